This is an optimization exercise on Yosys and OpenROAD, whose aim is small area, a short achievable clock period and few clock cycles, not a production implementation.
At most, simulation tests tie the RTL to the original design; equivalence was not proved.
Order is by start time. A run may have started before the one above it ended, and the first run may already hold edits.
Some runs may be left out. An edit can pass the tests and still lose a function that they never use.
Only the layout flow was run in runs 1 to 6; the RTL was not checked for function there.
Power figures rest on the tool's default switching activity, not on a simulated workload.

`config.mk`:
```
export PLATFORM = sky130hd
export DESIGN_NAME = mdu_top
export DESIGN_NICKNAME = mdu_top
export VERILOG_FILES = /design/flow/design.v
export SDC_FILE = /design/flow/constraint.sdc
export NUM_CORES = 4
export LEC_CHECK = 0
export CAP_MARGIN = 20
export CORE_MARGIN = 2
export CORE_UTILIZATION = 40
export PLACE_DENSITY = 0.6
export SLEW_MARGIN = 20
```
`constraint.sdc`:
```
create_clock -name core_clock -period 7.0 [get_ports {clk}]
set_input_delay 1.4000 -clock core_clock [delete_from_list [all_inputs] [get_ports {clk}]]
set_output_delay 1.4000 -clock core_clock [all_outputs]
set_load 0.01 [all_outputs]
```
`design.v`:
```
module mul(   
    input           clk,
    input           rst_n,
    input           mul_valid,
    input           flush,
    input           mulw,
    input [1:0]     mul_signed,
    input [63:0]    multiplicand,
    input [63:0]    multiplier,
    output          mul_ready,
    output          out_valid,
    output [63:0]   result_hi,
    output [63:0]   result_lo
);
    reg [15:0]  		fsm;
    reg [15:0]  		fsm_next;    
    wire [127:0]    	result_signed;
    wire 					multiplicand_sign;
    wire 					multiplier_sign;
    reg [63:0]  		multiplicand_reg;
    reg [63:0]  		multiplier_reg;
    reg [127:0] 		result_reg;
    wire [63:0] 		multiplicand_unsign;
    wire [63:0] 		multiplier_unsign;
	 wire [64:0]			unsign_add;
    reg 					re_sign;
    always@(*)begin
        if(fsm == 'd0)begin
            fsm_next = mul_valid ?16'd1:16'd0;
        end
        else begin
            if(fsm<=16'd64)
                fsm_next = fsm+16'd1;
            else 
                fsm_next = 'd0;
        end
    end
    always@(posedge clk)begin
        if(!rst_n)begin
            fsm <= 'd0;
        end
        else begin
            fsm <= flush?'d0:fsm_next;
        end
    end
    assign mul_ready = fsm=='d0;
    assign out_valid = fsm=='d65;
    assign {result_hi,result_lo} = result_signed;
    assign result_signed = re_sign?(~result_reg+1'b1):result_reg;
   assign {multiplicand_sign,multiplier_sign} = mul_signed;
    assign multiplicand_unsign =(multiplicand_sign&&multiplicand[63])?(64'b1+~multiplicand):multiplicand;
    assign multiplier_unsign = (multiplier_sign&&multiplier[63])?(64'b1+~multiplier):multiplier;
    always@(posedge clk)begin
        if(!rst_n)begin
            multiplicand_reg <= 'b0;
            multiplier_reg   <= 'b0;
        end
        else begin
            if(mul_valid&&(fsm=='d0))begin
                multiplicand_reg <= multiplicand_unsign;
                multiplier_reg   <= multiplier_unsign;
            end
            else if(fsm!='d0)begin
                multiplier_reg   <= {1'b0,multiplier_reg[63:1]};
            end
        end
    end
    always@(posedge clk)begin
        if(!rst_n)begin
            result_reg <= 'b0;
        end
        else begin
            if(fsm=='d0)
                result_reg <= 'b0;
            else
                result_reg <= {unsign_add,result_reg[63:1]};
        end
    end
	assign unsign_add = multiplier_reg[0]?result_reg[127:64]+multiplicand_reg:result_reg[127:64];
    always@(*)begin
        if(multiplicand_sign&&multiplier_sign)begin
            re_sign = multiplicand[63]^multiplier[63];
        end
        else begin
            if(multiplicand_sign||multiplier_sign)begin
                re_sign = multiplicand_sign?multiplicand[63]:multiplier[63];
            end
            else begin
                re_sign = 1'b0;
            end
        end
    end
endmodule
module ysyx_050518_div(
    input       clk,
    input       rst_n,
    input [63:0]    dividend,
    input [63:0]    divisor,
    input           div_valid,
    input           div_signed,
    input           flush,
    output          out_ready,
    output          out_valid,
    output wire [63:0]   quotient,
    output wire [63:0]   remainder
    );
    reg [6:0]   fsm;
    wire [6:0]   fsm_next;
    always@(posedge clk)begin
        if(!rst_n||flush)begin
            fsm <= 7'b0;
        end
        else begin  
            fsm <= fsm_next;
        end
    end
    assign fsm_next = (fsm==7'b0)?((div_valid)?7'd1:7'd0):((fsm==7'd65)?7'd0:(fsm+7'd1));
    assign out_ready = (fsm==7'b0);
    assign out_valid = (fsm==7'd65);
    reg [63:0]      dividend_r;
    reg [63:0]      divisor_r;
    wire            div_w_r = 1'b0;
    reg             div_signed_r;
    always@(posedge clk)begin
        if(div_valid&&out_ready)begin
           dividend_r   <= dividend; 
           divisor_r    <= divisor;
           div_signed_r <= div_signed;
        end
    end
    wire            quotient_sign;
    assign          quotient_sign  =  (!div_signed)|(div_w_r?(dividend[31] & divisor[31])|((!dividend[31]) & (!divisor[31])):(dividend[63] & divisor[63])|((!dividend[63]) & (!divisor[63])));
    wire            remainder_sign;
    assign          remainder_sign =  (!div_signed)|(div_w_r?((!dividend[31] & !divisor[31])|((dividend[31]) & (!divisor[31]))):((!dividend[63] & !divisor[63])|((!dividend[63]) & (divisor[63]))));
    wire [63:0]     sign_to_unsign_0 = div_w_r?(div_signed?(dividend[31] ?(~dividend)+1'b1:dividend):dividend):(div_signed?(dividend[63] ?(~dividend)+1'b1:dividend):dividend);
    wire [63:0]     sign_to_unsign_1 = div_w_r?(div_signed?(divisor[31] ?(~divisor)+1'b1:divisor):divisor):(div_signed?(divisor[63] ?(~divisor)+1'b1:divisor):divisor);
    reg [1:0]   sign_r;
    always@(posedge clk)begin
        if(fsm ==7'd1)begin
            sign_r <= {remainder_sign,quotient_sign};
        end
    end
    wire [127:0]     add_out;
    reg [127:0]      add_in1_r;
    reg [127:0]      add_in2_r;
    reg [127:0]     add_in2;
    wire [127:0] _add_in2_r;
    assign _add_in2_r = ~add_in2_r;
    wire c_out_add_0;
    assign add_out = add_in1_r + _add_in2_r +1'b1; 
    always@(posedge clk)begin
        if(!rst_n)begin
            add_in1_r   <= 128'b0;
        end
        else begin
            if(div_valid&&out_ready)begin
                add_in1_r <= {64'b0,sign_to_unsign_0};
            end
            else begin
                if((!add_out[127]))begin
                    add_in1_r <= add_out;
                end
            end
        end
    end    
    always@(posedge clk)begin
        if(!rst_n)begin
            add_in2_r   <= 128'b0;
        end
        else begin
            if(div_valid&&out_ready)begin
                add_in2_r <= {1'b0,sign_to_unsign_1,63'b0};
            end
            else begin
                add_in2_r <= {1'b0,add_in2_r[127:1]};
            end
        end
    end    
    reg [63:0]      ans;
    always@(posedge clk)begin
        if(!rst_n)begin
            ans <= 'b0;
        end
        else begin
            if(fsm!='d0)begin
                ans <= {ans[62:0],!add_out[127]};
            end
            else begin
                ans <= 'b0;
            end
        end
    end
    wire [63:0]q_signed;
    assign quotient = div_w_r?(sign_r[0]?ans:(({{32{1'b1}},~(ans[31:0])})+64'b1)):(sign_r[0]?ans:((~ans)+64'b1));
    wire [63:0]r_signed;
    assign remainder = div_w_r?(sign_r[1]?add_in1_r[63:0]:(({{32{1'b1}},~(add_in1_r[31:0])})+64'b1)):(sign_r[1]?add_in1_r[63:0]:((~add_in1_r[63:0])+64'b1));
endmodule
module mdu_top(
    input           clk,
    input           rst_n,
    input           in_valid,
    input           in_div,
    input  [1:0]    in_signed,
    input  [63:0]   a,
    input  [63:0]   b,
    output          in_ready,
    output          out_valid,
    output [63:0]   out_hi,
    output [63:0]   out_lo
);
    wire        mul_ready;
    wire        mul_out_valid;
    wire [63:0] mul_hi;
    wire [63:0] mul_lo;
    mul mul(
        .clk(clk)
        ,.rst_n(rst_n)
        ,.mul_valid(in_valid&&!in_div)
        ,.flush(1'b0)
        ,.mulw(1'b0)
        ,.mul_signed(in_signed)
        ,.multiplicand(a)
        ,.multiplier(b)
        ,.mul_ready(mul_ready)
        ,.out_valid(mul_out_valid)
        ,.result_hi(mul_hi)
        ,.result_lo(mul_lo)
    );
    wire        div_ready;
    wire        div_out_valid;
    wire [63:0] quotient;
    wire [63:0] remainder;
    ysyx_050518_div div(
        .clk(clk)
        ,.rst_n(rst_n)
        ,.dividend(a)
        ,.divisor(b)
        ,.div_valid(in_valid&&in_div)
        ,.div_signed(in_signed[1])
        ,.flush(1'b0)
        ,.out_ready(div_ready)
        ,.out_valid(div_out_valid)
        ,.quotient(quotient)
        ,.remainder(remainder)
    );
    assign in_ready  = mul_ready && div_ready;
    assign out_valid = mul_out_valid || div_out_valid;
    assign out_hi    = div_out_valid ? remainder : mul_hi;
    assign out_lo    = div_out_valid ? quotient  : mul_lo;
endmodule
```
`run.sh`:
```
#!/bin/bash
# synth_recipe.tcl (not shown) runs the flow's synth.tcl, then flattens the netlist and writes it again
# the make line also repeats each setting of config.mk as NAME=value (left out here)
make -C /OpenROAD-flow-scripts/flow DESIGN_CONFIG=/design/flow/config.mk WORK_HOME=/design/flow/orfs CLKGATE_MAP_FILE= SYNTH_SCRIPT=/design/flow/synth_recipe.tcl finish
```
==> results of run 1 <==
-- layout make-up --
cell class,instances,area [um^2]
clock buffers,102,2140
inverters,246,931
fillers,11000,57700
flip-flops and latches,599,12000
clock inverters,35,434
well taps,1403,1760
multi-input cells,4795,29100
repair buffers,318,3080
diodes,5,12.5
-- power breakdown --
group / internal (mW) / total, mW / switching [mW]
clock network: 2.45 / 4.11 / 1.65
registers: 3.82 / 4.39 / 0.568
logic: 4.11 / 11.6 / 7.45
-- cell usage after synthesis, types with 9 or more instances --
master    count  area share, %
xor2_1      306            6.2
xnor2_1     256            5.2
o41ai_1      24           0.48
a211oi_1    136            2.4
o21bai_1     57           0.99
mux2i_1      55            1.3
nor3b_1      10           0.17
a31oi_1      47           0.68
buf_1        26           0.23
nand3_1      70           0.81
ha_1        204            5.9
nor2b_1      19           0.27
a21oi_1     639            7.4
o21ai_0     325            3.8
o31ai_1      48           0.83
or4_1        34           0.59
and3_1      141            2.0
clkbuf_1    331            2.9
o211ai_1     21           0.36
nand3b_1     14           0.24
and2_1       23           0.33
nor4_1       64           0.92
nand2b_1     15           0.22
inv_1       246            2.1
nor2_1      946            8.2
a21boi_0     23           0.40
or2_2        17           0.25
a221oi_1     14           0.28
a311oi_1     84            1.7
a21o_1       99            1.7
dfxtp_1     597             28
nand2_1     538            4.7
and4_1       10           0.20
nand4_1      88            1.3
o21a_1       34           0.59
a41oi_1       9           0.18
nor3_1      186            2.1
or3_1       112            1.6
-- layout by cell type, fill, tap and decap left out, types with 14 or more instances in the layout --
master and count:
a31oi_1 47, inv_1 245, or2_2 17, nand2_1 534, nor3_1 184, clkbuf_16 77
clkdlybuf4s50_1 262, a21oi_1 638, a311oi_1 84, and2_1 21, xnor2_1 254, nand4_1 88
mux2i_1 55, o31ai_1 48, nor4_1 63, o41ai_1 24, buf_4 53, o211ai_1 21
xor2_1 306, a221oi_1 14, clkinv_2 17, o21bai_1 57, o21a_1 34, o21ai_0 325
or3_1 112, a21boi_0 23, dfxtp_1 596, nand3_1 68, a21o_1 99, nor2_1 944
nand2b_1 15, ha_1 204, nand3b_1 14, and3_1 140, a211oi_1 136, or4_1 34
nor2b_1 18
-- through the flow --
stage | cells | utilization, % | power [mW] | instance area (um^2)
global route | 7499 | 46.1 | 21.4 | 49400
floorplan | 6006 | - | 12.4 | 43400
detailed placement | 7359 | 43.7 | 15.7 | 46800
finish | 7503 | 46.1 | 20.1 | 49500
CTS | 7496 | 46.1 | 19.9 | 49400
global placement | 7359 | 43.7 | 15.6 | 46800
-- worst max-delay path, delay by kind of cell, from the launching register on --
family,cells,cell delay [ns]
AO/OA/AOI/OAI,2,0.78
XOR/XNOR,1,0.18
buffers and inverters,1,0.63
flip-flops,1,0.33
AND/OR/NAND/NOR,8,2.85
-- cells by family (layout without fill, tap and decap cells) --
logic type	Yosys count	after routing	share of synthesized area (%)
and+or+nand+nor	2342	2342	25.2
xor gates and xnor gates	562	562	11.4
DFF	599	599	27.7
AOI/OAI and AO/OA	1617	1617	22.9
other	1	14	0.00865
buffers and inverters	612	701	5.49
muxes	59	59	1.37
adders and majority gates	206	206	5.98
-- metal layers --
layer  vias to the layer above  share of wire (%)  global-route usage [%]
met1                     20600                 45                    38.5
met5                         -             0.0080                       0
li1                      21200                  -                       -
met3                       304                7.0                    4.45
met4                         2                4.3                    10.8
met2                      1611                 44                    44.0
-- how the worst max path moves through the flow --
stage / startpoint / to / slack [ns]
after floorplan: in_signed[1] / out_hi[7] / 2.06
final: mul.result_reg[32] / out_hi[20] / 0.20
after CTS: mul.result_reg[40] / out_hi[63] / 0.04
after global routing: div.add_in1_r[2] / out_hi[63] / 0.006
after detailed placement: mul.result_reg[40] / out_hi[63] / 0.75
after global placement: a[4] / div.add_in1_r[63] / 0.75
-- what timing repair did --
item                                    CTS  global route
setup buffers                             0             0
gates resized for setup                   0             3
hold endpoints to repair                  0             0
endpoints found under the setup margin    0             4
==> impl_metrics.py, run 1 <==
metrics = {
    "status": {
        "status": "no timing/DRC/antenna violations",
    },
    "timing": {
        "rsz0062_at_grt": "false",
        "finalHoldViolCount": 0,
        "hold_ws_ns": 0.429,
        "setup_tns_ns": 0,
        "min_period_ns": 6.80,
        "period_share_pct": 97.2,
        "worstMarginPinSlew_ns": 1.24,
        "slew_violations": 0,
        "fmax_mhz": 147,
        "skew_ns": 0.0202,
        "worst_slack_ns": 0.196,
        "finalSetupViolCount": 0,
        "slew_headroom_pct": 16.6,
    },
    "critical_path": {
        "r2r_end": "div.add_in1_r[122]",
        "r2r-start": "div.add_in1_r[0]",
        "startpoint_type": "flip-flop",
        "crit_fanout": 6,
        "cp.arrival_ns": 5.40,
        "critPathKind": "reg2out",
        "r2r_cells": 15,
        "crit_chain": "or4_4 -> nor4b_2 -> nand2_1 -> or3_4 -> or4_4 -> or2_4 -> nor2_4 -> nand2_1 -> o41ai_1 -> xor2_1 -> a21oi_1 -> clkdlybuf4s50_1",
        "worstPathRequired_ns": 5.60,
        "cp-end-kind": "output pin",
        "slowest_delay_ns": 0.63,
        "cpMaxStageDelayCell": "clkdlybuf4s50_1",
        "r2r_setup_slack_ns": 1.98,
    },
    "clocking": {
        "clk_latency_ns": 0.65,
        "clock_path_buffers": 3,
        "path_clk_slew_ns": 0.06,
        "cts-buffers-inserted": 76,
        "htreeDepth": 3,
        "tritoncts": "built",
        "clock-sinks": 599,
        "cts-root-buf": "clkbuf_16",
        "holdBufCountCts": 0,
    },
    "yosys": {
        "ys_ff_latch": 599,
        "ys_types": 90,
        "async_reset_ff_share_pct": 0,
        "synthCells": 5998,
        "yosysWarnings": 2,
        "synth_edf_count": 2,
        "ys.flop_type": "dfxtp_1",
        "yosysSeqAreaShare_pct": 27.7,
        "avgSynthCellArea_um2": 7.23,
        "syn_area_um2": 43300,
    },
    "die": {
        "core_um2": 107000,
        "num_io_pins": 264,
        "initial_core_util_pct": 40.4,
        "die_y_um": 333,
        "dieArea_um2": 111000,
        "die_w_um": 333,
        "rows": 120,
    },
    "placed_design": {
        "place_congestion": 1.06,
        "io_buffers": 263,
        "hpwlAfterDp_mm": 124,
        "post-place-ws_ns": 0.753,
    },
    "cells_and_area": {
        "area_growth_pct": 14.1,
        "layout-drive-gt1-share_pct": 4.40,
        "final_nets": 6376,
        "largest_reg_flops": 128,
    },
    "route": {
        "drt_iter0_drc": 4144,
        "via_per_inst": 5.84,
        "routed_wl_mm": 162,
        "via_count": 43800,
        "dr.pass1.iters": 6,
        "postRouteAntennaNets": 0,
        "drc_errors": 0,
        "wl_per_cell_um": 21.6,
    },
    "global_routing": {
        "grt_start_max_net_pins": 114,
        "grt_overflow_total": 0,
        "antenna_found_initial": 4,
        "grt_usage_pct": 28.1,
        "grt_pass1_wl_mm": 245,
        "grt_pass1_vias": 40600,
    },
    "power_and_ir_drop": {
        "ir_worst_vdd_uv": 492,
        "p_per_area_nw_per_um2": 406,
        "cellLeakagePower_nw": 20.1,
    },
    "worst_hold_path": {
        "hold_path_end": "div.add_in2_r[45]",
        "hp-class": "reg2reg",
        "worstHoldPathCells": 2,
        "min_from": "div.add_in2_r[46]",
    },
    "run": {
        "cap_violations": 0,
    },
}
==> run 2, diff against run 1 <==
==> design.v (replaced) <==
module mdu_top(
    input           clk,
    input           rst_n,
    input           in_valid,
    input           in_div,
    input  [1:0]    in_signed,
    input  [63:0]   a,
    input  [63:0]   b,
    output          in_ready,
    output          out_valid,
    output [63:0]   out_hi,
    output [63:0]   out_lo
);
    reg         busy;
    reg         ov;
    reg         isdiv;
    reg         swap;       
    reg         rneg;       
    reg         dsub;       
    reg         qneg;       
    reg [4:0]   cnt;
    reg [4:0]   SH;
    reg [63:0]  H;
    reg [63:0]  L;
    reg [65:0]  X;
    reg [8:0]   DG;
    assign in_ready  = !busy;
    assign out_valid = ov;
    wire start = in_valid && !busy;
    wire        sa = in_signed[1] & a[63];
    wire        sb = (in_div ? in_signed[1] : in_signed[0]) & b[63];
    wire [6:0]  bla, blb;      
    lzc64 u_lza(.x(a ^ {64{sa}}), .bl(bla));
    lzc64 u_lzb(.x(b ^ {64{sb}}), .bl(blb));
    wire        swap_n = bla < blb;
    wire        msel   = start ? swap_n : swap;
    wire        ms     = msel ? sa : sb;
    wire [63:0] mv     = msel ? a : b;
    wire [72:0] mx     = {{8{ms}}, mv, 1'b0};
    wire [3:0]  g0     = swap_n ? bla[6:3] : blb[6:3];
    wire [3:0]  gnext  = start ? g0 : (cnt[3:0] - 4'd1);
    wire [8:0]  dg_next = mx[{gnext, 3'b000} +: 9];
    wire [65:0] xe = X;
    reg  [73:0] rows [0:3];
    reg  [3:0]  negs;
    integer m;
    always @(*) begin
        for (m = 0; m < 4; m = m + 1) begin : booth
            reg y1, y0, ym;
            reg one, two, ng;
            reg [65:0] pp;
            y1 = DG[2*m+2]; y0 = DG[2*m+1]; ym = DG[2*m];
            one = y0 ^ ym;
            two = (y1 & ~y0 & ~ym) | (~y1 & y0 & ym);
            ng  = y1 & ~(y0 & ym);
            pp  = ({66{one}} & xe) | ({66{two}} & {xe[64:0], 1'b0});
            pp  = pp ^ {66{ng}};
            negs[m] = ng;
            rows[m] = {8'b0, ~pp[65], pp[64:0]} << (2*m);
        end
    end
    localparam [73:0] CB = (74'd1 << 65) + (74'd1 << 67) + (74'd1 << 69) + (74'd1 << 71);
    localparam [73:0] CK = ~CB + 74'd1;
    wire [73:0] accw = {2'b0, L, 8'b0} | {67'b0, negs[3], 1'b0, negs[2], 1'b0, negs[1], 1'b0, negs[0]};
    function [147:0] csa(input [73:0] x, input [73:0] y, input [73:0] z);
        csa = {x ^ y ^ z, ((x & y) | (x & z) | (y & z)) << 1};
    endfunction
    wire [73:0] s1, c1, s2, c2, s3, c3, s4, c4;
    assign {s1, c1} = csa(accw, rows[0], rows[1]);
    assign {s2, c2} = csa(rows[2], rows[3], CK);
    assign {s3, c3} = csa(s1, c1, s2);
    assign {s4, c4} = csa(s3, c3, c2);
    wire [73:0] V = s4 + c4;
    wire [55:0] up_inc = H[55:0] + 56'd1;
    wire [55:0] up_dec = H[55:0] - 56'd1;
    wire [55:0] up = V[73] ? up_dec : (V[72] ? up_inc : H[55:0]);
    wire pa = sa & onehot64(a ^ {a[62:0], 1'b0});
    wire pb = sb & onehot64(b ^ {b[62:0], 1'b0});
    wire [7:0] sdiff = {1'b0, bla} + {7'b0, pa} - {1'b0, blb} - {7'b0, pb};
    wire       qz = sdiff[7];
    wire       bz = (b == 64'd0);
    wire [4:0] dcnt = sdiff[5:1];
    wire [65:0] Xs = X << {SH, 1'b0};
    function onehot64(input [63:0] v);
        integer j;
        reg seen, bad;
        begin
            seen = 1'b0; bad = 1'b0;
            for (j = 0; j < 64; j = j + 1) begin
                bad = bad | (seen & v[j]);
                seen = seen | v[j];
            end
            onehot64 = seen & ~bad;
        end
    endfunction
    function [65:0] dstep(input [66:0] r, input [66:0] d, input sub, input neg);
        reg [66:0] q, t;
        reg        z, ok;
        begin
            q = d ^ {67{sub}};
            t = r + q + {66'b0, sub};
            z = sub ? (q == ~r) : ((r ^ q) == {r[65:0] | q[65:0], 1'b0});
            ok = neg ? (t[66] | z) : ~t[66];
            dstep = {ok, ok ? t[64:0] : r[64:0]};
        end
    endfunction
    wire [66:0] r0 = {{3{rneg & H[63]}}, H};
    wire [65:0] st1 = dstep(r0, {Xs[65], Xs}, dsub, rneg);
    wire [66:0] r1 = {{2{st1[64]}}, st1[64:0]};
    wire [66:0] r1x = {{3{rneg & st1[63]}}, st1[63:0]};
    wire [65:0] st2 = dstep(r1x, {{2{Xs[65]}}, Xs[65:1]}, dsub, rneg);
    always @(posedge clk) begin
        if (!rst_n) begin
            busy <= 1'b0;
            ov   <= 1'b0;
        end else if (start) begin
            busy <= 1'b1;
            ov   <= in_div & (bz | qz);
        end else if (ov) begin
            busy <= 1'b0;
            ov   <= 1'b0;
        end else if (busy) begin
            ov   <= (cnt == 5'd0);
        end
    end
    always @(posedge clk) begin
        if (start) begin
            isdiv <= in_div;
            swap  <= swap_n;
            rneg  <= sa;
            dsub  <= ~(sa ^ sb);
            qneg  <= in_div & (sa ^ sb) & ~bz & ~qz;
            DG    <= dg_next;
            if (in_div) begin
                H   <= a;
                L   <= bz ? (sa ? 64'd1 : {64{1'b1}}) : 64'd0;
                X   <= {sb, b, 1'b0};
                SH  <= dcnt;
                cnt <= dcnt;
            end else begin
                H   <= 64'd0;
                L   <= 64'd0;
                X   <= swap_n ? {{2{sb}}, b} : {{2{sa}}, a};
                cnt <= {1'b0, g0};
            end
        end else if (busy && !ov) begin
            cnt <= cnt - 5'd1;
            DG  <= dg_next;
            if (isdiv) begin
                H <= st2[63:0];
                L <= {L[61:0], st1[65], st2[65]};
                X  <= {{2{Xs[65]}}, Xs[65:2]};
                SH <= 5'd0;
            end else begin
                H <= {up, V[71:64]};
                L <= V[63:0];
            end
        end
    end
    assign out_hi = H;
    assign out_lo = qneg ? (~L + 64'd1) : L;
endmodule
module lzc64(input [63:0] x, output [6:0] bl);
    wire [31:0] v1; wire [31:0] c1;
    wire [15:0] v2; wire [31:0] c2;
    wire [7:0]  v3; wire [23:0] c3;
    wire [3:0]  v4; wire [15:0] c4;
    wire [1:0]  v5; wire [9:0]  c5;
    wire        v6; wire [5:0]  c6;
    genvar i;
    generate
        for (i = 0; i < 32; i = i + 1) begin : l1
            assign v1[i] = x[2*i+1] | x[2*i];
            assign c1[i] = x[2*i+1];
        end
        for (i = 0; i < 16; i = i + 1) begin : l2
            assign v2[i] = v1[2*i+1] | v1[2*i];
            assign c2[2*i +: 2] = v1[2*i+1] ? {1'b1, c1[2*i+1]} : {1'b0, c1[2*i]};
        end
        for (i = 0; i < 8; i = i + 1) begin : l3
            assign v3[i] = v2[2*i+1] | v2[2*i];
            assign c3[3*i +: 3] = v2[2*i+1] ? {1'b1, c2[2*(2*i+1) +: 2]} : {1'b0, c2[2*(2*i) +: 2]};
        end
        for (i = 0; i < 4; i = i + 1) begin : l4
            assign v4[i] = v3[2*i+1] | v3[2*i];
            assign c4[4*i +: 4] = v3[2*i+1] ? {1'b1, c3[3*(2*i+1) +: 3]} : {1'b0, c3[3*(2*i) +: 3]};
        end
        for (i = 0; i < 2; i = i + 1) begin : l5
            assign v5[i] = v4[2*i+1] | v4[2*i];
            assign c5[5*i +: 5] = v4[2*i+1] ? {1'b1, c4[4*(2*i+1) +: 4]} : {1'b0, c4[4*(2*i) +: 4]};
        end
    endgenerate
    assign v6 = v5[1] | v5[0];
    assign c6 = v5[1] ? {1'b1, c5[9:5]} : {1'b0, c5[4:0]};
    assign bl = v6 ? ({1'b0, c6} + 7'd1) : 7'd0;
endmodule
==> impl_metrics.py, run 2 <==
metrics = {
    "route": {
        "postRouteAntennaNets": 0,
        "via_per_inst": 5.98,
        "drc_errors": 0,
        "drt_iter0_drc": 8678,
        "dr.pass1.iters": 8,
        "wl_per_cell_um": 27.8,
        "via_count": 65000,
        "routed_wl_mm": 303,
    },
    "yosys": {
        "yosysSeqAreaShare_pct": 12.6,
        "avgSynthCellArea_um2": 7.60,
        "ys.flop_type": "edfxtp_1",
        "synth_fa_ha_area_share_pct": 18.9,
        "yosysMostFrequentCell": "inv_1",
        "synth_edf_count": 217,
        "synth_top_area_share_pct": 12.5,
        "synth_top_family_by_area": "compound AO/OA/AOI/OAI gates",
        "async_reset_ff_share_pct": 0,
        "synthCells": 6866,
        "synth_area_leader_cell": "edfxtp_1",
        "ys_top_cells_by_area": "edfxtp_1, ha_1, xnor2_1",
        "synth.top_cells.by_count": "inv_1, clkbuf_1, xnor2_1",
        "synth-simple-area-share_pct": 15.6,
        "synthMuxAreaShare_pct": 5.60,
        "yosysWarnings": 2,
        "synth_compound_area_share_pct": 25.1,
        "ys_types": 93,
        "syn_area_um2": 52200,
        "ys_ff_latch": 220,
        "synthXorXnorAreaFrac_pct": 12.8,
    },
    "timing": {
        "period_share_pct": 141,
        "min_period_ns": 9.85,
        "worst_slack_ns": -2.85,
        "worstMarginPinSlew_ns": 1.05,
        "fmax_mhz": 102,
        "finalSetupViolCount": 84,
        "rsz0062_at_grt": "true",
        "skew_ns": 0.0290,
        "setup_tns_ns": -161.99,
        "slew_headroom_pct": 30.1,
        "slew_violations": 0,
        "finalHoldViolCount": 0,
    },
    "critical_path": {
        "crit_fanout": 9,
        "r2r_end": "H[57]",
        "r2r_cells": 42,
        "r2r-start": "SH[1]",
        "startpoint_type": "primary input",
        "cp-end-kind": "flip-flop",
        "worstPathRequired_ns": 7.51,
        "r2r_setup_slack_ns": -2.19,
        "cp.arrival_ns": 10.36,
        "crit_top_cell": "or4_4",
        "slowest_delay_ns": 0.58,
        "cpMaxStageDelayCell": "fa_1",
        "critPathKind": "in2reg",
    },
    "placed_design": {
        "place_congestion": 1.07,
        "io_buffers": 263,
        "hpwlAfterDp_mm": 249,
    },
    "die": {
        "core_um2": 129000,
        "die_w_um": 365,
        "dieArea_um2": 133000,
        "rows": 132,
        "num_io_pins": 264,
        "die_y_um": 365,
        "initial_core_util_pct": 40.3,
    },
    "global_routing": {
        "antenna_found_initial": 23,
        "grt_start_max_net_pins": 90,
        "grt_usage_pct": 43.7,
        "grt_pass1_wl_mm": 425,
        "grt_overflow_total": 0,
        "grt_pass1_vias": 61400,
    },
    "cells_and_area": {
        "mostFrequentLayoutCells": "buf_4, inv_1, nand2_1",
        "fill_cells": 11600,
        "area_growth_pct": 54.6,
        "final_nets": 9899,
        "largest_reg_flops": 66,
        "layout_commonest_cell": "buf_4",
        "layout-drive-gt1-share_pct": 36.5,
    },
    "clocking": {
        "tritoncts": "built",
        "htreeDepth": 2,
        "cts-buffers-inserted": 36,
        "path_clk_slew_ns": 0.07,
        "clock-sinks": 220,
        "clock_path_buffers": 3,
        "clk_latency_ns": 0.64,
        "holdBufCountCts": 0,
        "cts-root-buf": "clkbuf_16",
    },
    "status": {
        "status": "failed layout checks",
        "so_faults": "negative setup slack",
    },
    "worst_hold_path": {
        "hp-class": "reg2reg",
        "min_from": "busy",
        "hold_path_end": "ov",
        "worstHoldPathCells": 2,
    },
    "run": {
        "cap_violations": 0,
    },
}
[run 2: cell count changes after synthesis, sizes merged, moves of 163 or more]
cell    change
dfxtp     -594
nor2      -515
inv       +468
a22oi     +291
ha        +267
xnor2     +248
edfxtp    +215
fa        +193
clkbuf    +183
a21oi     -163
[run 2: cell families (layout without fill, tap and decap cells)]
group	Yosys count	in the layout
compound gates	1997	1997
xor+xnor	760	760
mux	228	228
buf+inv	1302	3560
other cells	0	7
simple gates	1687	1688
fa+ha+maj	672	672
flops	220	220
[run 2: timing repair]
action,in CTS,in global routing
endpoints found under the setup margin,140,156
pin swaps,101,148
gates cloned,10,4
setup buffers,88,74
gates resized for setup,622,341
[run 2: critical path, delay by kind of cell]
| family | cells | cell delay, ns |
|---|---|---|
| AO/OA/AOI/OAI | 10 | 1.56 |
| XOR/XNOR | 1 | 0.17 |
| adder cells (fa/ha/maj) | 3 | 1.07 |
| buffers and inverters | 3 | 0.47 |
| multiplexers | 1 | 0.22 |
| AND/OR/NAND/NOR | 20 | 5.46 |
[run 2: worst max-delay path by stage]
stage | from | end | slack [ns] | cells after the start
final | b[2] | ov | -2.85 | 38
after global routing | b[2] | qneg | -3.06 | 38
after CTS | b[2] | ov | -2.85 | 39
after detailed placement | b[2] | ov | -4.41 | 40
after global placement | b[2] | ov | -4.36 | 40
after floorplan | b[2] | qneg | -2.74 | 37
[run 2: per-layer routing]
| layer | global-route usage (%) | vias to the layer above | part of all wire (%) |
|---|---|---|---|
| met4 | 21.6 | 14 | 6.1 |
| met5 | 0 | - | 0.027 |
| met3 | 10.7 | 785 | 12 |
| met2 | 63.4 | 3866 | 41 |
| met1 | 60.1 | 31500 | 41 |
| li1 | - | 28800 | - |
[run 2: stage by stage]
step | cells | utilization, % | hold WS [ns] | setup WS (ns) | cell area (um^2)
global route | 10900 | 62.3 | 0.639 | -3.06 | 80600
detailed placement | 10700 | 56.9 | 0.618 | -4.41 | 73700
floorplan | 6866 | - | 0.503 | -2.74 | 52900
global placement | 10700 | 56.9 | 0.645 | -4.36 | 73700
finish | 10900 | 62.3 | 0.639 | -2.85 | 80600
CTS | 10800 | 60.7 | 0.615 | -2.85 | 78500
[run 2: cell type report]
type,instances,area (um^2),area share (%)
flip-flops and latches,220,6580,8.15
clock buffers,43,970,1.20
well taps,1742,2180,2.70
inverters,719,2720,3.38
repair buffers,2777,22800,28.3
clock inverters,21,304,0.377
multi-input cells,5345,45000,55.8
diodes,7,17.5,0.0217
Power of run 2 is left out: the tool's default activity adds up to more than one toggle a clock period on the data nets, which glitch-free logic cannot reach.
==> run 3, diff against run 2 <==
--- a/design.v
+++ b/design.v
@@ -20,5 +20,7 @@
     reg         qneg;       
     reg [4:0]   cnt;
-    reg [4:0]   SH;
+    reg         align;      
+    reg [6:0]   LA;
+    reg [6:0]   LB;
     reg [63:0]  H;
     reg [63:0]  L;
@@ -75,23 +77,14 @@
     wire [55:0] up_dec = H[55:0] - 56'd1;
     wire [55:0] up = V[73] ? up_dec : (V[72] ? up_inc : H[55:0]);
-    wire pa = sa & onehot64(a ^ {a[62:0], 1'b0});
-    wire pb = sb & onehot64(b ^ {b[62:0], 1'b0});
-    wire [7:0] sdiff = {1'b0, bla} + {7'b0, pa} - {1'b0, blb} - {7'b0, pb};
-    wire       qz = sdiff[7];
+    wire pa, pb;
+    onehot64 u_pa(.v(a ^ {a[62:0], 1'b0}), .oh(pa));
+    onehot64 u_pb(.v(b ^ {b[62:0], 1'b0}), .oh(pb));
+    wire [6:0] la = bla + {6'b0, sa & pa};
+    wire [6:0] lb = blb + {6'b0, sb & pb};
+    wire       qz = la < lb;
     wire       bz = (b == 64'd0);
+    wire [6:0] sdiff = LA - LB;
     wire [4:0] dcnt = sdiff[5:1];
-    wire [65:0] Xs = X << {SH, 1'b0};
-    function onehot64(input [63:0] v);
-        integer j;
-        reg seen, bad;
-        begin
-            seen = 1'b0; bad = 1'b0;
-            for (j = 0; j < 64; j = j + 1) begin
-                bad = bad | (seen & v[j]);
-                seen = seen | v[j];
-            end
-            onehot64 = seen & ~bad;
-        end
-    endfunction
+    wire [65:0] Xs = X << {dcnt, 1'b0};
     function [65:0] dstep(input [66:0] r, input [66:0] d, input sub, input neg);
         reg [66:0] q, t;
@@ -106,8 +99,8 @@
     endfunction
     wire [66:0] r0 = {{3{rneg & H[63]}}, H};
-    wire [65:0] st1 = dstep(r0, {Xs[65], Xs}, dsub, rneg);
+    wire [65:0] st1 = dstep(r0, {X[65], X}, dsub, rneg);
     wire [66:0] r1 = {{2{st1[64]}}, st1[64:0]};
     wire [66:0] r1x = {{3{rneg & st1[63]}}, st1[63:0]};
-    wire [65:0] st2 = dstep(r1x, {{2{Xs[65]}}, Xs[65:1]}, dsub, rneg);
+    wire [65:0] st2 = dstep(r1x, {{2{X[65]}}, X[65:1]}, dsub, rneg);
     always @(posedge clk) begin
         if (!rst_n) begin
@@ -121,5 +114,5 @@
             ov   <= 1'b0;
         end else if (busy) begin
-            ov   <= (cnt == 5'd0);
+            ov   <= (cnt == 5'd0) & ~align;
         end
     end
@@ -131,25 +124,33 @@
             dsub  <= ~(sa ^ sb);
             qneg  <= in_div & (sa ^ sb) & ~bz & ~qz;
-            DG    <= dg_next;
+        end
+    end
+    always @(posedge clk) begin
+        DG <= dg_next;
+        if (start) begin
             if (in_div) begin
                 H   <= a;
                 L   <= bz ? (sa ? 64'd1 : {64{1'b1}}) : 64'd0;
                 X   <= {sb, b, 1'b0};
-                SH  <= dcnt;
-                cnt <= dcnt;
+                LA  <= la;
+                LB  <= lb;
+                align <= ~(bz | qz);
             end else begin
                 H   <= 64'd0;
                 L   <= 64'd0;
                 X   <= swap_n ? {{2{sb}}, b} : {{2{sa}}, a};
+                align <= 1'b0;
                 cnt <= {1'b0, g0};
             end
-        end else if (busy && !ov) begin
+        end else if (align) begin
+            align <= 1'b0;
+            cnt   <= dcnt;
+            X     <= Xs;
+        end else begin
             cnt <= cnt - 5'd1;
-            DG  <= dg_next;
             if (isdiv) begin
                 H <= st2[63:0];
                 L <= {L[61:0], st1[65], st2[65]};
-                X  <= {{2{Xs[65]}}, Xs[65:2]};
-                SH <= 5'd0;
+                X <= {{2{X[65]}}, X[65:2]};
             end else begin
                 H <= {up, V[71:64]};
@@ -195,2 +196,30 @@
     assign bl = v6 ? ({1'b0, c6} + 7'd1) : 7'd0;
 endmodule
+module onehot64(input [63:0] v, output oh);
+    wire [31:0] a1, m1; wire [15:0] a2, m2; wire [7:0] a3, m3;
+    wire [3:0] a4, m4; wire [1:0] a5, m5;
+    genvar i;
+    generate
+        for (i = 0; i < 32; i = i + 1) begin : l1
+            assign a1[i] = v[2*i] | v[2*i+1];
+            assign m1[i] = v[2*i] & v[2*i+1];
+        end
+        for (i = 0; i < 16; i = i + 1) begin : l2
+            assign a2[i] = a1[2*i] | a1[2*i+1];
+            assign m2[i] = m1[2*i] | m1[2*i+1] | (a1[2*i] & a1[2*i+1]);
+        end
+        for (i = 0; i < 8; i = i + 1) begin : l3
+            assign a3[i] = a2[2*i] | a2[2*i+1];
+            assign m3[i] = m2[2*i] | m2[2*i+1] | (a2[2*i] & a2[2*i+1]);
+        end
+        for (i = 0; i < 4; i = i + 1) begin : l4
+            assign a4[i] = a3[2*i] | a3[2*i+1];
+            assign m4[i] = m3[2*i] | m3[2*i+1] | (a3[2*i] & a3[2*i+1]);
+        end
+        for (i = 0; i < 2; i = i + 1) begin : l5
+            assign a5[i] = a4[2*i] | a4[2*i+1];
+            assign m5[i] = m4[2*i] | m4[2*i+1] | (a4[2*i] & a4[2*i+1]);
+        end
+    endgenerate
+    assign oh = (a5[0] | a5[1]) & ~(m5[0] | m5[1] | (a5[0] & a5[1]));
+endmodule
==> impl_metrics.py, run 3 <==
metrics = {
    "status": {
        "status": "failed layout checks",
        "so_faults": "negative setup slack",
    },
    "yosys": {
        "yosysSeqAreaShare_pct": 12.6,
        "yosysWarnings": 2,
        "syn_area_um2": 53300,
        "synth_top_area_share_pct": 12.1,
        "synth_area_leader_cell": "edfxtp_1",
        "ys_types": 91,
        "async_reset_ff_share_pct": 0,
        "yosysMostFrequentCell": "inv_1",
        "synth_edf_count": 215,
        "ys_ff_latch": 228,
        "synthCells": 7083,
        "synth.top_cells.by_count": "inv_1, a21oi_1, clkbuf_1",
        "ys.flop_type": "edfxtp_1",
        "ys_top_cells_by_area": "edfxtp_1, ha_1, fa_1",
        "avgSynthCellArea_um2": 7.53,
    },
    "timing": {
        "rsz0062_at_grt": "true",
        "skew_ns": 0.0436,
        "slew_violations": 0,
        "finalSetupViolCount": 74,
        "min_period_ns": 7.71,
        "worst_slack_ns": -0.711,
        "slew_headroom_pct": 20.2,
        "finalHoldViolCount": 0,
        "period_share_pct": 110,
        "fmax_mhz": 130,
        "worstMarginPinSlew_ns": 1.20,
        "setup_tns_ns": -36.55,
    },
    "critical_path": {
        "crit_start": "dsub",
        "cp_num_buf_inv": 11,
        "startpoint_type": "flip-flop",
        "cpMaxStageDelayCell": "or3_1",
        "critPathKind": "reg2reg",
        "cp-end-kind": "flip-flop",
        "cp.arrival_ns": 8.06,
        "crit_fanout": 17,
        "worstPathRequired_ns": 7.35,
        "slowest_delay_ns": 0.40,
        "crit_top_cell": "buf_4",
        "crit_family": "compound AO/OA/AOI/OAI gates",
        "r2r-start": "dsub",
    },
    "clocking": {
        "clk_latency_ns": 0.64,
        "tritoncts": "built",
        "clock-sinks": 228,
        "path_clk_slew_ns": 0.07,
        "htreeDepth": 2,
        "clock_path_buffers": 3,
        "cts-buffers-inserted": 34,
        "cts-root-buf": "clkbuf_16",
    },
    "route": {
        "routed_wl_mm": 322,
        "via_per_inst": 6.21,
        "dr.pass1.iters": 9,
        "postRouteAntennaNets": 0,
        "wl_per_cell_um": 30.5,
        "drt_iter0_drc": 9951,
        "via_count": 65600,
        "drc_errors": 0,
    },
    "die": {
        "initial_core_util_pct": 40.4,
        "dieArea_um2": 136000,
        "rows": 133,
        "die_w_um": 369,
        "die_y_um": 369,
        "num_io_pins": 264,
        "core_um2": 132000,
    },
    "cells_and_area": {
        "layout-drive-gt1-share_pct": 27.4,
        "fill_cells": 12500,
        "layout_commonest_cell": "buf_4",
        "final_nets": 9576,
        "final_cell_count_no_fill": 10600,
        "mostFrequentLayoutCells": "buf_4, inv_1, a21oi_1",
        "area_growth_pct": 41.1,
        "final_util_pct": 57.1,
        "multi_input_area_um2": 43700,
        "regArea_um2": 6720,
        "largest_reg_flops": 66,
    },
    "run": {
        "cap_violations": 0,
    },
    "global_routing": {
        "grt_pass1_vias": 62000,
        "grt_pass1_wl_mm": 450,
        "antenna_found_initial": 16,
        "grt_usage_pct": 45.6,
        "grt_start_max_net_pins": 132,
        "grt_overflow_total": 0,
    },
    "placed_design": {
        "hpwlAfterDp_mm": 267,
        "place_congestion": 1.10,
        "io_buffers": 263,
        "post-place-ws_ns": -1.59,
        "dp_cells": 10500,
    },
    "worst_hold_path": {
        "hp-class": "reg2reg",
        "min_from": "busy",
    },
}
run 3: cell count changes after synthesis, moves of 30 or more:
cell	before	now
a222oi_1	5	35
nand3_1	112	149
mux2i_1	149	245
xor2_1	256	363
o211ai_1	32	70
mux4_2	48	8
a21oi_1	476	560
xnor2_1	504	416
a211oi_1	101	50
o21ai_0	425	358
run 3: routing by layer:
layer / vias to the layer above / track usage (%) / part of all wire (%)
li1: 28700 / - / -
met5: - / 0.178 / 0.021
met1: 31600 / 62.0 / 40
met4: 8 / 28.5 / 7.9
met3: 813 / 12.6 / 13
met2: 4503 / 63.3 / 39
run 3: through the flow:
stage          hold slack (ns)  cell area (um^2)
2_1_floorplan            0.496             53500
4_1_cts                  0.614             74700
3_5_place_dp             0.599             71800
3_3_place_gp             0.589             71800
5_1_grt                  0.645             75200
6_report                 0.616             75200
run 3: repair_timing:
item,CTS,global route
buffers inserted,34,1
resized for setup,298,104
cloned,6,0
hold buffers,0,0
endpoints found under the setup margin,88,100
pin swaps,51,22
run 3: worst register-to-register path, delay by kind of cell, from the launching register on:
family                   cells  cell delay [ns]
multiplexers                 1             0.19
flip-flops                   1             0.38
adder cells (fa/ha/maj)      2             0.52
buffers and inverters       11             1.85
XOR/XNOR                     1             0.19
AND/OR/NAND/NOR              9             1.53
AO/OA/AOI/OAI               12             2.75
run 3: kinds of logic (layout without fill, tap and decap cells):
logic type	count (synthesis)	in the layout	synth area share [%]
AOI/OAI and AO/OA	2072	2072	25.7
and+or+nand+nor	1766	1766	16.1
buffers and inverters	1303	3021	9.20
xor gates and xnor gates	779	779	12.8
adders and majority gates	665	665	18.3
muxes	270	270	5.30
DFF	228	228	12.6
other	0	10	0
run 3: path summary, 6_finish.rpt:
kind	depth (start not counted)	endpoint	slack [ns]
max reg2reg	36	H[41]	-0.71
min	2	busy	0.62
max	36	H[41]	-0.71
min reg2reg	2	busy	0.62
run 3: cell type report:
type	count	area share (%)
repair buffers	2256	25.0
clock inverters	19	0.299
well taps	1755	2.92
inverters	707	3.54
multi-input cells	5552	58.1
flip-flops and latches	228	8.93
clock buffers	39	1.18
diodes	10	0.0333
Power of run 3 is left out for the same reason.
==> run 4, diff against run 3 <==
--- a/design.v
+++ b/design.v
@@ -24,4 +24,7 @@
     reg [6:0]   LB;
     reg [63:0]  H;
+    reg [63:0]  HB;         
+    reg         F;          
+    reg [6:0]   TZ;         
     reg [63:0]  L;
     reg [65:0]  X;
@@ -86,21 +89,18 @@
     wire [6:0] sdiff = LA - LB;
     wire [4:0] dcnt = sdiff[5:1];
-    wire [65:0] Xs = X << {dcnt, 1'b0};
-    function [65:0] dstep(input [66:0] r, input [66:0] d, input sub, input neg);
-        reg [66:0] q, t;
-        reg        z, ok;
-        begin
-            q = d ^ {67{sub}};
-            t = r + q + {66'b0, sub};
-            z = sub ? (q == ~r) : ((r ^ q) == {r[65:0] | q[65:0], 1'b0});
-            ok = neg ? (t[66] | z) : ~t[66];
-            dstep = {ok, ok ? t[64:0] : r[64:0]};
-        end
-    endfunction
-    wire [66:0] r0 = {{3{rneg & H[63]}}, H};
-    wire [65:0] st1 = dstep(r0, {X[65], X}, dsub, rneg);
-    wire [66:0] r1 = {{2{st1[64]}}, st1[64:0]};
-    wire [66:0] r1x = {{3{rneg & st1[63]}}, st1[63:0]};
-    wire [65:0] st2 = dstep(r1x, {{2{X[65]}}, X[65:1]}, dsub, rneg);
+    wire [65:0] Xs = (X << {dcnt, 1'b0}) | ({66{dsub}} & ~({66{1'b1}} << {dcnt, 1'b0}));
+    wire [63:0] R   = F ? H : HB;
+    wire [66:0] r0  = {{3{rneg & R[63]}}, R};
+    wire [66:0] xa  = {X[65], X};
+    wire [66:0] xb  = {{2{X[65]}}, X[65:1]};
+    wire [66:0] t1  = r0 + xa + {66'b0, dsub};
+    wire [66:0] t2b = r0 + xb + {66'b0, dsub};
+    wire [66:0] cs_s = r0 ^ xa ^ xb;
+    wire [66:0] cs_c = {(r0[65:0] & xa[65:0]) | (r0[65:0] & xb[65:0]) | (xa[65:0] & xb[65:0]), dsub};
+    wire [66:0] t2a = cs_s + cs_c + {66'b0, dsub};
+    wire ok1  = rneg ? (t1[66]  | (t1  == 67'd0)) : ~t1[66];
+    wire ok2a = rneg ? (t2a[66] | (t2a == 67'd0)) : ~t2a[66];
+    wire ok2b = rneg ? (t2b[66] | (t2b == 67'd0)) : ~t2b[66];
+    wire ok2  = ok1 ? ok2a : ok2b;
     always @(posedge clk) begin
         if (!rst_n) begin
@@ -131,6 +131,8 @@
             if (in_div) begin
                 H   <= a;
+                F   <= 1'b1;
+                TZ  <= 7'd64;
                 L   <= bz ? (sa ? 64'd1 : {64{1'b1}}) : 64'd0;
-                X   <= {sb, b, 1'b0};
+                X   <= {sb, b, 1'b0} ^ {66{~(sa ^ sb)}};
                 LA  <= la;
                 LB  <= lb;
@@ -138,4 +140,5 @@
             end else begin
                 H   <= 64'd0;
+                F   <= 1'b1;
                 L   <= 64'd0;
                 X   <= swap_n ? {{2{sb}}, b} : {{2{sa}}, a};
@@ -150,6 +153,9 @@
             cnt <= cnt - 5'd1;
             if (isdiv) begin
-                H <= st2[63:0];
-                L <= {L[61:0], st1[65], st2[65]};
+                H  <= ok1 ? t2a[63:0] : t2b[63:0];
+                HB <= ok1 ? t1[63:0] : R;
+                F  <= ok2;
+                L  <= {L[61:0], ok1, ok2};
+                TZ <= ok2 ? 7'd0 : ok1 ? 7'd1 : (TZ[6] ? TZ : TZ + 7'd2);
                 X <= {{2{X[65]}}, X[65:2]};
             end else begin
@@ -159,6 +165,7 @@
         end
     end
-    assign out_hi = H;
-    assign out_lo = qneg ? (~L + 64'd1) : L;
+    wire [63:0] above = ({64{1'b1}} << TZ[5:0]) << 1;
+    assign out_hi = F ? H : HB;
+    assign out_lo = L ^ ({64{qneg & ~TZ[6]}} & above);
 endmodule
 module lzc64(input [63:0] x, output [6:0] bl);
==> impl_metrics.py, run 4 <==
metrics = {
    "yosys": {
        "synth_top_family_by_area": "compound AO/OA/AOI/OAI gates",
        "synth.top_cells.by_count": "nand2_1, a21oi_1, inv_1",
        "ys.flop_type": "edfxtp_1",
        "yosysWarnings": 2,
        "synthXorXnorAreaFrac_pct": 10.6,
        "ys_types": 111,
        "avgSynthCellArea_um2": 7.72,
        "synth_area_leader_cell": "edfxtp_1",
        "synthCells": 7809,
        "synth_compound_area_share_pct": 26.2,
        "synth_top_area_share_pct": 14.3,
        "synthMuxAreaShare_pct": 6.85,
        "ys_top_cells_by_area": "edfxtp_1, fa_1, ha_1",
        "yosysMostFrequentCell": "nand2_1",
        "syn_area_um2": 60200,
        "yosysSeqAreaShare_pct": 14.7,
        "async_reset_ff_share_pct": 0,
        "synth-simple-area-share_pct": 16.8,
        "synth_fa_ha_area_share_pct": 17.2,
        "synth_edf_count": 286,
        "ys_ff_latch": 300,
    },
    "die": {
        "core_um2": 150000,
        "dieArea_um2": 154000,
        "num_io_pins": 264,
        "die_w_um": 392,
        "rows": 142,
        "initial_core_util_pct": 40.2,
        "die_y_um": 392,
    },
    "route": {
        "routed_wl_mm": 322,
        "postRouteAntennaNets": 0,
        "drc_errors": 0,
        "dr.pass1.iters": 9,
        "drt_iter0_drc": 8996,
        "via_per_inst": 6.40,
        "via_count": 68600,
        "wl_per_cell_um": 30.1,
    },
    "global_routing": {
        "grt_pass1_wl_mm": 454,
        "grt_start_max_net_pins": 100,
        "grt_overflow_total": 0,
        "grt_usage_pct": 40.3,
        "grt_pass1_vias": 64500,
        "antenna_found_initial": 21,
    },
    "clocking": {
        "tritoncts": "built",
        "cts-root-buf": "clkbuf_16",
        "holdBufCountCts": 0,
        "cts-buffers-inserted": 43,
        "clock-sinks": 300,
        "path_clk_slew_ns": 0.06,
        "htreeDepth": 2,
        "clk_latency_ns": 0.66,
        "clock_path_buffers": 3,
    },
    "critical_path": {
        "cp-end-kind": "flip-flop",
        "cpMaxStageDelayCell": "fa_1",
        "r2r-start": "DG[7]",
        "startpoint_type": "flip-flop",
        "cp_num_buf_inv": 7,
        "slowest_delay_ns": 0.51,
        "r2r_end": "H[43]",
        "critPathKind": "reg2reg",
        "r2r_cells": 28,
        "crit_fanout": 17,
        "crit_family": "compound AO/OA/AOI/OAI gates",
        "cp.arrival_ns": 7.61,
        "r2r_setup_slack_ns": -0.22,
        "worstPathRequired_ns": 7.39,
    },
    "worst_hold_path": {
        "hp-class": "reg2reg",
        "min_from": "busy",
        "worstHoldPathCells": 2,
        "hold_path_end": "busy",
    },
    "timing": {
        "slew_headroom_pct": 21.0,
        "worst_slack_ns": -0.219,
        "hold_ws_ns": 0.588,
        "min_period_ns": 7.22,
        "skew_ns": 0.0350,
        "finalSetupViolCount": 5,
        "slew_violations": 0,
        "rsz0062_at_grt": "true",
        "period_share_pct": 103,
        "finalHoldViolCount": 0,
        "fmax_mhz": 139,
        "worstMarginPinSlew_ns": 1.18,
    },
    "cells_and_area": {
        "mostFrequentLayoutCells": "buf_4, nand2_1, a21oi_1",
        "layout-drive-gt1-share_pct": 19.2,
        "final_nets": 9469,
        "largest_reg_flops": 66,
        "area_growth_pct": 25.5,
        "layout_commonest_cell": "buf_4",
    },
    "placed_design": {
        "io_buffers": 263,
        "place_congestion": 1.09,
        "post-place-ws_ns": -1.20,
        "hpwlAfterDp_mm": 262,
    },
    "run": {
        "cap_violations": 0,
    },
    "status": {
        "so_faults": "negative setup slack",
        "status": "failed layout checks",
    },
}
## run 4: how the worst max path moves through the flow
stage           from    end  slack [ns]  depth (start not counted)
2_1_floorplan  DG[2]  H[53]       0.004                         27
3_3_place_gp   DG[4]  H[43]       -1.20                         28
3_5_place_dp   DG[1]  H[43]       -1.20                         28
4_1_cts        DG[2]  H[43]       -0.05                         30
5_1_grt        DG[0]  H[43]       -0.22                         28
6_report       DG[7]  H[43]       -0.22                         28
## run 4: cell type report
class | instances | area [um^2]
well taps | 2016 | 2520
fillers | 14600 | 74100
inverters | 590 | 2220
multi-input cells | 6305 | 48500
flip-flops and latches | 300 | 8900
diodes | 5 | 12.5
clock buffers | 51 | 1140
repair buffers | 1426 | 12100
clock inverters | 26 | 240
## run 4: metrics by stage
| step | std cells | TNS (ns) | area (um^2) | utilization (%) |
|---|---|---|---|---|
| 2_1_floorplan | 7809 | 0 | 60300 | - |
| 3_5_place_dp | 10600 | -55.42 | 72200 | 48.2 |
| 3_3_place_gp | 10600 | -56.05 | 72200 | 48.2 |
| 5_1_grt | 10700 | -2.08 | 75600 | 50.5 |
| 4_1_cts | 10700 | -0.0527 | 74300 | 49.6 |
| 6_report | 10700 | -0.496 | 75600 | 50.5 |
## run 4: cells by family after synthesis
family	count (synthesis)
AOI/OAI and AO/OA	2390
DFF	300
adders and majority gates	670
xor gates and xnor gates	731
buffers and inverters	1204
and+or+nand+nor	2117
muxes	397
## run 4: metal layers
layer  vias to the layer above  wire, um  global-route usage (%)
met5                         -       137                       0
met2                      4430    132000                    58.9
met4                        20     22000                    21.8
met1                     33100    131000                    54.3
met3                       929     37200                    10.0
li1                      30100         -                       -
## run 4: worst reg2reg max path: cells and delay by family, from the launching register on
kind	cells	cell delay [ns]
simple gates	2	0.50
buf+inv	7	1.02
fa+ha+maj	5	1.78
compound gates	12	2.86
xor+xnor	2	0.41
flops	1	0.42
## run 4: what timing repair did
| item | in CTS | in global routing |
|---|---|---|
| gates cloned | 0 | 3 |
| endpoints found under the setup margin | 70 | 125 |
| pin swaps | 59 | 120 |
| setup buffers | 15 | 22 |
| gates resized for setup | 133 | 219 |
Power of run 4 is left out for the same reason.
==> run 5, diff against run 4 <==
--- a/design.v
+++ b/design.v
@@ -29,5 +29,6 @@
     reg [63:0]  L;
     reg [65:0]  X;
-    reg [8:0]   DG;
+    reg [11:0]  DG;         
+    reg [1:0]   KR;         
     assign in_ready  = !busy;
     assign out_valid = ov;
@@ -38,12 +39,48 @@
     lzc64 u_lza(.x(a ^ {64{sa}}), .bl(bla));
     lzc64 u_lzb(.x(b ^ {64{sb}}), .bl(blb));
-    wire        swap_n = bla < blb;
-    wire        msel   = start ? swap_n : swap;
-    wire        ms     = msel ? sa : sb;
-    wire [63:0] mv     = msel ? a : b;
-    wire [72:0] mx     = {{8{ms}}, mv, 1'b0};
-    wire [3:0]  g0     = swap_n ? bla[6:3] : blb[6:3];
-    wire [3:0]  gnext  = start ? g0 : (cnt[3:0] - 4'd1);
-    wire [8:0]  dg_next = mx[{gnext, 3'b000} +: 9];
+    wire [63:0] am = a ^ {64{sa}};
+    wire [63:0] bm = b ^ {64{sb}};
+    wire [8:0]  ta, tb;
+    assign ta[0] = 1'b1;
+    assign tb[0] = 1'b1;
+    genvar gg;
+    generate
+        for (gg = 1; gg <= 8; gg = gg + 1) begin : therm
+            assign ta[gg] = |am[63:8*gg-1];
+            assign tb[gg] = |bm[63:8*gg-1];
+        end
+    endgenerate
+    wire [8:0]  oha = ta & ~{1'b0, ta[8:1]};
+    wire [8:0]  ohb = tb & ~{1'b0, tb[8:1]};
+    wire        swap_n = |(tb & ~ta);
+    wire [72:0] ax     = {{8{sa}}, a, 1'b0};
+    wire [72:0] bx     = {{8{sb}}, b, 1'b0};
+    reg  [8:0]  ga0, gb0;
+    reg  [3:0]  gna, gnb;
+    integer k;
+    always @(*) begin
+        ga0 = 9'd0; gb0 = 9'd0; gna = 4'd0; gnb = 4'd0;
+        for (k = 0; k <= 8; k = k + 1) begin
+            ga0 = ga0 | ({9{oha[k]}} & ax[8*k +: 9]);
+            gb0 = gb0 | ({9{ohb[k]}} & bx[8*k +: 9]);
+            gna = gna | ({4{oha[k]}} & k[3:0]);
+            gnb = gnb | ({4{ohb[k]}} & k[3:0]);
+        end
+    end
+    wire [72:0] mx     = swap ? ax : bx;
+    wire [8:0]  gi     = mx[{cnt[3:0] - 4'd1, 3'b000} +: 9];
+    wire [3:0]  g0     = swap_n ? gna : gnb;
+    wire [8:0]  grp    = start ? (swap_n ? ga0 : gb0) : gi;
+    reg  [11:0] dg_next;
+    integer n;
+    always @(*) begin
+        for (n = 0; n < 4; n = n + 1) begin : enc
+            reg y1, y0, ym;
+            y1 = grp[2*n+2]; y0 = grp[2*n+1]; ym = grp[2*n];
+            dg_next[n]     = y0 ^ ym;
+            dg_next[4+n]   = (y1 & ~y0 & ~ym) | (~y1 & y0 & ym);
+            dg_next[8+n]   = y1 & ~(y0 & ym);
+        end
+    end
     wire [65:0] xe = X;
     reg  [73:0] rows [0:3];
@@ -52,11 +89,7 @@
     always @(*) begin
         for (m = 0; m < 4; m = m + 1) begin : booth
-            reg y1, y0, ym;
             reg one, two, ng;
             reg [65:0] pp;
-            y1 = DG[2*m+2]; y0 = DG[2*m+1]; ym = DG[2*m];
-            one = y0 ^ ym;
-            two = (y1 & ~y0 & ~ym) | (~y1 & y0 & ym);
-            ng  = y1 & ~(y0 & ym);
+            one = DG[m]; two = DG[4+m]; ng = DG[8+m];
             pp  = ({66{one}} & xe) | ({66{two}} & {xe[64:0], 1'b0});
             pp  = pp ^ {66{ng}};
@@ -77,7 +110,6 @@
     assign {s4, c4} = csa(s3, c3, c2);
     wire [73:0] V = s4 + c4;
-    wire [55:0] up_inc = H[55:0] + 56'd1;
-    wire [55:0] up_dec = H[55:0] - 56'd1;
-    wire [55:0] up = V[73] ? up_dec : (V[72] ? up_inc : H[55:0]);
+    wire [55:0] hk = {H[63:8] + {{54{KR[1]}}, KR}};
+    wire [55:0] up = {hk[47:0], H[7:0]};
     wire pa, pb;
     onehot64 u_pa(.v(a ^ {a[62:0], 1'b0}), .oh(pa));
@@ -131,4 +163,5 @@
             if (in_div) begin
                 H   <= a;
+                KR  <= 2'b00;
                 F   <= 1'b1;
                 TZ  <= 7'd64;
@@ -140,4 +173,5 @@
             end else begin
                 H   <= 64'd0;
+                KR  <= 2'b00;
                 F   <= 1'b1;
                 L   <= 64'd0;
@@ -154,4 +188,5 @@
             if (isdiv) begin
                 H  <= ok1 ? t2a[63:0] : t2b[63:0];
+                KR <= 2'b00;
                 HB <= ok1 ? t1[63:0] : R;
                 F  <= ok2;
@@ -160,5 +195,6 @@
                 X <= {{2{X[65]}}, X[65:2]};
             end else begin
-                H <= {up, V[71:64]};
+                H  <= {up, V[71:64]};
+                KR <= V[73:72];
                 L <= V[63:0];
             end
@@ -166,5 +202,5 @@
     end
     wire [63:0] above = ({64{1'b1}} << TZ[5:0]) << 1;
-    assign out_hi = F ? H : HB;
+    assign out_hi = F ? {hk, H[7:0]} : HB;
     assign out_lo = L ^ ({64{qneg & ~TZ[6]}} & above);
 endmodule
==> impl_metrics.py, run 5 <==
metrics = {
    "yosys": {
        "ys_types": 110,
        "yosysSeqAreaShare_pct": 13.5,
        "syn_area_um2": 66700,
        "synth.top_cells.by_count": "nand2_1, a21oi_1, nor2_1",
        "avgSynthCellArea_um2": 7.53,
        "yosysMostFrequentCell": "nand2_1",
        "synth_area_leader_cell": "edfxtp_1",
        "ys.flop_type": "edfxtp_1",
        "synthCells": 8855,
        "yosysWarnings": 2,
        "ys_ff_latch": 305,
        "synth_edf_count": 287,
        "ys_top_cells_by_area": "edfxtp_1, ha_1, fa_1",
        "async_reset_ff_share_pct": 0,
        "synth_top_area_share_pct": 12.9,
    },
    "critical_path": {
        "crit_fanout": 18,
        "startpoint_type": "flip-flop",
        "r2r-start": "F",
        "cp-end-kind": "flip-flop",
        "worstPathRequired_ns": 7.33,
        "r2r_end": "TZ[3]",
        "r2r_cells": 19,
        "critPathKind": "reg2reg",
        "r2r_setup_slack_ns": -0.02,
        "cp.arrival_ns": 7.36,
    },
    "die": {
        "die_w_um": 412,
        "dieArea_um2": 170000,
        "core_um2": 165000,
        "rows": 149,
        "die_y_um": 412,
        "num_io_pins": 264,
        "initial_core_util_pct": 40.3,
    },
    "cells_and_area": {
        "mostFrequentLayoutCells": "buf_4, nand2_1, a21oi_1",
        "multi_input_area_um2": 53100,
        "largest_reg_flops": 66,
        "final_util_pct": 47.8,
        "regArea_um2": 9030,
        "layout_commonest_cell": "buf_4",
        "final_nets": 10300,
        "fill_cells": 16600,
        "area_growth_pct": 18.6,
        "layout-drive-gt1-share_pct": 13.7,
    },
    "timing": {
        "min_period_ns": 7.02,
        "finalHoldViolCount": 0,
        "worstMarginPinSlew_ns": 1.22,
        "slew_headroom_pct": 18.2,
        "setup_tns_ns": -0.127,
        "fmax_mhz": 142,
        "skew_ns": 0.0682,
        "period_share_pct": 100,
        "finalSetupViolCount": 6,
        "worst_slack_ns": -0.0223,
        "slew_violations": 0,
    },
    "route": {
        "via_count": 78000,
        "dr.pass1.iters": 9,
        "routed_wl_mm": 387,
        "via_per_inst": 6.68,
        "postRouteAntennaNets": 0,
        "drc_errors": 0,
        "wl_per_cell_um": 33.1,
        "drt_iter0_drc": 12100,
    },
    "worst_hold_path": {
        "worstHoldPathCells": 2,
        "hold_path_end": "KR[0]",
        "hp-class": "reg2reg",
        "min_from": "KR[0]",
    },
    "placed_design": {
        "post-place-ws_ns": -0.227,
        "io_buffers": 263,
        "hpwlAfterDp_mm": 317,
        "place_congestion": 1.07,
    },
    "clocking": {
        "path_clk_slew_ns": 0.07,
        "cts-buffers-inserted": 45,
        "htreeDepth": 2,
        "cts-root-buf": "clkbuf_16",
        "tritoncts": "built",
        "clock_path_buffers": 3,
        "clock-sinks": 305,
        "clk_latency_ns": 0.69,
    },
    "run": {
        "cap_violations": 0,
    },
    "global_routing": {
        "grt_pass1_wl_mm": 538,
        "grtUsageMet1_pct": 61.4,
        "use_met3_pct": 12.3,
        "met2_usage_pct": 60.7,
        "antenna_found_initial": 22,
        "grt_usage_pct": 43.7,
        "grt_overflow_total": 0,
        "grt_pass1_vias": 71900,
        "top_usage_layer": "met1",
        "grt_start_max_net_pins": 77,
    },
    "status": {
        "status": "failed layout checks",
        "so_faults": "negative setup slack",
    },
}
run 5: layout make-up:
class,instances,area share (%)
Clock buffer,49,1.47
Tap cell,2189,3.46
Multi-Input combinational cell,7251,67.2
Sequential cell,305,11.4
Timing Repair Buffer,1235,13.1
Inverter,612,2.91
Antenna cell,6,0.0190
Clock inverter,34,0.411
run 5: stage by stage:
stage	cells	instance area (um^2)	hold slack, ns
global route	11700	79100	0.592
CTS	11700	78800	0.585
finish	11700	79100	0.589
global placement	11600	77200	0.628
floorplan	8855	66700	0.429
detailed placement	11600	77200	0.614
run 5: timing repair:
| item | 4_1_cts | 5_1_grt |
|---|---|---|
| resized for setup | 22 | 40 |
| buffers inserted | 9 | 5 |
| setup endpoints to repair | 12 | 103 |
| hold buffers | 0 | 0 |
| pin swaps | 4 | 6 |
run 5: cells by family (layout without fill, tap and decap cells):
| family | count (synthesis) | after routing | share of synthesized area, % |
|---|---|---|---|
| buffers and inverters | 1299 | 1930 | 7.50 |
| adders and majority gates | 720 | 720 | 16.4 |
| AOI/OAI and AO/OA | 2865 | 2865 | 28.1 |
| other | 0 | 6 | 0 |
| xor gates and xnor gates | 700 | 700 | 9.19 |
| DFF | 305 | 305 | 13.5 |
| muxes | 389 | 389 | 6.82 |
| and+or+nand+nor | 2577 | 2577 | 18.5 |
run 5: critical path, cell delays in order (launching register included):
cell	delay (ns)
dfxtp_4	0.41
buf_12	0.21
buf_4	0.17
mux2_2	0.46
ha_1	0.43
inv_1	0.09
o22ai_1	0.45
o21ai_1	0.26
o31ai_1	0.45
buf_4	0.19
a21oi_1	0.09
xor2_1	0.54
and4b_1	0.29
nand4_1	0.29
or4b_1	0.72
or4_1	0.61
nor4b_1	0.30
o21bai_2	0.19
buf_12	0.16
o21a_1	0.34
run 5: worst max path at each step:
stage               slack (ns)    endpoint  start
global placement         -0.17       H[58]   H[0]
global route            -0.008  out_hi[44]  KR[1]
floorplan                 0.61       TZ[0]      F
finish                   -0.02       TZ[3]      F
detailed placement       -0.23        H[6]  DG[5]
CTS                       0.03  out_hi[63]  KR[1]
run 5: routing by layer:
layer / vias up / wire length (um)
met5: - / 115
met4: 14 / 23400
met3: 1050 / 48900
met2: 5424 / 152000
met1: 37900 / 163000
li1: 33600 / -
Power of run 5 is left out for the same reason.
==> run 6, diff against run 5 <==
--- a/design.v
+++ b/design.v
@@ -118,4 +118,5 @@
     wire [6:0] lb = blb + {6'b0, sb & pb};
     wire       qz = la < lb;
+    wire       q2 = (la <= lb + 7'd1);
     wire       bz = (b == 64'd0);
     wire [6:0] sdiff = LA - LB;
@@ -131,7 +132,13 @@
     wire [66:0] cs_c = {(r0[65:0] & xa[65:0]) | (r0[65:0] & xb[65:0]) | (xa[65:0] & xb[65:0]), dsub};
     wire [66:0] t2a = cs_s + cs_c + {66'b0, dsub};
-    wire ok1  = rneg ? (t1[66]  | (t1  == 67'd0)) : ~t1[66];
-    wire ok2a = rneg ? (t2a[66] | (t2a == 67'd0)) : ~t2a[66];
-    wire ok2b = rneg ? (t2b[66] | (t2b == 67'd0)) : ~t2b[66];
+    function zsum(input [66:0] p, input [66:0] q, input c);
+        zsum = c ? &(p ^ q) : ((p ^ q) == {p[65:0] | q[65:0], 1'b0});
+    endfunction
+    wire z1   = zsum(r0, xa, dsub);
+    wire z2a  = zsum(cs_s, cs_c, dsub);
+    wire z2b  = zsum(r0, xb, dsub);
+    wire ok1  = rneg ? (t1[66]  | z1)  : ~t1[66];
+    wire ok2a = rneg ? (t2a[66] | z2a) : ~t2a[66];
+    wire ok2b = rneg ? (t2b[66] | z2b) : ~t2b[66];
     wire ok2  = ok1 ? ok2a : ok2b;
     always @(posedge clk) begin
@@ -170,5 +177,6 @@
                 LA  <= la;
                 LB  <= lb;
-                align <= ~(bz | qz);
+                align <= ~(bz | q2);
+                cnt   <= 5'd0;
             end else begin
                 H   <= 64'd0;
==> impl_metrics.py, run 6 <==
metrics = {
    "critical_path": {
        "worstPathRequired_ns": 5.60,
        "startpoint_type": "flip-flop",
        "crit_family": "compound AO/OA/AOI/OAI gates",
        "crit_cells": 14,
        "slowest_delay_ns": 0.54,
        "crit_start": "KR[1]",
        "r2r_end": "H[30]",
        "cp_num_buf_inv": 2,
        "setup.worst_path.end": "out_hi[47]",
        "crit_chain": "buf_12 -> ha_1 -> a22o_1 -> o31a_1 -> a41o_1 -> a311o_2 -> a211oi_4 -> a21oi_1 -> a21o_1 -> a2111o_1 -> a21oi_1 -> xnor2_2 -> a21o_1 -> clkdlybuf4s50_1",
        "critPathKind": "reg2out",
        "cpMaxStageDelayCell": "clkdlybuf4s50_1",
        "r2r_cells": 22,
        "cp-end-kind": "output pin",
        "r2r_setup_slack_ns": 0.25,
        "cp.arrival_ns": 5.45,
        "crit_fanout": 26,
        "r2r-start": "X[0]",
    },
    "yosys": {
        "ys_top_cells_by_area": "edfxtp_1, ha_1, xnor2_1",
        "ys_types": 105,
        "syn_area_um2": 66900,
        "synthCells": 8735,
        "synth_top_area_share_pct": 12.7,
        "synth_area_leader_cell": "edfxtp_1",
        "yosysMostFrequentCell": "inv_1",
        "synth_edf_count": 282,
        "async_reset_ff_share_pct": 0,
        "avgSynthCellArea_um2": 7.66,
        "ys.flop_type": "edfxtp_1",
        "synth.top_cells.by_count": "inv_1, a21oi_1, ha_1",
        "ys_ff_latch": 305,
        "yosysSeqAreaShare_pct": 13.3,
        "yosysWarnings": 2,
    },
    "die": {
        "die_y_um": 413,
        "core_um2": 167000,
        "num_io_pins": 264,
        "dieArea_um2": 171000,
        "initial_core_util_pct": 40.2,
        "rows": 150,
        "die_w_um": 413,
    },
    "clocking": {
        "tritoncts": "built",
        "htreeDepth": 2,
        "path_clk_slew_ns": 0.06,
        "clock_path_buffers": 3,
        "clock-sinks": 305,
        "cts-root-buf": "clkbuf_16",
        "cts-buffers-inserted": 42,
        "clk_latency_ns": 0.71,
    },
    "cells_and_area": {
        "mostFrequentLayoutCells": "inv_1, a21oi_1, buf_4",
        "area_growth_pct": 15.1,
        "layout-drive-gt1-share_pct": 10.7,
        "final_nets": 10100,
        "layout_commonest_cell": "inv_1",
        "largest_reg_flops": 66,
        "fill_cells": 16900,
    },
    "timing": {
        "finalHoldViolCount": 0,
        "rsz0062_at_grt": "false",
        "slew_violations": 0,
        "min_period_ns": 6.85,
        "finalSetupViolCount": 0,
        "worst_slack_ns": 0.152,
        "skew_ns": 0.0361,
        "slew_headroom_pct": 15.0,
        "fmax_mhz": 146,
        "worstMarginPinSlew_ns": 1.28,
        "period_share_pct": 97.8,
    },
    "route": {
        "drt_iter0_drc": 10200,
        "drc_errors": 0,
        "routed_wl_mm": 400,
        "dr.pass1.iters": 9,
        "postRouteAntennaNets": 0,
        "via_count": 73900,
        "via_per_inst": 6.54,
        "wl_per_cell_um": 35.4,
    },
    "placed_design": {
        "post-place-ws_ns": -0.00969,
        "place_congestion": 1.13,
        "io_buffers": 263,
        "hpwlAfterDp_mm": 332,
    },
    "global_routing": {
        "grt_pass1_wl_mm": 546,
        "grt_usage_pct": 45.3,
        "antenna_found_initial": 39,
        "grt_overflow_total": 0,
        "grt_start_max_net_pins": 103,
        "grt_pass1_vias": 69800,
    },
    "run": {
        "cap_violations": 0,
    },
    "worst_hold_path": {
        "hp-class": "reg2reg",
    },
    "status": {
        "status": "no timing/DRC/antenna violations",
    },
}
run 6: changes by cell type in the layout (fill, tap and decap cells not counted), moves of 50 or more:
| cell | before | now |
|---|---|---|
| inv_1 | 598 | 830 |
| ha_1 | 450 | 661 |
| nor3_1 | 167 | 103 |
| xnor2_1 | 505 | 623 |
| xor2_1 | 185 | 261 |
| buf_4 | 933 | 692 |
| a21o_1 | 212 | 262 |
| nand2_1 | 819 | 576 |
| o21ai_0 | 603 | 488 |
| mux2i_1 | 276 | 200 |
run 6: final cells by class:
| class | instances | area (um^2) | share of cell area [%] |
|---|---|---|---|
| Multi-Input combinational cell | 6871 | 52300 | 67.9 |
| Sequential cell | 305 | 8960 | 11.6 |
| Timing Repair Buffer | 987 | 8480 | 11.0 |
| Inverter | 840 | 3160 | 4.10 |
| Tap cell | 2204 | 2760 | 3.58 |
| Clock buffer | 53 | 1120 | 1.46 |
| Clock inverter | 25 | 250 | 0.325 |
| Antenna cell | 18 | 45.0 | 0.0585 |
run 6: how the worst min path moves through the flow:
stage,start,depth (start not counted),slack (ns),end
2_1_floorplan,KR[0],2,0.46,KR[0]
3_3_place_gp,cnt[4],2,0.58,cnt[4]
3_5_place_dp,cnt[4],2,0.58,cnt[4]
4_1_cts,cnt[4],2,0.60,cnt[4]
5_1_grt,cnt[4],2,0.63,cnt[4]
6_report,cnt[4],2,0.61,cnt[4]
run 6: logic make-up (layout without fill, tap and decap cells):
| kind of cell | after synthesis | after routing | synth area share, % |
|---|---|---|---|
| xor gates and xnor gates | 897 | 897 | 11.7 |
| and+or+nand+nor | 2128 | 2128 | 15.3 |
| muxes | 251 | 251 | 4.50 |
| DFF | 305 | 305 | 13.3 |
| other | 0 | 18 | 0 |
| buffers and inverters | 1559 | 1905 | 8.89 |
| adders and majority gates | 923 | 923 | 20.2 |
| AOI/OAI and AO/OA | 2672 | 2672 | 26.1 |
run 6: what timing repair did:
action	4_1_cts	5_1_grt
setup endpoints to repair	6	16
buffers inserted	0	11
hold buffers	0	0
gates resized for setup	5	11
pin swaps	0	1
run 6: metrics by stage:
| step | instances | util (%) | hold WS [ns] | setup TNS [ns] | cell area (um^2) |
|---|---|---|---|---|---|
| after floorplan | 8735 | - | 0.457 | 0 | 66900 |
| after global placement | 11200 | 45.3 | 0.577 | -0.00865 | 75400 |
| after detailed placement | 11200 | 45.3 | 0.580 | -0.00969 | 75400 |
| after CTS | 11300 | 46.1 | 0.598 | 0 | 76800 |
| after global routing | 11300 | 46.2 | 0.633 | 0 | 77000 |
| final | 11300 | 46.2 | 0.606 | 0 | 77100 |
run 6: worst register-to-register path: cells and delay by family, from the launching register on:
| family | cells | cell delay [ns] |
|---|---|---|
| buf+inv | 8 | 1.79 |
| fa+ha+maj | 2 | 0.67 |
| mux | 2 | 0.46 |
| simple gates | 1 | 0.51 |
| compound gates | 9 | 2.38 |
| flops | 1 | 0.65 |
run 6: per-layer routing:
metal	vias up	global-route usage [%]	part of all wire (%)
met5	-	0	0.049
met4	30	30.6	8.1
met3	1073	11.5	10
met2	4757	68.6	43
met1	36300	56.5	39
li1	31700	-	-
Power of run 6 is left out for the same reason.
==> run 7, diff against run 6 <==
--- a/design.v
+++ b/design.v
@@ -21,9 +21,5 @@
     reg [4:0]   cnt;
     reg         align;      
-    reg [6:0]   LA;
-    reg [6:0]   LB;
     reg [63:0]  H;
-    reg [63:0]  HB;         
-    reg         F;          
     reg [6:0]   TZ;         
     reg [63:0]  L;
@@ -120,8 +116,8 @@
     wire       q2 = (la <= lb + 7'd1);
     wire       bz = (b == 64'd0);
-    wire [6:0] sdiff = LA - LB;
-    wire [4:0] dcnt = sdiff[5:1];
+    wire [6:0] sdiff = la - lb;
+    wire [4:0] dcnt = cnt;
     wire [65:0] Xs = (X << {dcnt, 1'b0}) | ({66{dsub}} & ~({66{1'b1}} << {dcnt, 1'b0}));
-    wire [63:0] R   = F ? H : HB;
+    wire [63:0] R   = H;
     wire [66:0] r0  = {{3{rneg & R[63]}}, R};
     wire [66:0] xa  = {X[65], X};
@@ -171,16 +167,12 @@
                 H   <= a;
                 KR  <= 2'b00;
-                F   <= 1'b1;
                 TZ  <= 7'd64;
                 L   <= bz ? (sa ? 64'd1 : {64{1'b1}}) : 64'd0;
                 X   <= {sb, b, 1'b0} ^ {66{~(sa ^ sb)}};
-                LA  <= la;
-                LB  <= lb;
                 align <= ~(bz | q2);
-                cnt   <= 5'd0;
+                cnt   <= sdiff[5:1];
             end else begin
                 H   <= 64'd0;
                 KR  <= 2'b00;
-                F   <= 1'b1;
                 L   <= 64'd0;
                 X   <= swap_n ? {{2{sb}}, b} : {{2{sa}}, a};
@@ -190,13 +182,10 @@
         end else if (align) begin
             align <= 1'b0;
-            cnt   <= dcnt;
             X     <= Xs;
         end else begin
             cnt <= cnt - 5'd1;
             if (isdiv) begin
-                H  <= ok1 ? t2a[63:0] : t2b[63:0];
+                H  <= ok2 ? (ok1 ? t2a[63:0] : t2b[63:0]) : (ok1 ? t1[63:0] : R);
                 KR <= 2'b00;
-                HB <= ok1 ? t1[63:0] : R;
-                F  <= ok2;
                 L  <= {L[61:0], ok1, ok2};
                 TZ <= ok2 ? 7'd0 : ok1 ? 7'd1 : (TZ[6] ? TZ : TZ + 7'd2);
@@ -210,5 +199,5 @@
     end
     wire [63:0] above = ({64{1'b1}} << TZ[5:0]) << 1;
-    assign out_hi = F ? {hk, H[7:0]} : HB;
+    assign out_hi = {hk, H[7:0]};
     assign out_lo = L ^ ({64{qneg & ~TZ[6]}} & above);
 endmodule
==> impl_metrics.py, run 7 <==
metrics = {
    "yosys": {
        "avgSynthCellArea_um2": 7.49,
        "syn_area_um2": 63300,
        "ys.flop_type": "edfxtp_1",
        "synthCells": 8455,
        "ys_ff_latch": 228,
        "async_reset_ff_share_pct": 0,
        "yosysSeqAreaShare_pct": 10.5,
        "synth_edf_count": 211,
        "synth.top_cells.by_count": "inv_1, nand2_1, ha_1",
        "synth_top_area_share_pct": 13.0,
        "synth_area_leader_cell": "ha_1",
        "yosysMostFrequentCell": "inv_1",
        "ys_types": 106,
        "yosysWarnings": 2,
        "ys_top_cells_by_area": "ha_1, edfxtp_1, xnor2_1",
    },
    "clocking": {
        "path_clk_slew_ns": 0.06,
        "cts-root-buf": "clkbuf_16",
        "clock_path_buffers": 3,
        "htreeDepth": 1,
        "clock-sinks": 228,
        "clk_latency_ns": 0.65,
        "cts-buffers-inserted": 29,
        "tritoncts": "built",
    },
    "timing": {
        "slew_headroom_pct": 18.6,
        "worstMarginPinSlew_ns": 1.21,
        "period_share_pct": 97.8,
        "slew_violations": 0,
        "min_period_ns": 6.85,
        "fmax_mhz": 146,
        "finalHoldViolCount": 0,
        "setup_tns_ns": 0,
        "finalSetupViolCount": 0,
        "skew_ns": 0.0641,
    },
    "cells_and_area": {
        "layout-drive-gt1-share_pct": 10.2,
        "final_nets": 9764,
        "mostFrequentLayoutCells": "inv_1, nand2_1, ha_1",
        "largest_reg_flops": 66,
        "area_growth_pct": 14.1,
        "layout_commonest_cell": "inv_1",
    },
    "die": {
        "die_y_um": 402,
        "initial_core_util_pct": 40.1,
        "num_io_pins": 264,
        "rows": 146,
        "core_um2": 158000,
        "dieArea_um2": 162000,
        "die_w_um": 402,
    },
    "route": {
        "wl_per_cell_um": 34.5,
        "postRouteAntennaNets": 0,
        "via_count": 71200,
        "drt_iter0_drc": 10900,
        "via_per_inst": 6.59,
        "routed_wl_mm": 373,
        "dr.pass1.iters": 10,
        "drc_errors": 0,
    },
    "status": {
        "status": "no timing/DRC/antenna violations",
    },
    "placed_design": {
        "hpwlAfterDp_mm": 308,
        "io_buffers": 263,
        "place_congestion": 1.09,
    },
    "run": {
        "cap_violations": 0,
    },
    "global_routing": {
        "grt_usage_pct": 44.3,
        "antenna_found_initial": 21,
        "grt_start_max_net_pins": 120,
        "grt_pass1_wl_mm": 512,
        "grt_overflow_total": 0,
        "grt_pass1_vias": 66800,
    },
    "critical_path": {
        "startpoint_type": "flip-flop",
        "worstPathRequired_ns": 5.60,
        "r2r_setup_slack_ns": 0.24,
        "critPathKind": "reg2out",
        "cp-end-kind": "output pin",
        "crit_fanout": 19,
        "cp.arrival_ns": 5.45,
    },
    "worst_hold_path": {
        "hp-class": "reg2reg",
    },
}
-- run 7: changes by cell type in the layout (fill, tap and decap cells not counted), moves of 63 or more --
cell      previous run  this run
o211ai_1            87       157
a21oi_1            737       615
edfxtp_1           282       211
nand3_1            219       144
o21ai_1             14        77
nor2_1             573       494
mux2i_1            200        97
nand2_1            576       704
-- run 7: worst max-delay path, cell delays in order (launching register included) --
cell and delay (ns):
dfxtp_4 0.51, buf_4 0.28, ha_1 0.32, a21oi_1 0.15, a21boi_0 0.14, a211oi_2 0.28, buf_4 0.22, o311ai_0 0.15
o21ai_0 0.34, o41ai_2 0.14, a2111oi_2 0.63, o21ai_2 0.20, a221o_1 0.33, a21oi_1 0.24, o21ai_1 0.13, xnor2_1 0.19
clkdlybuf4s50_1 0.57
-- run 7: metrics by stage --
stage | setup WS, ns | utilization, % | hold WS (ns) | std cells | cell area, um^2
after CTS | 0.0116 | 45.7 | 0.528 | 10800 | 72200
after detailed placement | -0.0148 | 45.1 | 0.515 | 10700 | 71200
after global placement | -0.0845 | 45.1 | 0.499 | 10700 | 71200
final | 0.152 | 45.8 | 0.535 | 10800 | 72300
after floorplan | 0.998 | - | 0.473 | 8455 | 63300
after global routing | -0.0717 | 45.8 | 0.550 | 10800 | 72300
-- run 7: timing repair --
item	CTS	global route
endpoints found under the setup margin	6	12
gates resized for setup	3	15
hold buffers	0	0
buffers inserted	0	1
pin swaps	0	2
-- run 7: cell families after synthesis --
kind of cell               Yosys count  synth area share [%]
xor gates and xnor gates           890                  12.3
AOI/OAI and AO/OA                 2630                  27.2
muxes                              170                  4.00
buffers and inverters             1568                  9.48
DFF                                228                  10.5
adders and majority gates          923                  21.3
and+or+nand+nor                   2046                  15.1
-- run 7: final timing paths --
path         start          to  cells past startpoint
max reg2reg  X[23]       H[37]                     15
min reg2reg  KR[0]       KR[0]                      1
max          KR[1]  out_hi[63]                     16
min          KR[0]       KR[0]                      1
-- run 7: routing by layer --
layer | vias to the layer above | part of all wire (%) | GRT usage [%]
met5 | - | 0.058 | 0
met2 | 5036 | 40 | 62.7
met3 | 997 | 13 | 14.5
met4 | 18 | 7.1 | 25.1
li1 | 30500 | - | -
met1 | 34700 | 40 | 58.7
-- run 7: layout make-up --
type                            count  area (um^2)
Clock buffer                       36          762
Tap cell                         2072         2590
Clock inverter                     18          226
Multi-Input combinational cell   6659        50800
Antenna cell                       11         27.5
Sequential cell                   228         6720
Inverter                          858         3220
Timing Repair Buffer              933         7910
Fill cell                       16100        85600
Testbench counts for the RTL of run 7, summed over its fixed seeds: cycles 35,761.
Power of run 7 is left out for the same reason.
==> run 8, diff against run 7 <==
--- a/design.v
+++ b/design.v
@@ -106,6 +106,6 @@
     assign {s4, c4} = csa(s3, c3, c2);
     wire [73:0] V = s4 + c4;
-    wire [55:0] hk = {H[63:8] + {{54{KR[1]}}, KR}};
-    wire [55:0] up = {hk[47:0], H[7:0]};
+    wire [63:0] hk = H + {{54{KR[1]}}, KR, 8'b0} + {63'b0, isdiv & rneg};
+    wire [55:0] up = {hk[55:8], H[7:0]};
     wire pa, pb;
     onehot64 u_pa(.v(a ^ {a[62:0], 1'b0}), .oh(pa));
@@ -120,5 +120,5 @@
     wire [65:0] Xs = (X << {dcnt, 1'b0}) | ({66{dsub}} & ~({66{1'b1}} << {dcnt, 1'b0}));
     wire [63:0] R   = H;
-    wire [66:0] r0  = {{3{rneg & R[63]}}, R};
+    wire [66:0] r0  = {{3{rneg}}, R};
     wire [66:0] xa  = {X[65], X};
     wire [66:0] xb  = {{2{X[65]}}, X[65:1]};
@@ -128,13 +128,7 @@
     wire [66:0] cs_c = {(r0[65:0] & xa[65:0]) | (r0[65:0] & xb[65:0]) | (xa[65:0] & xb[65:0]), dsub};
     wire [66:0] t2a = cs_s + cs_c + {66'b0, dsub};
-    function zsum(input [66:0] p, input [66:0] q, input c);
-        zsum = c ? &(p ^ q) : ((p ^ q) == {p[65:0] | q[65:0], 1'b0});
-    endfunction
-    wire z1   = zsum(r0, xa, dsub);
-    wire z2a  = zsum(cs_s, cs_c, dsub);
-    wire z2b  = zsum(r0, xb, dsub);
-    wire ok1  = rneg ? (t1[66]  | z1)  : ~t1[66];
-    wire ok2a = rneg ? (t2a[66] | z2a) : ~t2a[66];
-    wire ok2b = rneg ? (t2b[66] | z2b) : ~t2b[66];
+    wire ok1  = t1[66]  ^ ~rneg;
+    wire ok2a = t2a[66] ^ ~rneg;
+    wire ok2b = t2b[66] ^ ~rneg;
     wire ok2  = ok1 ? ok2a : ok2b;
     always @(posedge clk) begin
@@ -165,5 +159,5 @@
         if (start) begin
             if (in_div) begin
-                H   <= a;
+                H   <= a - {63'b0, sa};
                 KR  <= 2'b00;
                 TZ  <= 7'd64;
@@ -199,5 +193,5 @@
     end
     wire [63:0] above = ({64{1'b1}} << TZ[5:0]) << 1;
-    assign out_hi = {hk, H[7:0]};
+    assign out_hi = hk;
     assign out_lo = L ^ ({64{qneg & ~TZ[6]}} & above);
 endmodule
==> impl_metrics.py, run 8 <==
metrics = {
    "yosys": {
        "synth.top_cells.by_count": "a21oi_1, inv_1, xnor2_1",
        "yosysMostFrequentCell": "a21oi_1",
        "ys_ff_latch": 228,
        "ys_top_cells_by_area": "ha_1, edfxtp_1, xnor2_1",
        "synth_area_leader_cell": "ha_1",
        "ys.flop_type": "edfxtp_1",
        "yosysSeqAreaShare_pct": 11.3,
        "synthCells": 7676,
        "synth_edf_count": 211,
        "avgSynthCellArea_um2": 7.70,
        "syn_area_um2": 59100,
        "synth_top_area_share_pct": 11.2,
        "async_reset_ff_share_pct": 0,
        "yosysWarnings": 2,
        "ys_types": 93,
    },
    "clocking": {
        "htreeDepth": 1,
        "cts-buffers-inserted": 31,
        "clk_latency_ns": 0.66,
        "clock_path_buffers": 3,
        "cts-root-buf": "clkbuf_16",
        "path_clk_slew_ns": 0.07,
        "clock-sinks": 228,
        "tritoncts": "built",
    },
    "global_routing": {
        "grt_pass1_wl_mm": 412,
        "grt_usage_pct": 36.4,
        "antenna_found_initial": 17,
        "grt_overflow_total": 0,
        "grt_pass1_vias": 60800,
        "grt_start_max_net_pins": 104,
    },
    "timing": {
        "finalHoldViolCount": 0,
        "rsz0062_at_grt": "false",
        "min_period_ns": 6.80,
        "fmax_mhz": 147,
        "finalSetupViolCount": 0,
        "worstMarginPinSlew_ns": 1.18,
        "skew_ns": 0.0286,
        "slew_headroom_pct": 21.1,
        "period_share_pct": 97.1,
        "slew_violations": 0,
    },
    "die": {
        "num_io_pins": 264,
        "die_y_um": 388,
        "die_w_um": 388,
        "dieArea_um2": 151000,
        "rows": 141,
        "initial_core_util_pct": 40.2,
        "core_um2": 147000,
    },
    "route": {
        "drt_iter0_drc": 7988,
        "dr.pass1.iters": 10,
        "drc_errors": 0,
        "postRouteAntennaNets": 0,
        "wl_per_cell_um": 28.5,
        "via_count": 63700,
        "via_per_inst": 6.38,
        "routed_wl_mm": 285,
    },
    "critical_path": {
        "critPathKind": "reg2out",
        "cp.arrival_ns": 5.40,
        "crit_start": "rneg",
        "crit_fanout": 4,
        "cp-end-kind": "output pin",
        "startpoint_type": "flip-flop",
        "r2r-start": "DG[1]",
        "worstPathRequired_ns": 5.60,
    },
    "cells_and_area": {
        "multi_input_area_um2": 47900,
        "regArea_um2": 6710,
        "final_util_pct": 46.4,
        "final_cell_count_no_fill": 9996,
        "area_growth_pct": 15.4,
        "mostFrequentLayoutCells": "a21oi_1, inv_1, buf_4",
        "final_nets": 8963,
        "fill_cells": 14900,
        "layout-drive-gt1-share_pct": 10.9,
        "largest_reg_flops": 66,
        "layout_commonest_cell": "a21oi_1",
    },
    "placed_design": {
        "dp_cells": 9932,
        "hpwlAfterDp_mm": 234,
        "io_buffers": 263,
        "place_congestion": 1.11,
    },
    "worst_hold_path": {
        "min_from": "busy",
        "hp-class": "reg2reg",
    },
    "run": {
        "cap_violations": 0,
    },
    "status": {
        "status": "no timing/DRC/antenna violations",
    },
}
==> run 8: critical path, stage by stage, from the launching register on <==
cell and delay, ns:
edfxtp_1 0.35, and2_2 0.27, ha_1 0.23, ha_1 0.21, nand2_1 0.08, or4_1 0.47, nand3_1 0.14, nor4b_1 0.27
buf_4 0.19, o2111a_1 0.28, o22ai_2 0.21, a311o_1 0.44, a21boi_1 0.26, o211ai_1 0.18, a21boi_2 0.22, nor4b_1 0.07
a311oi_1 0.27, clkdlybuf4s50_1 0.59
==> run 8: metrics by stage <==
| stage | setup slack, ns | hold WS [ns] | setup TNS, ns | area, um^2 |
|---|---|---|---|---|
| 2_1_floorplan | 0.341 | 0.457 | 0 | 59100 |
| 3_3_place_gp | -0.171 | 0.551 | -0.388 | 67100 |
| 5_1_grt | 0.00347 | 0.602 | 0 | 68200 |
| 6_report | 0.201 | 0.586 | 0 | 68200 |
| 4_1_cts | 0.0915 | 0.574 | 0 | 68100 |
| 3_5_place_dp | -0.0500 | 0.556 | -0.131 | 67100 |
==> run 8: metal layers <==
layer  track usage, %  part of all wire [%]
met1             48.1                    41
met3             8.68                    11
met4             19.9                   6.7
met5            0.128                 0.039
met2             54.6                    42
==> run 8: cells by family (layout without fill, tap and decap cells) <==
kind of cell | count (synthesis) | count (layout) | synth area share, %
AO/OA/AOI/OAI | 2535 | 2535 | 28.1
XOR/XNOR | 801 | 801 | 11.9
adder cells (fa/ha/maj) | 792 | 792 | 20.1
buffers and inverters | 1210 | 1597 | 7.88
flip-flops | 228 | 228 | 11.3
multiplexers | 279 | 279 | 6.10
other | 0 | 3 | 0
AND/OR/NAND/NOR | 1831 | 1831 | 14.6
==> run 8: what timing repair did <==
action                     in CTS  in global routing
pin swaps                       0                  1
buffers inserted                0                  3
hold buffers                    0                  0
gates resized for setup         7                  4
setup endpoints to repair       8                  6
==> run 8: cell type report <==
type	count	share of cell area [%]
timing repair buffer	909	11.4
clock inverter	17	0.242
inverter	630	3.47
tap	1930	3.54
clock buffer	41	1.28
multi-input combinational	6238	70.2
sequential	228	9.84
antenna	3	0.0110
==> run 8: worst paths after layout <==
check                                   to  slack (ns)  depth (start not counted)
worst max-delay path            out_hi[62]        0.20                         17
worst min-delay path                  busy        0.59                          2
worst max register to register        H[6]        0.26                         24
worst min register to register        busy        0.59                          2
Testbench counts for the RTL of run 8, summed over its fixed seeds: cycles 35,761.
Power of run 8 is left out for the same reason.
==> run 9, diff against run 8 <==
--- a/config.mk
+++ b/config.mk
@@ -10,3 +10,4 @@
 export CORE_UTILIZATION = 40
 export PLACE_DENSITY = 0.6
+export SETUP_SLACK_MARGIN = 0.4
 export SLEW_MARGIN = 20
==> impl_metrics.py, run 9 <==
metrics = {
    "yosys": {
        "yosysSeqAreaShare_pct": 11.3,
        "ys_types": 93,
        "ys_ff_latch": 228,
        "ys.flop_type": "edfxtp_1",
        "async_reset_ff_share_pct": 0,
        "synthCells": 7676,
        "synth_top_area_share_pct": 11.2,
        "ys_top_cells_by_area": "ha_1, edfxtp_1, xnor2_1",
        "syn_area_um2": 59100,
        "yosysWarnings": 2,
        "yosysMostFrequentCell": "a21oi_1",
        "avgSynthCellArea_um2": 7.70,
        "synth.top_cells.by_count": "a21oi_1, inv_1, xnor2_1",
        "synth_edf_count": 211,
        "synth_area_leader_cell": "ha_1",
    },
    "critical_path": {
        "worstPathRequired_ns": 5.60,
        "cp.arrival_ns": 5.13,
        "cpMaxStageDelayCell": "clkdlybuf4s50_1",
        "cp-end-kind": "output pin",
        "crit_chain": "buf_12 -> ha_1 -> a21o_1 -> a2111oi_1 -> o221ai_1 -> o2111a_2 -> o22ai_4 -> a311o_1 -> and4b_1 -> o31ai_1 -> buf_4 -> a221oi_1 -> xnor2_1 -> clkdlybuf4s50_1",
        "critPathKind": "reg2out",
        "crit_fanout": 11,
        "slowest_delay_ns": 0.57,
        "startpoint_type": "flip-flop",
    },
    "cells_and_area": {
        "layout_commonest_cell": "buf_4",
        "mostFrequentLayoutCells": "buf_4, a21oi_1, inv_1",
        "layout-drive-gt1-share_pct": 11.6,
        "area_growth_pct": 16.3,
        "post-route-cell-area_um2": 68700,
        "final_nets": 8983,
        "largest_reg_flops": 66,
        "final_cell_count_no_fill": 10000,
    },
    "global_routing": {
        "grt_start_max_net_pins": 97,
        "grt_pass1_wl_mm": 419,
        "antenna_found_initial": 16,
        "grt_overflow_total": 0,
        "grt_usage_pct": 37.2,
        "grt_pass1_vias": 60300,
    },
    "die": {
        "core_um2": 147000,
        "initial_core_util_pct": 40.2,
        "num_io_pins": 264,
        "die_w_um": 388,
        "rows": 141,
        "die_y_um": 388,
        "dieArea_um2": 151000,
    },
    "timing": {
        "worstMarginPinSlew_ns": 1.25,
        "min_period_ns": 6.53,
        "slew_headroom_pct": 15.9,
        "finalSetupViolCount": 0,
        "skew_ns": 0.0356,
        "finalHoldViolCount": 0,
        "period_share_pct": 93.3,
        "fmax_mhz": 153,
        "slew_violations": 0,
        "rsz0062_at_grt": "false",
    },
    "clocking": {
        "htreeDepth": 2,
        "clock_path_buffers": 3,
        "cts-buffers-inserted": 34,
        "cts-root-buf": "clkbuf_16",
        "clock-sinks": 228,
        "clk_latency_ns": 0.63,
        "path_clk_slew_ns": 0.06,
        "tritoncts": "built",
    },
    "route": {
        "postRouteAntennaNets": 0,
        "dr.pass1.iters": 8,
        "via_count": 64400,
        "routed_wl_mm": 291,
        "drt_iter0_drc": 7904,
        "via_per_inst": 6.43,
        "wl_per_cell_um": 29.1,
        "drc_errors": 0,
    },
    "placed_design": {
        "io_buffers": 263,
        "dp_cells": 9926,
        "place_congestion": 1.07,
        "hpwlAfterDp_mm": 239,
        "dpl-instance-area_um2": 67000,
    },
    "status": {
        "status": "no timing/DRC/antenna violations",
    },
    "run": {
        "cap_violations": 0,
    },
    "worst_hold_path": {
        "hp-class": "reg2reg",
    },
}
run 9: what timing repair did:
item / CTS / global route
setup endpoints to repair: 22 / 54
pin swaps: 2 / 5
gates resized for setup: 16 / 60
setup buffers: 5 / 20
hold buffers: 0 / 0
cloned: 0 / 0
run 9: final timing paths:
check / startpoint / to / slack [ns] / cells past startpoint
min: busy / busy / 0.57 / 2
max: KR[1] / out_hi[60] / 0.47 / 14
max reg2reg: X[17] / L[57] / 0.56 / 24
min reg2reg: busy / busy / 0.57 / 2
run 9: layout make-up:
cell class,count,area [um^2]
fill,14800,78400
multi-input combinational,6238,48100
timing repair buffer,926,7970
sequential,228,6720
tap,1930,2410
inverter,630,2360
clock buffer,37,872
clock inverter,25,280
antenna,2,5.00
run 9: cells by family after synthesis:
logic type      share of synthesized area (%)
compound gates                           28.1
simple gates                             14.6
buf+inv                                  7.88
xor+xnor                                 11.9
fa+ha+maj                                20.1
mux                                      6.10
flops                                    11.3
run 9: through the flow:
stage	worst slack [ns]	setup TNS [ns]	utilization (%)	hold slack, ns
5_1_grt	0.396	0	46.7	0.596
2_1_floorplan	0.655	0	-	0.457
3_3_place_gp	-0.190	-0.656	45.5	0.525
6_report	0.472	0	46.7	0.567
3_5_place_dp	-0.111	-0.352	45.5	0.545
4_1_cts	0.395	0	46.4	0.559
run 9: worst max-delay path: cells and delay by family (launching register included):
family                   cells  cell delay [ns]
flip-flops                   1             0.48
adder cells (fa/ha/maj)      1             0.32
XOR/XNOR                     1             0.17
buffers and inverters        3             0.95
AND/OR/NAND/NOR              1             0.24
AO/OA/AOI/OAI                8             2.32
run 9: per-layer routing:
layer | global-route usage [%] | vias to the layer above | share of wire (%)
li1 | - | 28700 | -
met2 | 55.9 | 3641 | 42
met3 | 6.52 | 590 | 9.8
met5 | 0 | - | 0.042
met1 | 51.2 | 31400 | 42
met4 | 18.4 | 20 | 6.1
Power of run 9 is left out for the same reason.
==> run 10, diff against run 9 <==
--- a/config.mk
+++ b/config.mk
@@ -10,4 +10,4 @@
 export CORE_UTILIZATION = 40
 export PLACE_DENSITY = 0.6
-export SETUP_SLACK_MARGIN = 0.4
+export SETUP_SLACK_MARGIN = 0.7
 export SLEW_MARGIN = 20
==> impl_metrics.py, run 10 <==
metrics = {
    "global_routing": {
        "grt_usage_pct": 37.0,
        "grt_start_max_net_pins": 104,
        "grt_pass1_vias": 60800,
        "grt_pass1_wl_mm": 417,
        "grt_overflow_total": 0,
        "antenna_found_initial": 15,
    },
    "die": {
        "die_w_um": 388,
        "initial_core_util_pct": 40.2,
        "rows": 141,
        "num_io_pins": 264,
        "core_um2": 147000,
        "die_y_um": 388,
        "dieArea_um2": 151000,
    },
    "yosys": {
        "yosysMostFrequentCell": "a21oi_1",
        "synth.top_cells.by_count": "a21oi_1, inv_1, xnor2_1",
        "synth_fa_ha_area_share_pct": 20.1,
        "syn_area_um2": 59100,
        "synthXorXnorAreaFrac_pct": 11.9,
        "synth_top_family_by_area": "compound AO/OA/AOI/OAI gates",
        "synth-simple-area-share_pct": 14.6,
        "ys_top_cells_by_area": "ha_1, edfxtp_1, xnor2_1",
        "synthMuxAreaShare_pct": 6.10,
        "avgSynthCellArea_um2": 7.70,
        "synthCells": 7676,
        "synth_edf_count": 211,
        "ys_ff_latch": 228,
        "ys_types": 93,
        "async_reset_ff_share_pct": 0,
        "yosysWarnings": 2,
        "synth_compound_area_share_pct": 28.1,
        "synth_area_leader_cell": "ha_1",
        "synth_top_area_share_pct": 11.2,
        "ys.flop_type": "edfxtp_1",
        "yosysSeqAreaShare_pct": 11.3,
    },
    "critical_path": {
        "cp-end-kind": "flip-flop",
        "cp.arrival_ns": 6.52,
        "r2r_cells": 26,
        "crit_fanout": 7,
        "critPathKind": "reg2reg",
        "worstPathRequired_ns": 7.32,
        "startpoint_type": "flip-flop",
    },
    "timing": {
        "period_share_pct": 88.7,
        "worstMarginPinSlew_ns": 1.14,
        "slew_violations": 0,
        "finalHoldViolCount": 0,
        "fmax_mhz": 161,
        "min_period_ns": 6.21,
        "rsz0062_at_grt": "true",
        "setup_tns_ns": 0,
        "finalSetupViolCount": 0,
        "slew_headroom_pct": 24.0,
        "skew_ns": 0.0335,
    },
    "clocking": {
        "clock-sinks": 228,
        "htreeDepth": 2,
        "tritoncts": "built",
        "clk_latency_ns": 0.62,
        "path_clk_slew_ns": 0.06,
        "cts-root-buf": "clkbuf_16",
        "clock_path_buffers": 3,
        "holdBufCountCts": 0,
        "cts-buffers-inserted": 35,
    },
    "cells_and_area": {
        "layout-drive-gt1-share_pct": 12.9,
        "layout_commonest_cell": "buf_4",
        "area_growth_pct": 17.9,
        "largest_reg_flops": 66,
        "final_cell_count_no_fill": 10000,
        "mostFrequentLayoutCells": "buf_4, inv_1, a21oi_1",
        "final_nets": 9005,
        "fill_cells": 14700,
    },
    "route": {
        "via_count": 64300,
        "routed_wl_mm": 291,
        "wl_per_cell_um": 29.0,
        "drt_iter0_drc": 7556,
        "postRouteAntennaNets": 0,
        "drc_errors": 0,
        "dr.pass1.iters": 9,
        "via_per_inst": 6.40,
    },
    "worst_hold_path": {
        "hp-class": "reg2reg",
        "worstHoldPathCells": 2,
    },
    "placed_design": {
        "dp_cells": 9915,
        "hpwlAfterDp_mm": 238,
        "place_congestion": 1.07,
        "io_buffers": 263,
    },
    "run": {
        "cap_violations": 0,
    },
    "status": {
        "status": "no timing/DRC/antenna violations",
    },
}
[run 10: path summary, 6_finish.rpt]
check | to | slack, ns | start
min reg2reg | busy | 0.60 | busy
max | H[7] | 0.79 | X[18]
max reg2reg | H[7] | 0.79 | X[18]
min | busy | 0.60 | busy
[run 10: stage by stage]
stage	worst slack, ns	hold WS [ns]	cell area (um^2)	utilization [%]
floorplan	0.712	0.457	59100	-
global placement	-0.210	0.573	66900	45.5
detailed placement	-0.220	0.572	66900	45.5
CTS	0.628	0.589	68800	46.7
global route	0.623	0.626	69600	47.3
finish	0.793	0.601	69700	47.3
[run 10: what timing repair did]
action	4_1_cts	5_1_grt
pin swaps	15	45
gates cloned	0	0
gates resized for setup	76	147
setup endpoints to repair	61	133
hold endpoints to repair	0	0
buffers inserted	31	27
[run 10: layout make-up]
| class | count | area, um^2 | share of cell area (%) |
|---|---|---|---|
| repair buffers | 947 | 8250 | 11.8 |
| well taps | 1930 | 2410 | 3.47 |
| diodes | 5 | 12.5 | 0.0180 |
| flip-flops and latches | 228 | 6730 | 9.66 |
| multi-input cells | 6238 | 48700 | 69.8 |
| clock buffers | 42 | 943 | 1.35 |
| inverters | 630 | 2360 | 3.39 |
| clock inverters | 21 | 293 | 0.420 |
[run 10: critical path: stages (launching register included)]
cell and delay (ns):
edfxtp_1 0.53, a22oi_2 0.28, xnor2_2 0.09, fa_1 0.51
inv_1 0.05, fa_1 0.46, fa_1 0.51, inv_1 0.06
ha_1 0.30, buf_4 0.19, nand4_1 0.11, o211ai_1 0.33
a2111oi_2 0.08, buf_4 0.17, a21oi_1 0.13, buf_4 0.16
o2111ai_2 0.13, buf_4 0.18, a31oi_4 0.24, a211o_1 0.19
o211ai_1 0.22, buf_4 0.22, nor3_2 0.22, o21a_1 0.15
o32a_1 0.14, buf_4 0.17, o21ai_0 0.08
[run 10: layer usage]
metal,GRT usage [%],routed length [um],up-vias
li1,-,-,28800
met2,54.8,121000,3526
met5,0,78,-
met4,21.0,19600,12
met1,49.0,120000,31300
met3,9.29,30200,659
[run 10: cell families (layout without fill, tap and decap cells)]
family                   count (synthesis)  count (layout)
AO/OA/AOI/OAI                         2535            2535
AND/OR/NAND/NOR                       1831            1831
buffers and inverters                 1210            1640
XOR/XNOR                               801             801
adder cells (fa/ha/maj)                792             792
multiplexers                           279             279
flip-flops                             228             228
other                                    0               5
Power of run 10 is left out for the same reason.
==> run 11, diff against run 10 <==
--- a/config.mk
+++ b/config.mk
@@ -10,4 +10,4 @@
 export CORE_UTILIZATION = 40
 export PLACE_DENSITY = 0.6
-export SETUP_SLACK_MARGIN = 0.7
+export SETUP_SLACK_MARGIN = 1.0
 export SLEW_MARGIN = 20
==> impl_metrics.py, run 11 <==
metrics = {
    "global_routing": {
        "antenna_found_initial": 15,
        "grt_start_max_net_pins": 103,
        "grt_pass1_wl_mm": 426,
        "grt_pass1_vias": 61100,
        "grt_overflow_total": 0,
        "grt_usage_pct": 37.9,
    },
    "yosys": {
        "avgSynthCellArea_um2": 7.70,
        "async_reset_ff_share_pct": 0,
        "ys.flop_type": "edfxtp_1",
        "synth_edf_count": 211,
        "ys_types": 93,
        "synth_top_area_share_pct": 11.2,
        "synth.top_cells.by_count": "a21oi_1, inv_1, xnor2_1",
        "synth_area_leader_cell": "ha_1",
        "ys_ff_latch": 228,
        "yosysMostFrequentCell": "a21oi_1",
        "ys_top_cells_by_area": "ha_1, edfxtp_1, xnor2_1",
        "syn_area_um2": 59100,
        "yosysWarnings": 2,
        "yosysSeqAreaShare_pct": 11.3,
        "synthCells": 7676,
    },
    "die": {
        "core_um2": 147000,
        "die_w_um": 388,
        "rows": 141,
        "dieArea_um2": 151000,
        "initial_core_util_pct": 40.2,
        "die_y_um": 388,
        "num_io_pins": 264,
    },
    "critical_path": {
        "r2r_setup_slack_ns": 0.84,
        "crit_top_cell": "buf_4",
        "setup.worst_path.end": "H[5]",
        "worstPathRequired_ns": 7.33,
        "r2r_cells": 27,
        "cp_num_buf_inv": 9,
        "cp.arrival_ns": 6.49,
        "crit_cells": 27,
        "r2r-start": "X[11]",
        "cpMaxStageDelayCell": "fa_1",
        "cp-end-kind": "flip-flop",
        "startpoint_type": "flip-flop",
        "crit_start": "X[11]",
        "r2r_end": "H[5]",
        "critPathKind": "reg2reg",
        "crit_fanout": 5,
        "slowest_delay_ns": 0.52,
        "crit_family": "compound AO/OA/AOI/OAI gates",
    },
    "route": {
        "drc_errors": 0,
        "drt_iter0_drc": 8143,
        "postRouteAntennaNets": 0,
        "via_per_inst": 6.42,
        "via_count": 65100,
        "wl_per_cell_um": 29.7,
        "routed_wl_mm": 301,
        "dr.pass1.iters": 10,
    },
    "timing": {
        "min_period_ns": 6.16,
        "period_share_pct": 88.0,
        "fmax_mhz": 162,
        "slew_headroom_pct": 18.6,
        "worstMarginPinSlew_ns": 1.21,
        "finalHoldViolCount": 0,
        "skew_ns": 0.0372,
        "rsz0062_at_grt": "true",
        "setup_tns_ns": 0,
        "finalSetupViolCount": 0,
        "slew_violations": 0,
    },
    "cells_and_area": {
        "layout-drive-gt1-share_pct": 16.8,
        "mostFrequentLayoutCells": "buf_4, a21oi_1, xnor2_1",
        "largest_reg_flops": 66,
        "final_nets": 9094,
        "area_growth_pct": 22.3,
        "final_util_pct": 49.1,
        "layout_commonest_cell": "buf_4",
        "fill_cells": 14700,
    },
    "clocking": {
        "cts-root-buf": "clkbuf_16",
        "cts-buffers-inserted": 35,
        "htreeDepth": 2,
        "clock-sinks": 228,
        "clock_path_buffers": 3,
        "tritoncts": "built",
        "path_clk_slew_ns": 0.06,
        "clk_latency_ns": 0.63,
        "holdBufCountCts": 0,
    },
    "placed_design": {
        "hpwlAfterDp_mm": 241,
        "place_congestion": 1.05,
        "io_buffers": 263,
    },
    "worst_hold_path": {
        "hp-class": "reg2reg",
    },
    "run": {
        "cap_violations": 0,
    },
    "status": {
        "status": "no timing/DRC/antenna violations",
    },
}
[run 11: cell counts after synthesis]
Identical to the previous run, type by type.
[run 11: how the worst min path moves through the flow]
stage / to / from / cells past startpoint / slack [ns]
floorplan: KR[0] / KR[0] / 2 / 0.46
global placement: busy / busy / 2 / 0.52
detailed placement: busy / busy / 2 / 0.53
CTS: busy / busy / 2 / 0.54
global route: busy / busy / 2 / 0.57
finish: busy / busy / 2 / 0.54
[run 11: cell type report]
type                       count  area, um^2  share of cell area (%)
clock inverter                22         249                   0.345
inverter                     630        2370                    3.28
tap                         1930        2410                    3.34
clock buffer                  41         918                    1.27
antenna                        3        7.51                  0.0104
multi-input combinational   6238       50300                    69.6
timing repair buffer        1036        9270                    12.8
sequential                   228        6730                    9.31
[run 11: tightest hold or removal path: stages, from the launching register on]
cell and delay, ns:
dfxtp_1 0.33, nand2_1 0.06, o211a_1 0.12
[run 11: repair_timing]
item | 4_1_cts | 5_1_grt
pin swaps | 72 | 148
cloned | 3 | 3
setup buffers | 74 | 53
gates resized for setup | 225 | 392
endpoints found under the setup margin | 140 | 195
[run 11: metrics by stage]
stage | cells | hold WS, ns | setup WS (ns) | instance area (um^2)
after floorplan | 7676 | 0.457 | 1.05 | 59200
final | 10100 | 0.541 | 0.838 | 72300
after detailed placement | 9928 | 0.528 | 0.0702 | 67100
after global routing | 10100 | 0.575 | 0.695 | 72200
after CTS | 10100 | 0.543 | 0.786 | 69900
after global placement | 9928 | 0.523 | 0.00573 | 67100
[run 11: kinds of logic after synthesis]
| kind of cell | Yosys count | synth area share [%] |
|---|---|---|
| compound gates | 2535 | 28.1 |
| xor+xnor | 801 | 11.9 |
| fa+ha+maj | 792 | 20.1 |
| buf+inv | 1210 | 7.88 |
| flops | 228 | 11.3 |
| mux | 279 | 6.10 |
| simple gates | 1831 | 14.6 |
[run 11: layer usage]
metal	vias to the layer above	part of all wire (%)	track usage [%]
met5	-	0.022	0
met4	10	6.0	19.1
met3	628	9.8	6.80
met2	3563	43	57.0
met1	31900	42	51.9
li1	29000	-	-
Power of run 11 is left out for the same reason.
==> run 12, diff against run 11 <==
--- a/config.mk
+++ b/config.mk
@@ -10,4 +10,4 @@
 export CORE_UTILIZATION = 40
 export PLACE_DENSITY = 0.6
-export SETUP_SLACK_MARGIN = 1.0
+export SETUP_SLACK_MARGIN = 0.8
 export SLEW_MARGIN = 20
==> impl_metrics.py, run 12 <==
metrics = {
    "status": {
        "status": "no timing/DRC/antenna violations",
    },
    "worst_hold_path": {
        "min_from": "busy",
        "hp-class": "reg2reg",
        "worstHoldPathCells": 2,
        "hold_path_end": "busy",
    },
    "yosys": {
        "yosysSeqAreaShare_pct": 11.3,
        "ys_top_cells_by_area": "ha_1, edfxtp_1, xnor2_1",
        "ys_types": 93,
        "synth_edf_count": 211,
        "synthCells": 7676,
        "avgSynthCellArea_um2": 7.70,
        "async_reset_ff_share_pct": 0,
        "ys_ff_latch": 228,
        "ys.flop_type": "edfxtp_1",
        "synth_area_leader_cell": "ha_1",
        "yosysWarnings": 2,
        "syn_area_um2": 59100,
        "synth_top_area_share_pct": 11.2,
        "synth.top_cells.by_count": "a21oi_1, inv_1, xnor2_1",
        "yosysMostFrequentCell": "a21oi_1",
    },
    "placed_design": {
        "post-place-ws_ns": -0.160,
        "dpl-instance-area_um2": 67100,
        "place_congestion": 1.07,
        "io_buffers": 263,
        "dp_cells": 9950,
        "hpwlAfterDp_mm": 243,
    },
    "critical_path": {
        "cp.arrival_ns": 6.57,
        "startpoint_type": "flip-flop",
        "r2r_setup_slack_ns": 0.77,
        "cp-end-kind": "flip-flop",
        "r2r_cells": 26,
        "r2r_end": "H[5]",
        "worstPathRequired_ns": 7.34,
        "crit_fanout": 6,
        "critPathKind": "reg2reg",
        "r2r-start": "DG[1]",
    },
    "global_routing": {
        "grt_overflow_total": 0,
        "grt_pass1_vias": 61700,
        "top_usage_layer": "met2",
        "grt_usage_pct": 37.9,
        "use_met3_pct": 8.46,
        "met2_usage_pct": 56.1,
        "grtUsageMet1_pct": 50.9,
        "antenna_found_initial": 22,
        "grt_pass1_wl_mm": 426,
        "grt_start_max_net_pins": 104,
    },
    "route": {
        "via_count": 65300,
        "drc_errors": 0,
        "via_per_inst": 6.44,
        "drt_iter0_drc": 7830,
        "routed_wl_mm": 299,
        "wl_per_cell_um": 29.5,
        "dr.pass1.iters": 10,
        "postRouteAntennaNets": 0,
    },
    "cells_and_area": {
        "area_growth_pct": 20.4,
        "layout_commonest_cell": "buf_4",
        "final_nets": 9109,
        "largest_reg_flops": 66,
        "layout-drive-gt1-share_pct": 15.0,
        "post-route-cell-area_um2": 71100,
        "final_cell_count_no_fill": 10100,
        "mostFrequentLayoutCells": "buf_4, a21oi_1, inv_1, xnor2_1, nand2_1",
    },
    "clocking": {
        "cts-buffers-inserted": 36,
        "path_clk_slew_ns": 0.06,
        "cts-root-buf": "clkbuf_16",
        "clock-sinks": 228,
        "clk_latency_ns": 0.64,
        "tritoncts": "built",
        "htreeDepth": 2,
        "holdBufCountCts": 0,
        "clock_path_buffers": 3,
    },
    "die": {
        "die_y_um": 388,
        "initial_core_util_pct": 40.2,
        "num_io_pins": 264,
        "die_w_um": 388,
        "core_um2": 147000,
        "dieArea_um2": 151000,
        "rows": 141,
    },
    "timing": {
        "fmax_mhz": 161,
        "min_period_ns": 6.23,
        "skew_ns": 0.0411,
        "slew_headroom_pct": 21.0,
        "period_share_pct": 88.9,
        "worstMarginPinSlew_ns": 1.18,
        "worst_slack_ns": 0.774,
        "finalSetupViolCount": 0,
        "rsz0062_at_grt": "true",
        "hold_ws_ns": 0.579,
        "slew_violations": 0,
        "finalHoldViolCount": 0,
    },
    "run": {
        "cap_violations": 0,
    },
}
## run 12: worst max-delay path, cell delays in order (launching register included)
cell and delay [ns]:
dfxtp_4 0.41, buf_8 0.16, buf_12 0.13, a22oi_2 0.20
xnor2_2 0.11, fa_1 0.51, inv_1 0.05, fa_2 0.57
fa_1 0.47, inv_2 0.09, ha_4 0.20, and3_4 0.19
and3_4 0.20, a2111oi_4 0.37, buf_6 0.19, a21oi_4 0.07
o2111ai_2 0.26, a31oi_1 0.13, buf_4 0.18, a211o_1 0.26
o211ai_1 0.20, buf_4 0.20, o211ai_1 0.12, xor2_1 0.20
buf_4 0.19, a22oi_2 0.18, o21ai_1 0.08
## run 12: logic make-up after synthesis
logic type                 after synthesis  synth area share, %
AOI/OAI and AO/OA                     2535                 28.1
xor gates and xnor gates               801                 11.9
adders and majority gates              792                 20.1
buffers and inverters                 1210                 7.88
DFF                                    228                 11.3
muxes                                  279                 6.10
and+or+nand+nor                       1831                 14.6
## run 12: how the worst max path moves through the flow
stage / from / to / slack [ns] / depth (start not counted)
after floorplan: b[33] / qneg / 0.80 / 23
after global placement: b[14] / ov / -0.25 / 24
after detailed placement: b[14] / ov / -0.16 / 24
after CTS: KR[1] / out_hi[62] / 0.72 / 18
after global routing: DG[1] / H[7] / 0.63 / 28
final: DG[1] / H[5] / 0.77 / 26
## run 12: metrics by stage
stage	utilization (%)	setup TNS (ns)
final	48.3	0
after detailed placement	45.6	-0.634
after CTS	47.1	0
after global routing	48.3	0
after floorplan	-	0
after global placement	45.6	-0.836
## run 12: repair_timing
item,in CTS,in global routing
setup endpoints to repair,90,163
cloned,0,1
setup buffers,64,60
hold endpoints to repair,0,0
gates resized for setup,104,276
pin swaps,28,99
## run 12: area by class of cell
type / count / area [um^2]
Timing Repair Buffer: 1049 / 9130
Multi-Input combinational cell: 6239 / 49300
Fill cell: 14700 / 76000
Clock inverter: 20 / 241
Inverter: 630 / 2360
Antenna cell: 6 / 15.0
Sequential cell: 228 / 6730
Tap cell: 1930 / 2410
Clock buffer: 43 / 947
## run 12: routing by layer
layer	part of all wire [%]	up-vias	wire length, um
li1	-	29000	-
met1	41	31800	122000
met2	42	3751	124000
met3	11	749	31600
met4	6.9	16	20600
met5	0.035	-	105
Power of run 12 is left out for the same reason.
==> run 13, diff against run 12 <==
--- a/config.mk
+++ b/config.mk
@@ -8,6 +8,6 @@
 export CAP_MARGIN = 20
 export CORE_MARGIN = 2
-export CORE_UTILIZATION = 40
-export PLACE_DENSITY = 0.6
-export SETUP_SLACK_MARGIN = 0.8
+export CORE_UTILIZATION = 48
+export PLACE_DENSITY = 0.65
+export SETUP_SLACK_MARGIN = 0.7
 export SLEW_MARGIN = 20
==> impl_metrics.py, run 13 <==
metrics = {
    "route": {
        "routed.top_layer": "met5",
        "via_count": 65300,
        "via_per_inst": 6.71,
        "wl_met3_mm": 36.4,
        "drt_iter0_drc": 9169,
        "wl_per_cell_um": 29.6,
        "wl_met2_mm": 118,
        "routed_wl_mm": 289,
        "dr.pass1.iters": 7,
        "postRouteAntennaNets": 0,
        "drc_errors": 0,
        "drt-met1-wl_mm": 113,
    },
    "die": {
        "dieArea_um2": 126000,
        "die_w_um": 355,
        "num_io_pins": 264,
        "rows": 128,
        "core_um2": 122000,
        "initial_core_util_pct": 48.5,
        "die_y_um": 355,
    },
    "run": {
        "cap_violations": 0,
    },
    "yosys": {
        "synth_top_area_share_pct": 11.2,
        "ys_ff_latch": 228,
        "ys_types": 93,
        "ys.flop_type": "edfxtp_1",
        "synth.top_cells.by_count": "a21oi_1, inv_1, xnor2_1",
        "ys_top_cells_by_area": "ha_1, edfxtp_1, xnor2_1",
        "synth_area_leader_cell": "ha_1",
        "yosysSeqAreaShare_pct": 11.3,
        "synthCells": 7676,
        "yosysWarnings": 2,
        "yosysMostFrequentCell": "a21oi_1",
        "syn_area_um2": 59100,
        "async_reset_ff_share_pct": 0,
        "avgSynthCellArea_um2": 7.70,
        "synth_edf_count": 211,
    },
    "cells_and_area": {
        "largest_reg_flops": 66,
        "multi_input_area_um2": 48900,
        "mostFrequentLayoutCells": "a21oi_1, inv_1, buf_4",
        "area_growth_pct": 17.7,
        "final_nets": 8994,
        "layout-drive-gt1-share_pct": 13.1,
        "regArea_um2": 6720,
        "layout_commonest_cell": "a21oi_1",
        "fill_cells": 11500,
        "final_cell_count_no_fill": 9732,
        "final_util_pct": 57.1,
    },
    "timing": {
        "worstMarginPinSlew_ns": 1.17,
        "finalHoldViolCount": 0,
        "fmax_mhz": 158,
        "min_period_ns": 6.34,
        "slew_headroom_pct": 22.1,
        "finalSetupViolCount": 0,
        "rsz0062_at_grt": "true",
        "period_share_pct": 90.5,
        "skew_ns": 0.0232,
        "slew_violations": 0,
    },
    "global_routing": {
        "grt_overflow_total": 0,
        "grt_start_max_net_pins": 104,
        "antenna_found_initial": 15,
        "grt_pass1_wl_mm": 412,
        "grt_usage_pct": 44.0,
        "grt_pass1_vias": 60900,
    },
    "worst_hold_path": {
        "hold_path_end": "busy",
        "worstHoldPathCells": 2,
        "hp-class": "reg2reg",
        "min_from": "busy",
    },
    "critical_path": {
        "critPathKind": "reg2reg",
        "crit_fanout": 5,
        "startpoint_type": "flip-flop",
        "r2r_setup_slack_ns": 0.66,
        "r2r_cells": 27,
        "worstPathRequired_ns": 7.34,
        "cp-end-kind": "flip-flop",
        "r2r-start": "X[19]",
        "r2r_end": "H[5]",
        "cp.arrival_ns": 6.67,
    },
    "clocking": {
        "cts-root-buf": "clkbuf_16",
        "tritoncts": "built",
        "htreeDepth": 2,
        "path_clk_slew_ns": 0.06,
        "clk_latency_ns": 0.62,
        "clock-sinks": 228,
        "clock_path_buffers": 3,
        "cts-buffers-inserted": 34,
    },
    "status": {
        "status": "no timing/DRC/antenna violations",
    },
    "placed_design": {
        "place_congestion": 1.10,
        "dp_cells": 9584,
        "hpwlAfterDp_mm": 234,
        "io_buffers": 263,
    },
}
-- run 13: cell counts after synthesis --
No cell type changed its count.
-- run 13: logic make-up after synthesis --
| family | synth area share, % |
|---|---|
| adder cells (fa/ha/maj) | 20.1 |
| flip-flops | 11.3 |
| AO/OA/AOI/OAI | 28.1 |
| XOR/XNOR | 11.9 |
| multiplexers | 6.10 |
| AND/OR/NAND/NOR | 14.6 |
| buffers and inverters | 7.88 |
-- run 13: repair_timing --
item / in CTS / in global routing
buffers inserted: 42 / 31
gates resized for setup: 59 / 210
setup endpoints to repair: 78 / 127
gates cloned: 0 / 0
pin swaps: 17 / 67
hold endpoints to repair: 0 / 0
hold buffers: 0 / 0
-- run 13: final cells by class --
class | count | area share (%)
multi-input cells | 6238 | 70.3
repair buffers | 937 | 12.0
flip-flops and latches | 228 | 9.67
inverters | 630 | 3.40
well taps | 1625 | 2.92
clock buffers | 38 | 1.26
clock inverters | 23 | 0.455
diodes | 13 | 0.0468
-- run 13: critical path, stage by stage, from the launching register on --
cell and delay (ns):
edfxtp_1 0.52, buf_6 0.18, a22oi_2 0.27, xnor2_2 0.12
fa_1 0.49, inv_1 0.06, fa_1 0.49, fa_1 0.58
inv_2 0.07, ha_4 0.21, and3_4 0.19, and3_4 0.18
buf_6 0.13, a2111oi_4 0.30, buf_6 0.18, a21oi_4 0.08
o2111ai_4 0.25, buf_6 0.16, a31oi_4 0.10, buf_6 0.15
a211o_1 0.24, o211ai_1 0.08, buf_4 0.19, o211ai_1 0.18
xor2_1 0.20, buf_4 0.18, a22oi_2 0.15, o21ai_1 0.08
-- run 13: layer usage --
metal | global-route usage [%] | up-vias
met2 | 64.3 | 4213
met4 | 25.0 | 2
met1 | 57.3 | 31600
li1 | - | 28800
met3 | 13.4 | 778
met5 | 0 | -
-- run 13: worst max-delay path by stage --
stage / start / to / slack, ns / cells past startpoint
after global routing: X[19] / H[5] / 0.57 / 27
after CTS: KR[1] / out_hi[61] / 0.53 / 16
after global placement: b[8] / ov / -0.24 / 25
final: X[19] / H[5] / 0.66 / 27
after floorplan: b[8] / qneg / 0.71 / 22
after detailed placement: b[8] / qneg / -0.11 / 24
-- run 13: through the flow --
step | area, um^2 | hold WS [ns] | setup TNS [ns] | setup slack (ns)
floorplan | 59100 | 0.457 | 0 | 0.712
global placement | 66400 | 0.545 | -0.939 | -0.243
detailed placement | 66400 | 0.563 | -0.319 | -0.114
CTS | 68300 | 0.576 | 0 | 0.529
global route | 69500 | 0.605 | 0 | 0.573
finish | 69600 | 0.585 | 0 | 0.663
Power of run 13 is left out for the same reason.

==> static timing again, ports no longer ideal <==
The results above use ideal ports. As a check the final layouts listed here were re-extracted and re-timed, cells and wires unchanged.
Step 1 sets driving cells, clkbuf_16 on the clock port and buf_2 on the other inputs (assumed; they add their load-dependent delay and slew).
Step 2 moves the port delays by t, midway between the first and last clock arrival at a register: inputs arrive t later, outputs are due t later. That takes back most of the time a late clock gives input paths.
Three values: no drivers, after step 1, after step 2; two values: the first two.
run | t, ns | slack for setup (ns) | worst register clock-pin slew, ns | cell pins on the clock port's net
run 1 | 0.707 | 0.196 / 0.128 / 0.835 | 0.06 / 0.06 | 1
run 2 | 0.704 | -2.845 / -2.815 / -3.520 | 0.07 / 0.07 | 1
run 3 | 0.700 | -0.711 / -0.711 / -0.711 | 0.07 / 0.07 | 1
run 4 | 0.732 | -0.219 / -0.219 / -0.482 | 0.08 / 0.08 | 1
run 5 | 0.752 | -0.022 / -0.022 / -0.234 | 0.07 / 0.07 | 1
run 6 | 0.780 | 0.152 / 0.059 / -0.075 | 0.08 / 0.08 | 1
run 7 | 0.693 | 0.152 / 0.077 / -0.298 | 0.08 / 0.08 | 1
run 8 | 0.730 | 0.201 / 0.122 / -0.045 | 0.07 / 0.07 | 1
run 9 | 0.694 | 0.472 / 0.386 / 0.052 | 0.07 / 0.07 | 1
run 10 | 0.674 | 0.793 / 0.733 / 0.194 | 0.07 / 0.07 | 1
run 11 | 0.698 | 0.838 / 0.838 / 0.475 | 0.07 / 0.07 | 1
run 12 | 0.697 | 0.774 / 0.773 / 0.186 | 0.07 / 0.07 | 1
run 13 | 0.687 | 0.663 / 0.621 / 0.161 | 0.07 / 0.07 | 1
Met with ideal ports but missed after step 2: setup timing in run 6, run 7 and run 8. The setup slack of run 2, which loses most, moves by +0.030 ns with the drivers and by -0.675 ns with both steps.
